Background: an optimization exercise with open tools, aiming at small area. Do not read the settings as production practice.
Only simulation tests tie the RTL to the original design; equivalence was not proved.
Order is by start time. A run may have started before the one above it ended, and the first run may already hold edits.
Not every run is shown, and edits may drop behaviour that the tests do not exercise.
Power and IR drop assume default switching activity.

===== flow/constraint.sdc =====
create_clock -name core_clock -period 12.0 [get_ports {clk}]
set_input_delay 2.4000 -clock core_clock [delete_from_list [all_inputs] [get_ports {clk}]]
set_output_delay 2.4000 -clock core_clock [all_outputs]
set_load 0.01 [all_outputs]

===== flow/config.mk =====
export PLATFORM = sky130hd
export DESIGN_NAME = IOTDF
export DESIGN_NICKNAME = IOTDF
export VERILOG_FILES = /design/flow/design.v
export SDC_FILE = /design/flow/constraint.sdc
export NUM_CORES = 8
export LEC_CHECK = 0
export CAP_MARGIN = 20
export CORE_MARGIN = 2
export CORE_UTILIZATION = 50
export SLEW_MARGIN = 20

===== flow/design.v =====
`timescale 1ns/10ps
module IOTDF( clk, rst, in_en, iot_in, fn_sel, busy, valid, iot_out);
input          clk;
input          rst;
input          in_en;
input  [7:0]   iot_in;
input  [2:0]   fn_sel;
output         busy;
output         valid;
output [127:0] iot_out;
reg	[127:0]	iot_out_w, iot_out_r;
reg			valid_w, valid_r,
			busy_w, busy_r;
reg	[127:0]	data[7:0], data_next[7:0];  
reg	[142:0]	sum, sum_next;  
reg	[2:0]	cur_state, next_state;  
reg	[7:0]	start_bit;  
reg	[3:0]	count_cycle, count_cycle_next;  
reg [2:0]	count_data, count_data_next;  
reg [2:0]	data_idx, data_idx_next;  
reg	[3:0]	count_round, count_round_next;  
reg [127:0] compare, compare_next;  
reg [127:0] last_extre, last_extre_next;  
reg	[3:0]	i;
parameter S_IDLE	= 3'b000;  
parameter S_LOAD	= 3'b001;  
parameter S_EX		= 3'b010;  
parameter S_OUT		= 3'b011;  
parameter S_END		= 3'b111;  
parameter F_MAX		= 3'b001;  
parameter F_MIN		= 3'b010;  
parameter F_AVG		= 3'b011;  
parameter F_EXTRACT	= 3'b100;  
parameter F_EXCLUDE	= 3'b101;  
parameter F_PEAKMAX	= 3'b110;  
parameter F_PEAKMIN	= 3'b111;  
assign iot_out	= iot_out_r;  
assign valid	= valid_r;  
assign busy		= busy_r;  
always@(*) begin
	count_data_next		= count_data;
	data_idx_next		= data_idx;
	case(cur_state) 
		S_IDLE: begin
			next_state	= S_LOAD;
		end
		S_LOAD: begin
			if(count_cycle == 4'd15) begin
				count_data_next	= count_data + 1;
				data_idx_next	= count_data;
				next_state	= S_EX;
			end else begin
				next_state		= S_LOAD;
			end
		end
		S_EX: begin
			if(count_round == 12) begin
				next_state	= S_END;
			end else begin
				next_state	= S_LOAD;
			end
		end
		S_END: begin
			next_state	= S_END;
		end
		default: begin
			next_state	= S_LOAD;
		end
	endcase
end
always@(*) begin
	for(i=0;i<=7;i=i+1)
		data_next[i] = data[i];
	start_bit			= 127 - (count_cycle << 3);  
	if(in_en) begin
		data_next[count_data][start_bit -: 8]	= iot_in;  
		count_cycle_next	= count_cycle + 1;
	end else begin
		count_cycle_next	= count_cycle;
	end
end
always@(*) begin
	valid_w				= 0;
	busy_w				= 0;
	iot_out_w			= 0;
	sum_next			= sum;
	last_extre_next		= last_extre;
	count_round_next	= count_round;
	compare_next		= compare;
	if(cur_state == S_EX) begin
		if(data_idx == 7) begin
			count_round_next	= count_round + 1;
		end
		case(fn_sel)
			F_MAX: begin
				if(data_idx == 0) begin
					compare_next	= data[0];
				end else begin
					compare_next	= (compare > data[data_idx])? compare : data[data_idx];
				end
				if(data_idx == 7) begin
					valid_w			= 1;
					iot_out_w		= (compare > data[data_idx])? compare : data[data_idx];
				end else begin 
					valid_w		= 0;
					iot_out_w	= 0;
				end
			end
			F_MIN: begin
				if(data_idx == 0) begin
					compare_next	= data[0];
				end else begin
					compare_next	= (compare < data[data_idx])? compare : data[data_idx];
				end
				if(data_idx == 7) begin
					valid_w			= 1;
					iot_out_w		= (compare < data[data_idx])? compare : data[data_idx];
				end else begin 
					valid_w		= 0;
					iot_out_w	= 0;
				end
			end
			F_AVG: begin
				if(data_idx == 0) begin
					sum_next = 143'd0 + data[data_idx];
				end else begin
					sum_next = sum + data[data_idx];
				end
				if(data_idx == 7) begin
					valid_w			= 1;
					iot_out_w		= (sum + data[data_idx]) / 8;
				end else begin 
					valid_w		= 0;
					iot_out_w	= 0;
				end
			end
			F_EXTRACT: begin
				if(data[data_idx] > 128'h6FFFFFFFFFFFFFFFFFFFFFFFFFFFFFFF && data[data_idx] < 128'hAFFFFFFFFFFFFFFFFFFFFFFFFFFFFFFF) begin
					valid_w		= 1;
					iot_out_w	= data[data_idx];
				end else begin 
					valid_w		= 0;
					iot_out_w	= 0;
				end
			end
			F_EXCLUDE: begin
				if(data[data_idx] < 128'h7FFFFFFFFFFFFFFFFFFFFFFFFFFFFFFF || data[data_idx] > 128'hBFFFFFFFFFFFFFFFFFFFFFFFFFFFFFFF) begin
					valid_w		= 1;
					iot_out_w	= data[data_idx];
				end else begin 
					valid_w		= 0;
					iot_out_w	= 0;
				end
			end
			F_PEAKMAX: begin
				last_extre_next	= last_extre;
				compare_next	= compare;
				if(count_round == 0) begin
					if(data_idx == 0) begin
						compare_next	= data[0];
					end else begin
						compare_next	= (compare > data[data_idx])? compare : data[data_idx];
					end
					if(data_idx == 7) begin
						valid_w			= 1;
						iot_out_w		= (compare > data[data_idx])? compare : data[data_idx];
						last_extre_next	= (compare > data[data_idx])? compare : data[data_idx];
					end else begin
						valid_w			= 0;
						iot_out_w		= 0;
					end
				end else begin
					if(data[data_idx] > last_extre) begin
						valid_w			= 1;
						iot_out_w		= data[data_idx];
						compare_next	= (compare > data[data_idx])? compare : data[data_idx];
					end else begin 
						valid_w			= 0;
						iot_out_w		= 0;
					end
					if(data_idx == 7) begin
						last_extre_next	= (compare > data[data_idx])? compare : data[data_idx];
					end
				end
			end
			F_PEAKMIN: begin
				last_extre_next	= last_extre;
				compare_next	= compare;
				if(count_round == 0) begin
					if(data_idx == 0) begin
						compare_next	= data[0];
					end else begin
						compare_next	= (compare < data[data_idx])? compare : data[data_idx];
					end
					if(data_idx == 7) begin
						valid_w			= 1;
						iot_out_w		= (compare < data[data_idx])? compare : data[data_idx];
						last_extre_next	= (compare < data[data_idx])? compare : data[data_idx];
					end else begin
						valid_w			= 0;
						iot_out_w		= 0;
					end
				end else begin
					if(data[data_idx] < last_extre) begin
						valid_w			= 1;
						iot_out_w		= data[data_idx];
						compare_next	= (compare < data[data_idx])? compare : data[data_idx];
					end else begin 
						valid_w			= 0;
						iot_out_w		= 0;
					end
					if(data_idx == 7) begin
						last_extre_next	= (compare < data[data_idx])? compare : data[data_idx];
					end
				end
			end
			default: begin
				valid_w			= 0;
				iot_out_w		= 0;
			end
		endcase
	end else begin
		valid_w			= 0;
		iot_out_w		= 0;
	end
end
always@(posedge clk or posedge rst) begin
	if(rst) begin
		iot_out_r	<= 0;
		valid_r		<= 0;
		busy_r		<= 0;
		for(i=0;i<=7;i=i+1)
			data[i]		<= 0;
		compare		<= 0;
		sum			<= 0;
		data_idx	<= 0;
		count_round	<= 0;
		last_extre	<= 0;
		count_data	<= 0;
		count_cycle	<= 0;
		cur_state	<= S_IDLE;
	end else begin
		for(i=0;i<=7;i=i+1)
			data[i]		<= data_next[i];
		sum			<= sum_next;
		compare		<= compare_next;
		data_idx	<= data_idx_next;
		last_extre	<= last_extre_next;
		count_round	<= count_round_next;
		count_data	<= count_data_next;
		count_cycle	<= count_cycle_next;
		cur_state	<= next_state;
		busy_r		<= busy_w;
		valid_r		<= valid_w;
		iot_out_r	<= iot_out_w;
	end
end
endmodule

===== flow/run.sh =====
#!/bin/bash
# synth_recipe.tcl (not shown) runs the flow's synth.tcl, then flattens the netlist and writes it again
# the make line also repeats each setting of config.mk as NAME=value (left out here)
make -C /OpenROAD-flow-scripts/flow DESIGN_CONFIG=/design/flow/config.mk WORK_HOME=/design/flow/orfs CLKGATE_MAP_FILE= SYNTH_SCRIPT=/design/flow/synth_recipe.tcl finish

==> run notes, run 1 <==
Status: no timing/DRC/antenna violations
CP required: 12.67 ns
Hold Vio Cnt, Final: 0
Element type at the critical path end: flip-flop
# IOs: 144
Hold_ws: 0.4830 ns
I/O Buffers: 142
H-Tree Level Count: 4
Crit-path max FO: 68
DR vias/cell: 7.006
Via count: 95950
Max clock buf depth: 3
Worst EP arrival: 10.01 ns
Initial DRC Count: 12910
DR DRC count: 0
Critical Path Start: data_idx[0]$_DFFE_PP0P_
CP Launch Type: flip-flop
Clock Sinks: 1557
Synth Area in Compound Gates: 26.34%
Tmin final: 9.333 ns
Initial antenna violation count: 44
Die X: 458.1 microns
Routability Congestion: 1.084
Synth cell types: 92
F_max: 107.2 MHz
Cell family with most CP delay: compound AO/OA/AOI/OAI gates
Post-synth EDFFs: 0
Antenna-violating nets left: 0
Post-Route Setup TNS: 0 ns
Num CTS Buffers: 181
# rows: 166
Syn Area/Cell: 9.358 sq um
Core Region: 204800 sq um
Hold Crit Start: last_extre[15]$_DFFE_PP0P_
Post-Syn Area: 103100 sq um
Largest net degree at the start of global routing: 169
All-layer global routing usage: 42.56%
RSZ-0062 raised after global routing: false
Average routed wire per standard cell: 33.49 microns
Leakage Power: 52.29 nW
DRT Pass-1 Iters: 9
Share of cells above drive strength 1: 7.537%
Hold Crit Class: flip-flop to flip-flop
Post_cts resized: 0
Grt ovf: 0
Initial Utilization: 50.35%
Setup bufs post-CTS: 0
Max-slew violations: 0
Synth Area in Adders: 9.447%
Die ar.: 209900 sq um
Most common cell on crit path: buf_4
DP HPWL: 327700 microns
Main combinational cell family by area after synthesis: compound AO/OA/AOI/OAI gates
Post-synth ARST share: 100.0%
Yosys warning count: 3
Finished Layout Cells: 13700
WS Path Type: flip-flop to flip-flop
Power Total: 31.13 mW
Later-pin clock latency in the skew report: 0.87 ns
Area Overhead vs Synth: 10.28%
Final nets: 11630
Clock transition at the registers of the reported paths: 0.06 ns
PD cells: 273.7 nW/um^2
Yosys reg bits: 1557
Syn_nets: 11810
CTS Hold Bufs: 0
CTS tree: done
MaxCap Viol Count: 0
Cells after Synth: 11020
Final worst-path cycle share: 77.77%
Finish-stage setup viols: 0
Worst slew pin tran: 1.232 ns
Synth Area in Simple Gates: 11.66%
CP Cell Sequence: inv_6 -> buf_4 -> buf_4 -> o21ai_0 -> a222oi_1 -> o21ai_0 -> ha_1 -> a21oi_1 -> nand3b_1 -> a221oi_1 -> o21ai_0 -> nor3_1 -> o211ai_1 -> nor2_1 -> buf_4 -> a21o_2 -> buf_4 -> a221oi_1 -> o22ai_1
Die H: 458.1 microns
Most common flop cell mapped by yosys: dfrtp_1
Vias in the first global route: 91410
Placed instance count: 13340
Post-Synth XOR/XNOR Area: 1.996%
Setup Skew: 0.04495 ns
Mux share of post-synthesis cell area: 7.529%
Seq/Total Area, Yosys: 37.78%
Root Driver: clkbuf_16
Slew margin rel.: 17.89%
Global-route wire length before repair: 657700 microns
Worst flop-to-flop path startpoint: data_idx[0]$_DFFE_PP0P_
Crit path largest cell delay: 0.80 ns
VDD IR max: 0.0003168 V
Post-Route WL: 458700 microns
CP max stage cell: a221oi_1
Worst path bufs/invs: 5
[layout by cell type, fill, tap and decap left out, types with 337 or more instances in the layout]
cell     count
ha_1       777
nor2_1     511
a21o_1     337
a22o_1     979
inv_1      587
dfrtp_1   1554
nand2_1    988
mux2i_1    491
a21oi_1    815
o21ai_0    622
[where the power goes]
part	switching [mW]	internal (mW)	total (mW)	leakage (nW)
clock	2.53	3.65	6.18	3.17
sequential	1.44	6.48	7.92	21.1
combinational	11.6	5.40	17.0	28.0
total	15.6	15.5	31.1	52.3
[per-stage QoR]
| stage | cell area, sq um | worst slack [ns] | utilization, % |
|---|---|---|---|
| 3_5_place_dp | 107100 | 3.242 | 52.28 |
| 2_1_floorplan | 103100 | -11.97 | - |
| 3_3_place_gp | 107000 | 2.015 | 52.24 |
| 5_1_grt | 113700 | 2.584 | 55.51 |
| 6_report | 113700 | 2.667 | 55.53 |
| 4_1_cts | 113600 | 3.156 | 55.46 |
[cells in the mapped netlist (22+ instances only)]
master / instances / area [sq um]
buf_2: 101 / 505.5
mux2i_1: 491 / 4915
nor2b_1: 72 / 450.4
a2111o_1: 47 / 529.3
o31ai_1: 27 / 202.7
xnor2_1: 157 / 1375
inv_2: 22 / 82.58
a21o_1: 338 / 2537
or3_1: 24 / 150.1
nor2_1: 516 / 1937
ha_1: 777 / 9722
nand4_1: 236 / 1476
a21boi_0: 22 / 165.2
a222oi_1: 121 / 1211
inv_1: 588 / 2207
and2_1: 52 / 325.3
o2bb2ai_1: 73 / 639.4
o21a_1: 110 / 825.8
nor3_1: 142 / 710.7
o21bai_1: 75 / 563.0
xor2_1: 78 / 683.2
nor4_1: 39 / 244.0
a21oi_1: 820 / 4104
nand3_1: 113 / 565.5
mux2_1: 57 / 641.9
a31oi_1: 94 / 588.1
a211oi_1: 53 / 397.9
a22oi_1: 72 / 540.5
o211ai_1: 51 / 382.9
o22ai_1: 134 / 838.3
nand2_1: 996 / 3739
and4_1: 27 / 236.5
clkbuf_1: 468 / 1757
mux2_2: 156 / 1757
a22o_1: 979 / 8574
nand2b_1: 74 / 462.9
o21ai_0: 625 / 3128
nand3b_1: 117 / 878.3
and3_1: 65 / 406.6
buf_4: 59 / 442.9
a221oi_1: 31 / 271.5
o21ai_1: 54 / 270.3
dfrtp_1: 1557 / 38960
buf_1: 60 / 225.2
[flip-flops by register name, summed over array words and instances, names as in the netlist, 4 cells and up]
name         flops
data          1024
count_cycle      4
count_round      4
last_extre     128
compare        128
iot_out_r      128
sum            131
[metal layers]
| metal | up-vias | GRT usage (%) | share of wire, % |
|---|---|---|---|
| met2 | 6159 | 60.99 | 41 |
| li1 | 40810 | - | - |
| met1 | 47680 | 57.46 | 40 |
| met5 | - | 0 | 0.049 |
| met4 | 30 | 23.78 | 6.6 |
| met3 | 1271 | 12.31 | 12 |
[layout make-up]
class | instances | area (sq um)
antenna | 22 | 55.05
clock buffer | 237 | 5092
fill | 18350 | 91070
tap | 2688 | 3363
timing repair buffer | 346 | 3314
sequential | 1557 | 38970
inverter | 611 | 2302
clock inverter | 93 | 1434
multi-input combinational | 8142 | 59180
[cell families after synthesis]
kind of cell	after synthesis
mux	724
simple gates	2529
flops	1557
other cells	1
compound gates	3875
xor+xnor	235
buf+inv	1320
fa+ha+maj	778
[worst register-to-register path: stages (launching register included)]
cell and delay [ns]:
dfrtp_4 0.73, inv_6 0.69, buf_4 0.55, buf_4 0.54, o21ai_0 0.21, a222oi_1 0.36
o21ai_0 0.50, ha_1 0.38, a21oi_1 0.47, nand3b_1 0.13, a221oi_1 0.80, o21ai_0 0.18
nor3_1 0.56, o211ai_1 0.38, nor2_1 0.17, buf_4 0.37, a21o_2 0.40, buf_4 0.71
a221oi_1 0.46, o22ai_1 0.55
[worst paths after layout]
check	cells past startpoint	slack [ns]	to
max	19	2.67	iot_out_r[126]$_DFF_PP0_
min	2	0.48	last_extre[15]$_DFFE_PP0P_
max reg2reg	19	2.67	iot_out_r[126]$_DFF_PP0_
min reg2reg	2	0.48	last_extre[15]$_DFFE_PP0P_
max in group asynchronous	4	7.89	data_idx[0]$_DFFE_PP0P_
min in group asynchronous	2	1.97	last_extre[44]$_DFFE_PP0P_
==> run 2: changes to the inputs <==
==> flow/design.v (replaced) <==
`timescale 1ns/10ps
module IOTDF( clk, rst, in_en, iot_in, fn_sel, busy, valid, iot_out);
input          clk;
input          rst;
input          in_en;
input  [7:0]   iot_in;
input  [2:0]   fn_sel;
output         busy;
output         valid;
output [127:0] iot_out;
wire f_max  = (fn_sel == 3'd1);
wire f_min  = (fn_sel == 3'd2);
wire f_avg  = (fn_sel == 3'd3);
wire f_ext  = (fn_sel == 3'd4);
wire f_exc  = (fn_sel == 3'd5);
wire f_pmax = (fn_sel == 3'd6);
wire f_pmin = (fn_sel == 3'd7);
wire f_peak = f_pmax | f_pmin;
wire lo_mode = f_min | f_pmin;           
reg  [3:0] bcnt;         
reg  [2:0] wcnt;         
reg        rnd0;         
reg        pass;         
reg  [3:0] pcnt;         
wire last_b  = in_en & (bcnt == 4'd15);
wire first_b = (bcnt == 4'd0);
always @(posedge clk or posedge rst) begin
	if (rst) begin
		bcnt <= 4'd0;
		wcnt <= 3'd0;
		rnd0 <= 1'b1;
		pass <= 1'b0;
		pcnt <= 4'd0;
	end else begin
		if (in_en) bcnt <= bcnt + 4'd1;
		if (last_b) wcnt <= wcnt + 3'd1;
		if (last_b & (wcnt == 3'd7)) rnd0 <= 1'b0;
		if (pass) pcnt <= pcnt + 4'd1;
		if (f_avg & last_b & (wcnt == 3'd7)) pass <= 1'b1;
		else if (pcnt == 4'd15) pass <= 1'b0;
	end
end
reg  [127:0] ra;         
reg  [127:0] rb;         
reg  [119:0] ro;         
reg  [14:0]  pc;         
reg  [2:0]   x3;         
reg          eb, gb;     
reg          ea, ga;     
reg          fd, fq, ff;  
wire [7:0] ha = ra[127:120];
wire [7:0] hb = rb[127:120];
function [1:0] cmp8;
	input [7:0] a, b;
	reg gt, eq;
	integer j;
	begin
		gt = 1'b0;
		eq = 1'b1;
		for (j = 7; j >= 0; j = j - 1) begin
			gt = gt | (eq & a[j] & ~b[j]);
			eq = eq & ~(a[j] ^ b[j]);
		end
		cmp8 = {gt, eq};
	end
endfunction
wire eb_e = first_b | eb;
wire gb_e = ~first_b & gb;
wire [1:0] cb = cmp8(iot_in, hb);
wire b_eq = cb[0];
wire b_bt = lo_mode ? ~(cb[1] | cb[0]) : cb[1];
wire b_first = (f_peak ? rnd0 : 1'b1) & (wcnt == 3'd0);
wire b_sel = b_first | f_avg | gb_e | (eb_e & b_bt);
wire [7:0] tb = b_sel ? iot_in : hb;
wire ea_e = first_b | ea;
wire ga_e = ~first_b & ga;
wire [1:0] ca = cmp8(iot_in, ha);
wire a_eq = ca[0];
wire a_bt = lo_mode ? ~(ca[1] | ca[0]) : ca[1];
wire a_win = ga_e | (ea_e & a_bt);      
reg cin;
reg [7:0] la_s;
reg       la_p;
integer k;
always @(*) begin
	cin = 1'b0;
	for (k = 15; k >= 1; k = k - 1) begin
		la_s = ra[127-8*k -: 8];
		la_p = (k <= 14) ? pc[k] : 1'b0;
		cin = (&la_s[7:1]) & ((la_s[0] & la_p) | ((la_s[0] ^ la_p) & cin));
	end
end
wire       w1    = (wcnt == 3'd1);
wire [7:0] add_a = (w1 & ~pass) ? hb : ha;
wire [7:0] add_b = pass ? {7'd0, cin} : iot_in;
wire       add_c = (w1 & ~pass) ? 1'b0 : pc[0];
wire [8:0] add_s = add_a + add_b + add_c;
wire [2:0] top3  = (pcnt == 4'd0) ? (x3 + add_s[8]) : x3;
wire [7:0] avg_o = {top3, add_s[7:3]};
wire in_ff = (iot_in == 8'hFF);
wire d0 = f_ext ? ((iot_in >= 8'h70) & (iot_in < 8'hAF)) :
                  ((iot_in < 8'h7F) | (iot_in >= 8'hC0));
wire q0 = f_ext ? (iot_in == 8'hAF) : (iot_in == 8'h7F);
wire x_cond = fd | (fq & ~(ff & in_ff));
wire copy_b = f_max | f_min | (f_peak & rnd0);
wire [7:0] to = copy_b ? tb : (f_avg ? avg_o : iot_in);
assign iot_out = {ro, to};
assign busy = 1'b0;
assign valid = f_avg ? (pass & (pcnt == 4'd15)) :
               (last_b & ((f_max | f_min) ? (wcnt == 3'd7) :
                          (f_ext | f_exc) ? x_cond :
                          f_peak ? (rnd0 ? (wcnt == 3'd7) : a_win) : 1'b0));
wire en_a = f_avg ? (pass | (in_en & (wcnt != 3'd0))) : in_en;
wire [7:0] ta = f_avg ? (pass ? 8'd0 : add_s[7:0]) :
                ((wcnt == 3'd7) ? tb : ha);
always @(posedge clk) begin
	ro <= {ro[111:0], to};
	if (in_en) begin
		rb <= {rb[119:0], tb};
		eb <= eb_e & b_eq;
		gb <= gb_e | (eb_e & b_bt);
		ea <= ea_e & a_eq;
		ga <= a_win;
		if (first_b) begin
			fd <= d0;
			fq <= q0;
			ff <= 1'b1;
		end else begin
			ff <= ff & in_ff;
		end
	end
	if (en_a) begin
		ra <= {ra[119:0], ta};
		pc <= {~pass & ~first_b & add_s[8], pc[14:1]};
	end
	if (pass)
		x3 <= add_s[2:0];
	else if (f_avg & in_en & (wcnt != 3'd0) & first_b)
		x3 <= (w1 ? 3'd0 : x3) + add_s[8];
end
endmodule
==> run 2 against run 1 <==
Clock power is about 80% lower. Non-clock buffer count shrank 199. Flip-flop and latch count fell by 1143. First-iteration DRC count decreased by 96%. Via count shrank 93%. Sequential power decreased by 77%. Core utilization rose by 7.1 points. Critical endpoint is now iot_out[7]. Die area shrank 86%. Count of clock-buffer cells in the layout is 182 lower.
==> run notes, run 2 <==
Initial Utilization: 51.00% (+0.64 points)
Worst slew pin tran: 0.9219 ns (-0.3098 ns)
Initial DRC Count: 470 (-96%)
CP Launch Type: input pin
Worst flop-to-flop path startpoint: pc[13]$_DFFE_PP_
Internal: 2.773 mW (-82%)
Setup bufs post-CTS: 0 (unchanged)
Final worst-path cycle share: 75.22% (-2.6 points)
Place WS: 3.009 ns (-0.2330 ns)
Share of cells above drive strength 1: 8.417% (+0.88 points)
Synth cell types: 60 (-35%)
Die X: 170.0 microns (-63%)
MaxCap Viol Count: 0 (unchanged)
Max clock buf depth: 3 (unchanged)
VDD IR max: 0.0001390 V (-56%)
Area Overhead vs Synth: 22.77%
Finish-stage setup viols: 0 (unchanged)
RSZ-0062 raised after global routing: false
Later-pin clock latency in the skew report: 0.52 ns (-0.35 ns)
Synth top cells by count: 281 x edfxtp_1, 120 x dfxtp_1, 34 x ha_1, 34 x nand4_1, 34 x nor2_1
Element type at the critical path end: output port
Die ar.: 28910 sq um (-86%)
Most common flop cell mapped by yosys: edfxtp_1
Cells after Synth: 792 (-93%)
Grt ovf: 0 (unchanged)
Antenna-violating nets left: 0 (unchanged)
Seq pwr share: 50.3% (+25 points)
Post_cts resized: 0 (unchanged)
Clock power share: 33.3% (+13 points)
CP required: 9.60 ns (-3.07 ns)
Max-slew violations: 0 (unchanged)
PD cells: 217.2 nW/um^2 (-21%)
Cell family with most CP delay: compound AO/OA/AOI/OAI gates
DR vias/cell: 5.261 (-25%)
Placed instance count: 1263 (-91%)
Top flop regs: ra: 128 flops, rb: 128 flops, ro: 120 flops
Core Region: 27030 sq um (-87%)
Average routed wire per standard cell: 18.61 microns (-44%)
Post-synth EDFFs: 281 (+281)
Root Driver: clkbuf_16
DRT Pass-1 Iters: 5 (-4)
Sw frac: 24.55% (-26 points)
Combinational group share of total power: 16.3% (-38 points)
Final nets: 1016 (-91%)
F_max: 110.8 MHz (+3.4%)
Hold Crit Class: flip-flop to flip-flop
Yosys reg bits: 414 (-73%)
Clock Sinks: 414 (-73%)
# IOs: 144 (unchanged)
# rows: 60 (-64%)
DR DRC count: 0 (unchanged)
Sw Pwr: 0.9022 mW (-94%)
Most frequent cells in the layout: 281 x edfxtp_1, 141 x clkdlybuf4s50_1, 120 x dfxtp_1
Post-synth ARST share: 3.140% (-97 points)
Setup Skew: 0.01781 ns (-0.02714 ns)
Dominant cells by area after synthesis: edfxtp_1 61%, dfxtp_1 17%, ha_1 3.1%, dfrtp_1 2.2%, nand4_1 1.5%
CP Cell Sequence: clkdlybuf4s50_1 -> inv_1 -> o22ai_1 -> fa_1 -> fa_1 -> a21o_1 -> a21oi_1 -> o21bai_1 -> a21oi_1 -> o21bai_1 -> a21o_1 -> ha_1 -> ha_1 -> nand2_1 -> xnor2_1 -> o22ai_1 -> a21oi_1 -> clkdlybuf4s50_1
Most common cell on crit path: a21oi_1
Power Total: 3.675 mW (-88%)
Slew margin rel.: 38.54% (+21 points)
Global-route wire length before repair: 38330 microns (-94%)
Worst EP arrival: 6.63 ns (-3.38 ns)
Routability Congestion: 0.8611 (-21%)
Initial antenna violation count: 0 (-100%)
Final worst slack: 2.974 ns (+0.3067 ns)
Seq/Total Area, Yosys: 81.03% (+43 points)
Vias in the first global route: 6902 (-92%)
Post-Syn Area: 13780 sq um (-87%)
Post-Route WL: 24920 microns (-95%)
DP HPWL: 16780 microns (-95%)
Ant. Diodes: 0 (-100%)
Num CTS Buffers: 42 (-77%)
Post-Route Setup TNS: 0 ns (unchanged)
Critical Path Start: iot_in[0]
All-layer global routing usage: 17.28% (-25 points)
Top cell type's share of synthesized area: 61.23% (+23 points)
Crit path largest cell delay: 0.58 ns (-0.22 ns)
CTS tree: done
Tmin final: 9.026 ns (-0.3067 ns)
Syn_nets: 842 (-93%)
WS Path Type: input pin to output port
Status: no timing/DRC/antenna violations
Clock transition at the registers of the reported paths: 0.06 ns (about the same)
Most common cell after layout, fill and taps aside: edfxtp_1
Hold Vio Cnt, Final: 0 (unchanged)
Syn Area/Cell: 17.40 sq um (+86%)
Leading area contributor after synthesis: edfxtp_1
Hold Crit Start: ro[110]$_DFF_P_
Worst path bufs/invs: 3 (-2)
Largest net degree at the start of global routing: 78 (-54%)
Via count: 7045 (-93%)
Leakage Power: 6.255 nW (-88%)
CP max stage cell: clkdlybuf4s50_1
CTS Hold Bufs: 0 (unchanged)
Most common cell in the synthesized netlist: edfxtp_1
H-Tree Level Count: 2 (-2)
Finished Layout Cells: 1339 (-90%)
I/O Buffers: 142 (unchanged)
Crit-path max FO: 5 (-93%)
Die H: 170.0 microns (-63%)
Yosys warning count: 1 (-2)
-- run 2: final timing paths --
kind	to	slack (ns)	cells past startpoint
setup / recovery	iot_out[7]	2.97	18
hold / removal	ro[118]$_DFF_P_	0.35	0
setup reg to reg	ro[6]$_DFF_P_	7.01	22
hold reg to reg	ro[118]$_DFF_P_	0.35	0
max in group asynchronous	rnd0$_DFFE_PP1P_	9.42	2
min in group asynchronous	bcnt[1]$_DFFE_PP0P_	2.22	2
-- run 2: final cells by class --
type | count | area (sq um)
Inverter | 23 | 86.33
Tap cell | 341 | 426.7
Fill cell | 1944 | 10110
Clock inverter | 21 | 158.9
Multi-Input combinational cell | 338 | 2464
Sequential cell | 414 | 11170
Clock buffer | 55 | 1161
Timing Repair Buffer | 147 | 1456
-- run 2: routing by layer --
layer  track usage [%]  part of all wire, %  vias up
li1                  -                    -     3328
met1             23.91                   45     3439
met3             3.791                  6.2       54
met4             6.169                  2.7        0
met2             27.28                   46      224
met5                 0                    0        -
-- run 2: through the flow --
step | hold WS [ns] | area, sq um | util, %
finish | 0.3460 | 16920 | 62.61
global route | 0.3522 | 16920 | 62.61
CTS | 0.3484 | 16920 | 62.61
detailed placement | 0.3345 | 15600 | 57.72
global placement | 0.3307 | 15600 | 57.72
floorplan | 0.3817 | 13780 | -
-- run 2: kinds of logic after synthesis --
kind of cell               synth area share (%)
and+or+nand+nor                           5.783
other                                   0.02721
xor gates and xnor gates                  1.843
AOI/OAI and AO/OA                         5.002
muxes                                     1.707
adders and majority gates                 3.459
DFF                                       81.03
buffers and inverters                     1.153
-- run 2: power groups by stage --
stage | combinational, mW | clock (mW) | sequential [mW]
after floorplan | 0.244 | 0 | 1.90
after global placement | 0.600 | 0 | 1.87
after detailed placement | 0.601 | 0 | 1.88
after CTS | 0.605 | 1.26 | 1.85
after global routing | 0.650 | 1.32 | 1.87
final | 0.600 | 1.23 | 1.85
==> run 3: changes to the inputs <==
--- a/flow/design.v
+++ b/flow/design.v
@@ -30,12 +30,10 @@
 		wcnt <= 3'd0;
 		rnd0 <= 1'b1;
 		pass <= 1'b0;
-		pcnt <= 4'd0;
 	end else begin
 		if (in_en) bcnt <= bcnt + 4'd1;
 		if (last_b) wcnt <= wcnt + 3'd1;
 		if (last_b & (wcnt == 3'd7)) rnd0 <= 1'b0;
-		if (pass) pcnt <= pcnt + 4'd1;
 		if (f_avg & last_b & (wcnt == 3'd7)) pass <= 1'b1;
 		else if (pcnt == 4'd15) pass <= 1'b0;
 	end
@@ -52,16 +50,16 @@
 wire [7:0] hb = rb[127:120];
 function [1:0] cmp8;
 	input [7:0] a, b;
-	reg gt, eq;
+	reg gt, lt;
 	integer j;
 	begin
 		gt = 1'b0;
-		eq = 1'b1;
-		for (j = 7; j >= 0; j = j - 1) begin
-			gt = gt | (eq & a[j] & ~b[j]);
-			eq = eq & ~(a[j] ^ b[j]);
+		lt = 1'b0;
+		for (j = 0; j <= 7; j = j + 1) begin
+			gt = (a[j] & ~b[j]) | (a[j] & gt) | (~b[j] & gt);
+			lt = (~a[j] & b[j]) | (~a[j] & lt) | (b[j] & lt);
 		end
-		cmp8 = {gt, eq};
+		cmp8 = {gt, ~(gt | lt)};
 	end
 endfunction
 wire eb_e = first_b | eb;
@@ -87,14 +85,24 @@
 	for (k = 15; k >= 1; k = k - 1) begin
 		la_s = ra[127-8*k -: 8];
 		la_p = (k <= 14) ? pc[k] : 1'b0;
-		cin = (&la_s[7:1]) & ((la_s[0] & la_p) | ((la_s[0] ^ la_p) & cin));
+		cin = (&la_s[7:1]) & ((la_s[0] & la_p) | (la_s[0] & cin) | (la_p & cin));
 	end
 end
 wire       w1    = (wcnt == 3'd1);
 wire [7:0] add_a = (w1 & ~pass) ? hb : ha;
 wire [7:0] add_b = pass ? {7'd0, cin} : iot_in;
 wire       add_c = (w1 & ~pass) ? 1'b0 : pc[0];
-wire [8:0] add_s = add_a + add_b + add_c;
+reg  [8:0] add_s;
+reg        add_k;
+integer    m;
+always @(*) begin
+	add_k = add_c;
+	for (m = 0; m < 8; m = m + 1) begin
+		add_s[m] = add_a[m] ^ add_b[m] ^ add_k;
+		add_k = (add_a[m] & add_b[m]) | (add_a[m] & add_k) | (add_b[m] & add_k);
+	end
+	add_s[8] = add_k;
+end
 wire [2:0] top3  = (pcnt == 4'd0) ? (x3 + add_s[8]) : x3;
 wire [7:0] avg_o = {top3, add_s[7:3]};
 wire in_ff = (iot_in == 8'hFF);
@@ -111,24 +119,23 @@
                           (f_ext | f_exc) ? x_cond :
                           f_peak ? (rnd0 ? (wcnt == 3'd7) : a_win) : 1'b0));
 wire en_a = f_avg ? (pass | (in_en & (wcnt != 3'd0))) : in_en;
-wire [7:0] ta = f_avg ? (pass ? 8'd0 : add_s[7:0]) :
+wire [7:0] ta = f_avg ? add_s[7:0] :
                 ((wcnt == 3'd7) ? tb : ha);
+always @(posedge clk)
+	pcnt <= pass ? pcnt + 4'd1 : 4'd0;
 always @(posedge clk) begin
 	ro <= {ro[111:0], to};
-	if (in_en) begin
+	eb <= eb_e & b_eq;
+	gb <= gb_e | (eb_e & b_bt);
+	ea <= ea_e & a_eq;
+	ga <= a_win;
+	ff <= first_b | (ff & in_ff);
+	if (first_b) begin
+		fd <= d0;
+		fq <= q0;
+	end
+	if (in_en)
 		rb <= {rb[119:0], tb};
-		eb <= eb_e & b_eq;
-		gb <= gb_e | (eb_e & b_bt);
-		ea <= ea_e & a_eq;
-		ga <= a_win;
-		if (first_b) begin
-			fd <= d0;
-			fq <= q0;
-			ff <= 1'b1;
-		end else begin
-			ff <= ff & in_ff;
-		end
-	end
 	if (en_a) begin
 		ra <= {ra[119:0], ta};
 		pc <= {~pass & ~first_b & add_s[8], pc[14:1]};
==> flow/flow/run.sh (new file) <==
#!/bin/bash
# Layout flow: the standard ORFS flow (standard.sh) with three changes:
#  - synthesis is the standard flow's synth_recipe.tcl unchanged, except that its final
#    technology-mapping abc call runs flow/abc_area_deep.script (a longer
#    area-oriented ABC script). Flip-flops are mapped before that call by
#    dfflibmap and are left as they are, so registers keep their names and cells.
#  - port buffers use sky130_fd_sc_hd__buf_1 (every port is still buffered).
#  - CTS clusters sinks with clkbuf_8 buffers and inserts no dummy loads.
# Each tool's full output stays in the ORFS logs under orfs/logs; make's output
# goes to flow.log in this folder.
set -uo pipefail
W=$(pwd)
{
  echo 'proc abc {args} { set i [lsearch -exact $args -script]; if {$i >= 0} { lset args [expr {$i + 1}] $::env(OWN_ABC_SCRIPT) }; yosys abc {*}$args }'
  cat "$W/synth_recipe.tcl"
} > "$W/synth_own.tcl"
export OWN_ABC_SCRIPT="$W/flow/abc_area_deep.script"
bash "$W/standard.sh" \
  SYNTH_SCRIPT="$W/synth_own.tcl" \
  ABC_AREA=1 \
  BUFFER_PORTS_ARGS="-buffer_cell sky130_fd_sc_hd__buf_1" \
  CTS_ARGS="-sink_clustering_enable -repair_clock_nets -dont_use_dummy_load -sink_clustering_size 20 -sink_clustering_max_diameter 60 -buf_list sky130_fd_sc_hd__clkbuf_8" \
  finish > "$W/flow.log" 2>&1
rc=$?
mkdir -p "$W/logs_copy"
cp -r "$W/orfs/logs/." "$W/logs_copy/" 2>/dev/null || true
exit $rc
==> flow/flow/abc_area_deep.script (new file) <==
strash
&get -n
&deepsyn -T 60
&put
dch -f
map -a
topo
stime -c
buffer -c
upsize -c
dnsize -c
==> flow/standard.sh (new file) <==
#!/bin/bash
# synth_recipe.tcl (not shown) runs the flow's synth.tcl, then flattens the netlist and writes it again
# the make line also repeats each setting of config.mk as NAME=value (left out here)
make -C /OpenROAD-flow-scripts/flow DESIGN_CONFIG=/design/flow/config.mk WORK_HOME=/design/flow/orfs CLKGATE_MAP_FILE= SYNTH_SCRIPT=/design/flow/synth_recipe.tcl "${@:-finish}"
--- a/flow/config.mk
+++ b/flow/config.mk
@@ -5,6 +5,7 @@
 export SDC_FILE = /design/flow/constraint.sdc
 export NUM_CORES = 8
 export LEC_CHECK = 0
+export ABC_AREA = 1
 export CAP_MARGIN = 20
 export CORE_MARGIN = 2
 export CORE_UTILIZATION = 50
removed: flow/run.sh
==> run 3 against run 2 <==
Core utilization decreased by 6.7 points. Critical path depth increased by 14. Flip-flop and latch count unchanged. Wire length decreased by 4.6%. Critical path type is now flip-flop to output port.
==> run notes, run 3 <==
Finished Layout Cells: 1272 (-5.0%)
Yosys reg bits: 414 (unchanged)
Element type at the critical path end: output port
Antenna-violating nets left: 0 (unchanged)
Grt ovf: 0 (unchanged)
Crit-path max FO: 2 (-3)
Initial DRC Count: 617 (+31%)
Worst slew pin tran: 1.033 ns (+0.1110 ns)
DR DRC count: 0 (unchanged)
F_max: 100.8 MHz (-9.0%)
DR WL met3: 1607 microns (+4.6%)
Worst EP arrival: 7.52 ns (+0.89 ns)
CP max stage cell: fa_1
Average routed wire per standard cell: 18.68 microns (+0.39%)
Slew margin rel.: 31.14% (-7.4 points)
Most common cell in the synthesized netlist: edfxtp_1
All-layer global routing usage: 16.91% (-0.36 points)
Post-Route Setup TNS: 0 ns (unchanged)
R2R depth: 31 (+41%)
Tmin final: 9.918 ns (+0.8925 ns)
Routability Congestion: 0.9242 (+7.3%)
Hold Vio Cnt, Final: 0 (unchanged)
Synth top cells by count: 276 x edfxtp_1, 129 x dfxtp_1, 60 x nand2_1
Most common cell on crit path: fa_1
Placed instance count: 1243 (-1.6%)
Root Driver: clkbuf_8
Hold Crit Class: flip-flop to flip-flop
Top cell type's share of synthesized area: 63.27% (+2.0 points)
Num CTS Buffers: 29 (-31%)
Via count: 6689 (-5.1%)
Leading area contributor after synthesis: edfxtp_1
CP required: 9.60 ns (about the same)
Syn_nets: 799 (-5.1%)
Setup bufs post-CTS: 0 (unchanged)
Clock Sinks: 414 (unchanged)
Seq/Total Area, Yosys: 84.71% (+3.7 points)
CTS Hold Bufs: 0 (unchanged)
Die X: 165.9 microns (-2.4%)
Status: no timing/DRC/antenna violations
Die ar.: 27510 sq um (-4.8%)
# rows: 59 (-1.7%)
Final worst-path cycle share: 82.65% (+7.4 points)
Post-Syn Area: 13100 sq um (-4.9%)
Leakage Power: 5.170 nW (-17%)
Global-route wire length before repair: 36160 microns (-5.7%)
Initial Utilization: 50.56% (-0.44 points)
Area Overhead vs Synth: 10.63%
Die H: 165.9 microns (-2.4%)
Later-pin clock latency in the skew report: 0.60 ns (+0.08 ns)
DP HPWL: 15880 microns (-5.3%)
Synth cell types: 38 (-37%)
MaxCap Viol Count: 0 (unchanged)
Highest Signal Layer: met4
Most common cell after layout, fill and taps aside: edfxtp_1
Post-Route WL: 23760 microns (-4.6%)
Clock transition at the registers of the reported paths: 0.10 ns (+0.04 ns)
Yosys warning count: 1 (unchanged)
Finish-stage setup viols: 0 (unchanged)
Max-slew violations: 0 (unchanged)
Dominant cells by area after synthesis: edfxtp_1 63%, dfxtp_1 20%, nand2_1 1.7%, dfrtp_1 1.5%, inv_1 1.5%
WS Path Type: flip-flop to output port
I/O Buffers: 142 (unchanged)
Post_cts resized: 0 (unchanged)
Worst hold path depth: 0 (unchanged)
Syn Area/Cell: 17.12 sq um (-1.6%)
Place WS: 2.573 ns (-0.4356 ns)
Initial antenna violation count: 0 (unchanged)
PD cells: 210.2 nW/um^2 (-3.2%)
CP Launch Type: flip-flop
Final worst slack: 2.082 ns (-0.8925 ns)
Post-synth ARST share: 2.174% (-0.97 points)
Share of cells above drive strength 1: 5.870% (-2.5 points)
Cells after Synth: 765 (-3.4%)
Crit path largest cell delay: 0.44 ns (-0.14 ns)
H-Tree Level Count: 1 (-1)
Ant. Diodes: 0 (unchanged)
WL met2: 10660 microns (-6.8%)
Power Total: 3.047 mW (-17%)
Setup Skew: 0.07630 ns (+0.05849 ns)
Final nets: 973 (-4.2%)
VDD IR max: 0.0001531 V (+10%)
RSZ-0062 raised after global routing: false
Layout Utilization: 55.93% (-6.7 points)
Max clock buf depth: 3 (unchanged)
Largest net degree at the start of global routing: 86 (+10%)
Vias in the first global route: 6327 (-8.3%)
# IOs: 144 (unchanged)
Post-synth EDFFs: 276 (-1.8%)
Top flop regs: ra: 128 flops, rb: 128 flops, ro: 120 flops
Most frequent cells in the layout: 276 x edfxtp_1, 141 x buf_1, 129 x dfxtp_1
Core Region: 25910 sq um (-4.1%)
Wire length on met1: 10650 microns (-5.6%)
DR vias/cell: 5.259 (about the same)
DRT Pass-1 Iters: 5 (unchanged)
Most common flop cell mapped by yosys: edfxtp_1
CTS tree: done
-- run 3: cell count changes after synthesis, moves of 13 or more --
cell / previous run / this run
a21o_1: 14 / 0
ha_1: 34 / 12
nand4_1: 34 / 16
o21ai_0: 8 / 21
nand2_1: 33 / 60
xnor2_1: 23 / 1
inv_1: 21 / 53
-- run 3: layout make-up --
cell class | instances | area, sq um
Fill cell | 2072 | 11420
Sequential cell | 414 | 11100
Multi-Input combinational cell | 287 | 1770
Timing Repair Buffer | 149 | 589.3
Tap cell | 335 | 419.2
Clock buffer | 29 | 399.1
Inverter | 58 | 217.7
-- run 3: per-stage QoR --
step           area (sq um)  hold WS [ns]
4_1_cts               14490        0.3326
2_1_floorplan         13100        0.3817
6_report              14490        0.3298
3_5_place_dp          14090        0.3344
5_1_grt               14490        0.3322
3_3_place_gp          14090        0.3295
-- run 3: metal layers --
| layer | track usage [%] | up-vias |
|---|---|---|
| li1 | - | 3119 |
| met1 | 24.11 | 3263 |
| met2 | 26.43 | 255 |
| met3 | 3.313 | 52 |
| met4 | 5.784 | 0 |
| met5 | 0 | - |
-- run 3: worst paths after layout --
| path | from | end | slack, ns |
|---|---|---|---|
| min in group asynchronous | rst | bcnt[2]$_DFFE_PP0P_ | 1.79 |
| setup reg to reg | pc[14]$_DFFE_PP_ | ro[7]$_DFF_P_ | 5.04 |
| max in group asynchronous | rst | rnd0$_DFFE_PP1P_ | 9.88 |
| hold / removal | ro[94]$_DFF_P_ | ro[102]$_DFF_P_ | 0.33 |
| hold reg to reg | ro[94]$_DFF_P_ | ro[102]$_DFF_P_ | 0.33 |
| setup / recovery | pc[14]$_DFFE_PP_ | iot_out[7] | 2.08 |
-- run 3: cell families (layout without fill, tap and decap cells) --
group,after synthesis,after routing,synth area share (%)
flops,414,414,84.71
simple gates,155,155,5.224
compound gates,105,105,5.396
buf+inv,64,236,1.863
fa+ha+maj,20,20,2.369
xor+xnor,5,5,0.3343
other cells,1,1,0.02863
mux,1,1,0.07641
-- run 3: critical path, delay by kind of cell, from the launching register on --
family | cells | cell delay (ns)
buffers and inverters | 3 | 0.29
adders and majority gates | 10 | 3.43
AOI/OAI and AO/OA | 17 | 2.68
DFF | 1 | 0.36
and+or+nand+nor | 2 | 0.21
-- run 3: power by group --
part,leakage (nW),internal [mW],switching (mW),total [mW]
logic,1.07,0.150,0.338,0.488
registers,3.89,1.82,0.136,1.95
clock network,0.209,0.216,0.389,0.605
total,5.17,2.18,0.862,3.05
==> run 4: changes to the inputs <==
==> flow/run.sh (new file) <==
#!/bin/bash
# synth_recipe.tcl (not shown) runs the flow's synth.tcl, then flattens the netlist and writes it again
# the make line also repeats each setting of config.mk as NAME=value (left out here)
make -C /OpenROAD-flow-scripts/flow DESIGN_CONFIG=/design/flow/config.mk WORK_HOME=/design/flow/orfs CLKGATE_MAP_FILE= SYNTH_SCRIPT=/design/flow/synth_recipe.tcl finish
--- a/flow/config.mk
+++ b/flow/config.mk
@@ -9,4 +9,6 @@
 export CAP_MARGIN = 20
 export CORE_MARGIN = 2
 export CORE_UTILIZATION = 50
+export CTS_CLUSTER_DIAMETER = 100
+export CTS_CLUSTER_SIZE = 30
 export SLEW_MARGIN = 20
removed: flow/flow/run.sh
removed: flow/flow/abc_area_deep.script
removed: flow/standard.sh
==> run 4 against run 3 <==
Still clean on timing, DRC and antenna. Die area up 2.0%. Non-clock buffer count is 3 lower. Flip-flop and latch count stayed put. Final area grew 8.2%. Critical path depth is 12 lower. Clock skew decreased by 0.065 ns. Register-to-register slack improved by 0.63 ns. Power up 8.3%. Wire length fell by 1.8%. Area after synthesis rose by 2.0%. Global-route usage shrank 0.34 points. Worst hold slack better by 0.020 ns. Critical path type is now input pin to output port.
==> run notes, run 4 <==
Post_cts resized: 0 (unchanged)
Leakage Power: 5.854 nW (+13%)
Top cell type's share of synthesized area: 62.01% (-1.3 points)
Leading area contributor after synthesis: edfxtp_1
Num CTS Buffers: 17 (-41%)
Cell family with most CP delay: adder cells
Synth top cells by count: 276 x edfxtp_1, 139 x nand2_1, 129 x dfxtp_1
Combinational group share of total power: 21.4% (+5.4 points)
Later-pin clock latency in the skew report: 0.51 ns (-0.09 ns)
All-layer global routing usage: 16.58% (-0.34 points)
Die X: 167.5 microns (+0.98%)
Post-synth ARST share: 2.174% (unchanged)
Grt ovf: 0 (unchanged)
Initial antenna violation count: 0 (unchanged)
Yosys warning count: 1 (unchanged)
CTS tree: done
Worst EP arrival: 7.78 ns (+0.26 ns)
Worst hold path depth: 0 (unchanged)
CP max stage cell: clkdlybuf4s50_1
Crit path largest cell delay: 0.56 ns (+0.12 ns)
CP Cell Sequence: clkdlybuf4s50_1 -> inv_1 -> nor2_1 -> a21oi_1 -> fa_1 -> fa_1 -> fa_1 -> fa_1 -> fa_1 -> fa_1 -> fa_1 -> fa_1 -> inv_1 -> ha_1 -> ha_1 -> nand2_1 -> xnor2_1 -> o21ai_0 -> nand2_1 -> clkdlybuf4s50_1
Worst slew pin tran: 1.058 ns (+0.02502 ns)
Most common cell on crit path: fa_1
Root Driver: clkbuf_16
Area Overhead vs Synth: 17.35%
Initial Utilization: 51.14% (+0.59 points)
Initial DRC Count: 557 (-9.7%)
DR DRC count: 0 (unchanged)
Most frequent cells in the layout: 276 x edfxtp_1, 141 x clkdlybuf4s50_1, 139 x nand2_1
Synth cell types: 38 (unchanged)
Max clock buf depth: 3 (unchanged)
Reg-to-reg endpoint: x3[2]$_DFFE_PP_
Post-Route WL: 23330 microns (-1.8%)
DR vias/cell: 5.147 (-2.1%)
CP Launch Type: input pin
R2R depth: 43 (+39%)
Antenna-violating nets left: 0 (unchanged)
Internal: 2.425 mW (+11%)
Status: no timing/DRC/antenna violations
Layout Utilization: 60.02% (+4.1 points)
Post-synth EDFFs: 276 (unchanged)
I/O Buffers: 142 (unchanged)
Finished Layout Cells: 1357 (+6.7%)
Routability Congestion: 0.8262 (-11%)
Ant. Diodes: 0 (unchanged)
Setup bufs post-CTS: 0 (unchanged)
CP required: 9.60 ns (about the same)
WS Path Type: input pin to output port
Global-route wire length before repair: 36380 microns (+0.61%)
Element type at the critical path end: output port
Crit-path max FO: 5 (+3)
Post-Route Setup TNS: 0 ns (unchanged)
F_max: 98.21 MHz (-2.6%)
Clock Sinks: 414 (unchanged)
DP HPWL: 15740 microns (-0.88%)
Top flop regs: ra: 128 flops, rb: 128 flops, ro: 120 flops
Die ar.: 28050 sq um (+2.0%)
Max-slew violations: 0 (unchanged)
Largest net degree at the start of global routing: 84 (-2.3%)
Yosys reg bits: 414 (unchanged)
Slew margin rel.: 29.47% (-1.7 points)
Post-Syn Area: 13370 sq um (+2.0%)
Syn Area/Cell: 15.61 sq um (-8.8%)
Setup Skew: 0.01158 ns (-0.06472 ns)
Dominant cells by area after synthesis: edfxtp_1 62%, dfxtp_1 19%, nand2_1 3.9%, dfrtp_1 1.5%, nand3_1 1.4%
Vias in the first global route: 6673 (+5.5%)
CTS Hold Bufs: 0 (unchanged)
Finish-stage setup viols: 0 (unchanged)
Sw Pwr: 0.8754 mW (+1.5%)
VDD IR max: 0.0001088 V (-29%)
H-Tree Level Count: 1 (unchanged)
Core Region: 26130 sq um (+0.85%)
Hold Vio Cnt, Final: 0 (unchanged)
Most common flop cell mapped by yosys: edfxtp_1
Reg2reg setup slack: 5.67 ns (+0.63 ns)
RSZ-0062 raised after global routing: false
Critical Path Start: iot_in[0]
Final worst-path cycle share: 84.86% (+2.2 points)
Most common cell after layout, fill and taps aside: edfxtp_1
# IOs: 144 (unchanged)
Hold EP: ro[11]$_DFF_P_
Clock transition at the registers of the reported paths: 0.11 ns (about the same)
PD cells: 210.5 nW/um^2 (+0.10%)
Average routed wire per standard cell: 17.20 microns (-8.0%)
Hold Crit Start: ro[3]$_DFF_P_
Worst path bufs/invs: 4 (+1)
Cells after Synth: 856 (+12%)
Sw frac: 26.52% (-1.8 points)
Syn_nets: 890 (+11%)
MaxCap Viol Count: 0 (unchanged)
# rows: 59 (unchanged)
Seq pwr share: 58.4% (-5.8 points)
DRT Pass-1 Iters: 18 (+13)
Most common cell in the synthesized netlist: edfxtp_1
Clock power share: 20.2% (+0.4 points)
Seq/Total Area, Yosys: 83.03% (-1.7 points)
Via count: 6985 (+4.4%)
Die H: 167.5 microns (+0.98%)
Worst flop-to-flop path startpoint: ra[11]$_DFFE_PP_
Final nets: 1045 (+7.4%)
Placed instance count: 1327 (+6.8%)
Tmin final: 10.18 ns (+0.2643 ns)
Share of cells above drive strength 1: 4.697% (-1.2 points)
Power Total: 3.301 mW (+8.3%)
Hold Crit Class: flip-flop to flip-flop
==> run 4: cell count changes after synthesis, sizes merged, moves of 11 or more <==
cell,previous run,this run
nand3,17,37
a21oi,14,28
inv,58,47
a22oi,12,0
nand2,60,149
o22ai,15,4
==> run 4: layout make-up <==
class,instances,area (sq um)
clock buffers,28,466.7
clock inverters,2,16.27
fillers,2051,10450
inverters,48,180.2
multi-input cells,384,2056
flip-flops and latches,414,11100
well taps,335,419.2
repair buffers,146,1449
==> run 4: power by group through the flow <==
stage	Sequential, mW	Clock [mW]	Combinational, mW
global placement	1.96	0	0.708
global route	1.96	0.741	0.766
CTS	1.93	0.697	0.714
finish	1.93	0.666	0.706
floorplan	2.01	0	0.236
detailed placement	1.96	0	0.712
==> run 4: through the flow <==
| step | hold slack [ns] | setup slack, ns | cell area, sq um |
|---|---|---|---|
| floorplan | 0.3817 | 1.863 | 13370 |
| global placement | 0.3308 | 1.896 | 15200 |
| detailed placement | 0.3344 | 1.821 | 15200 |
| CTS | 0.3546 | 1.820 | 15680 |
| global route | 0.3575 | 1.488 | 15680 |
| finish | 0.3498 | 1.817 | 15680 |
==> run 4: kinds of logic after synthesis <==
| group | count (synthesis) | share of synthesized area, % |
|---|---|---|
| compound gates | 83 | 3.557 |
| xor+xnor | 5 | 0.3277 |
| fa+ha+maj | 20 | 2.322 |
| buf+inv | 58 | 1.676 |
| flops | 414 | 83.03 |
| other cells | 1 | 0.02806 |
| simple gates | 275 | 9.062 |
==> run 4: worst max-delay path by stage <==
stage | to | slack [ns] | cells past startpoint
6_report | iot_out[7] | 1.82 | 20
5_1_grt | iot_out[7] | 1.49 | 20
4_1_cts | iot_out[7] | 1.82 | 20
3_5_place_dp | iot_out[5] | 1.82 | 19
3_3_place_gp | iot_out[7] | 1.90 | 20
2_1_floorplan | pc[0]$_DFFE_PP_ | 1.86 | 5
==> run 4: routing by layer <==
| layer | wire length, microns | track usage (%) |
|---|---|---|
| met1 | 10540 | 23.46 |
| met2 | 10910 | 27.06 |
| met3 | 1450 | 2.836 |
| met4 | 441 | 4.310 |
| met5 | 0 | 0 |
==> run 5: changes to the inputs <==
--- a/flow/design.v
+++ b/flow/design.v
@@ -89,9 +89,10 @@
 	end
 end
 wire       w1    = (wcnt == 3'd1);
-wire [7:0] add_a = (w1 & ~pass) ? hb : ha;
-wire [7:0] add_b = pass ? {7'd0, cin} : iot_in;
-wire       add_c = (w1 & ~pass) ? 1'b0 : pc[0];
+wire       a_w0  = f_avg & w1 & ~pass;
+wire [7:0] add_a = a_w0 ? hb : ha;
+wire [7:0] add_b = pass ? {7'd0, cin} : (iot_in & {8{f_avg}});
+wire       add_c = f_avg & ~a_w0 & pc[0];
 reg  [8:0] add_s;
 reg        add_k;
 integer    m;
@@ -103,13 +104,14 @@
 	end
 	add_s[8] = add_k;
 end
-wire [2:0] top3  = (pcnt == 4'd0) ? (x3 + add_s[8]) : x3;
+wire [2:0] x3_i  = ((w1 & ~pass) ? 3'd0 : x3) + add_s[8];
+wire [2:0] top3  = (pcnt == 4'd0) ? x3_i : x3;
 wire [7:0] avg_o = {top3, add_s[7:3]};
 wire in_ff = (iot_in == 8'hFF);
 wire d0 = f_ext ? ((iot_in >= 8'h70) & (iot_in < 8'hAF)) :
                   ((iot_in < 8'h7F) | (iot_in >= 8'hC0));
 wire q0 = f_ext ? (iot_in == 8'hAF) : (iot_in == 8'h7F);
-wire x_cond = fd | (fq & ~(ff & in_ff));
+wire x_cond = ga | (ea & ~(ff & in_ff));
 wire copy_b = f_max | f_min | (f_peak & rnd0);
 wire [7:0] to = copy_b ? tb : (f_avg ? avg_o : iot_in);
 assign iot_out = {ro, to};
@@ -119,21 +121,16 @@
                           (f_ext | f_exc) ? x_cond :
                           f_peak ? (rnd0 ? (wcnt == 3'd7) : a_win) : 1'b0));
 wire en_a = f_avg ? (pass | (in_en & (wcnt != 3'd0))) : in_en;
-wire [7:0] ta = f_avg ? add_s[7:0] :
-                ((wcnt == 3'd7) ? tb : ha);
+wire [7:0] ta = (f_peak & (wcnt == 3'd7)) ? tb : add_s[7:0];
 always @(posedge clk)
 	pcnt <= pass ? pcnt + 4'd1 : 4'd0;
 always @(posedge clk) begin
 	ro <= {ro[111:0], to};
 	eb <= eb_e & b_eq;
 	gb <= gb_e | (eb_e & b_bt);
-	ea <= ea_e & a_eq;
-	ga <= a_win;
+	ea <= (f_ext | f_exc) ? (first_b ? q0 : ea) : (ea_e & a_eq);
+	ga <= (f_ext | f_exc) ? (first_b ? d0 : ga) : a_win;
 	ff <= first_b | (ff & in_ff);
-	if (first_b) begin
-		fd <= d0;
-		fq <= q0;
-	end
 	if (in_en)
 		rb <= {rb[119:0], tb};
 	if (en_a) begin
@@ -143,6 +140,6 @@
 	if (pass)
 		x3 <= add_s[2:0];
 	else if (f_avg & in_en & (wcnt != 3'd0) & first_b)
-		x3 <= (w1 ? 3'd0 : x3) + add_s[8];
+		x3 <= x3_i;
 end
 endmodule
==> flow/flow/run.sh (new file) <==
#!/bin/bash
# Layout flow: the standard ORFS flow (standard.sh) with three changes:
#  - synthesis is the standard flow's synth_recipe.tcl unchanged, except that its final
#    technology-mapping abc call runs flow/abc_area_deep.script (a longer
#    area-oriented ABC script). Flip-flops are mapped before that call by
#    dfflibmap and are left as they are, so registers keep their names and cells.
#  - port buffers use sky130_fd_sc_hd__buf_1 (every port is still buffered).
#  - CTS clusters sinks with clkbuf_8 buffers and inserts no dummy loads.
# Each tool's full output stays in the ORFS logs under orfs/logs; make's output
# goes to flow.log in this folder.
set -uo pipefail
W=$(pwd)
{
  echo 'proc abc {args} { set i [lsearch -exact $args -script]; if {$i >= 0} { lset args [expr {$i + 1}] $::env(OWN_ABC_SCRIPT) }; yosys abc {*}$args }'
  cat "$W/synth_recipe.tcl"
} > "$W/synth_own.tcl"
export OWN_ABC_SCRIPT="$W/flow/abc_area_deep.script"
bash "$W/standard.sh" \
  SYNTH_SCRIPT="$W/synth_own.tcl" \
  ABC_AREA=1 \
  BUFFER_PORTS_ARGS="-buffer_cell sky130_fd_sc_hd__buf_1" \
  CTS_ARGS="-sink_clustering_enable -repair_clock_nets -dont_use_dummy_load -sink_clustering_size 20 -sink_clustering_max_diameter 60 -buf_list sky130_fd_sc_hd__clkbuf_8" \
  finish > "$W/flow.log" 2>&1
rc=$?
mkdir -p "$W/logs_copy"
cp -r "$W/orfs/logs/." "$W/logs_copy/" 2>/dev/null || true
exit $rc
==> flow/flow/abc_area_deep.script (new file) <==
strash
&get -n
&deepsyn -T 60
&put
dch -f
map -a
topo
stime -c
buffer -c
upsize -c
dnsize -c
==> flow/standard.sh (new file) <==
#!/bin/bash
# synth_recipe.tcl (not shown) runs the flow's synth.tcl, then flattens the netlist and writes it again
# the make line also repeats each setting of config.mk as NAME=value (left out here)
make -C /OpenROAD-flow-scripts/flow DESIGN_CONFIG=/design/flow/config.mk WORK_HOME=/design/flow/orfs CLKGATE_MAP_FILE= SYNTH_SCRIPT=/design/flow/synth_recipe.tcl "${@:-finish}"
--- a/flow/config.mk
+++ b/flow/config.mk
@@ -9,6 +9,4 @@
 export CAP_MARGIN = 20
 export CORE_MARGIN = 2
 export CORE_UTILIZATION = 50
-export CTS_CLUSTER_DIAMETER = 100
-export CTS_CLUSTER_SIZE = 30
 export SLEW_MARGIN = 20
removed: flow/run.sh
==> run 5 against run 4 <==
Still clean. Non-clock buffer count increased by 2. Via count shrank 6.3%. Setup slack lost 0.36 ns. Critical path type unchanged.
==> run notes, run 5 <==
WL met2: 10120 microns (-7.2%)
VDD IR max: 0.0001531 V (+41%)
Post-Route Setup TNS: 0 ns (unchanged)
Largest net degree at the start of global routing: 82 (-2.4%)
Most common flop cell mapped by yosys: edfxtp_1
Num CTS Buffers: 28 (+11)
Synth Area in Adders: 2.194% (-0.13 points)
Top cell type's share of synthesized area: 63.75% (+1.7 points)
Most common cell after layout, fill and taps aside: edfxtp_1
Hold Crit Class: flip-flop to flip-flop
Vias in the first global route: 6107 (-8.5%)
Place WS: 1.468 ns (-0.3535 ns)
Post-Syn Area: 13000 sq um (-2.7%)
Post-synth EDFFs: 276 (unchanged)
DR vias/cell: 5.189 (+0.80%)
# rows: 59 (unchanged)
Wire length on met1: 10200 microns (-3.2%)
DRT Pass-1 Iters: 5 (-13)
Slew margin rel.: 34.24% (+4.8 points)
Initial antenna violation count: 0 (unchanged)
Core Region: 25760 sq um (-1.4%)
Hold Vio Cnt, Final: 0 (unchanged)
DR DRC count: 0 (unchanged)
Grt ovf: 0 (unchanged)
Setup Skew: 0.06556 ns (+0.05398 ns)
Leakage Power: 5.087 nW (-13%)
Area Overhead vs Synth: 10.60%
Antenna-violating nets left: 0 (unchanged)
Most common cell in the synthesized netlist: edfxtp_1
Final worst slack: 1.461 ns (-0.3564 ns)
Max clock buf depth: 3 (unchanged)
WS Path Type: input pin to output port
Initial Utilization: 50.46% (-0.69 points)
Post-Route WL: 22350 microns (-4.2%)
DP HPWL: 15260 microns (-3.1%)
I/O Buffers: 142 (unchanged)
Syn_nets: 788 (-11%)
Cells after Synth: 756 (-12%)
Post-Synth XOR/XNOR Area: 0.3369% (+0.0092 points)
Routability Congestion: 0.8807 (+6.6%)
CTS Hold Bufs: 0 (unchanged)
Average routed wire per standard cell: 17.73 microns (+3.1%)
Main combinational cell family by area after synthesis: compound AO/OA/AOI/OAI gates
Via count: 6543 (-6.3%)
Worst slew pin tran: 0.9864 ns (-0.07151 ns)
CTS tree: done
DR WL met3: 1740 microns (+20%)
H-Tree Level Count: 1 (unchanged)
MaxCap Viol Count: 0 (unchanged)
Yosys warning count: 1 (unchanged)
Dominant cells by area after synthesis: edfxtp_1 64%, dfxtp_1 20%, nand2_1 1.8%, dfrtp_1 1.5%, inv_1 1.5%
Later-pin clock latency in the skew report: 0.58 ns (+0.07 ns)
Initial DRC Count: 592 (+6.3%)
Status: no timing/DRC/antenna violations
PD cells: 196.6 nW/um^2 (-6.6%)
Final worst-path cycle share: 87.83% (+3.0 points)
Mux share of post-synthesis cell area: 0% (unchanged)
Worst EP arrival: 8.14 ns (+0.36 ns)
Synth Area in Simple Gates: 5.207% (-3.9 points)
Clock Sinks: 412 (-0.48%)
Most frequent cells in the layout: 276 x edfxtp_1, 141 x buf_1, 127 x dfxtp_1
Synth Area in Compound Gates: 5.390% (+1.8 points)
Post_cts resized: 0 (unchanged)
Finish-stage setup viols: 0 (unchanged)
Die ar.: 27310 sq um (-2.7%)
Post-synth ARST share: 2.184% (+0.011 points)
Yosys reg bits: 412 (-0.48%)
Crit-path max FO: 16 (+11)
Leading area contributor after synthesis: edfxtp_1
Root Driver: clkbuf_8
Ant. Diodes: 0 (unchanged)
Final nets: 960 (-8.1%)
Share of cells above drive strength 1: 5.184% (+0.49 points)
Syn Area/Cell: 17.20 sq um (+10%)
CP required: 9.60 ns (about the same)
Seq/Total Area, Yosys: 85.05% (+2.0 points)
Clock transition at the registers of the reported paths: 0.11 ns (about the same)
Die H: 165.2 microns (-1.3%)
Synth top cells by count: 276 x edfxtp_1, 127 x dfxtp_1, 61 x nand2_1
Element type at the critical path end: output port
Tmin final: 10.54 ns (+0.3564 ns)
Setup bufs post-CTS: 0 (unchanged)
Top flop regs: ra: 128 flops, rb: 128 flops, ro: 120 flops
RSZ-0062 raised after global routing: false
# IOs: 144 (unchanged)
Global-route wire length before repair: 33350 microns (-8.3%)
All-layer global routing usage: 16.06% (-0.52 points)
Reg2reg setup slack: 4.83 ns (-0.84 ns)
CP Launch Type: input pin
F_max: 94.88 MHz (-3.4%)
Highest Signal Layer: met4
Hold_ws: 0.3240 ns (-0.02584 ns)
Layout Utilization: 55.81% (-4.2 points)
Synth cell types: 37 (-2.6%)
Die X: 165.2 microns (-1.3%)
Max-slew violations: 0 (unchanged)
[run 5: cell families after synthesis]
group	count (synthesis)
flops	412
simple gates	155
compound gates	104
buf+inv	61
fa+ha+maj	18
xor+xnor	5
other cells	1
[run 5: worst paths after layout]
check                                startpoint             endpoint  depth (start not counted)
worst min-delay path             ro[31]$_DFF_P_       ro[39]$_DFF_P_                          0
worst max-delay path                  fn_sel[0]           iot_out[7]                         25
max in group asynchronous                   rst     pass$_DFFE_PP0P_                          2
worst min register to register   ro[31]$_DFF_P_       ro[39]$_DFF_P_                          0
min in group asynchronous                   rst  bcnt[1]$_DFFE_PP0P_                          2
worst max register to register  ra[8]$_DFFE_PP_        ro[7]$_DFF_P_                         30
[run 5: worst max-delay path, stage by stage]
cell	delay [ns]
buf_1	0.18
inv_1	0.06
nor2_1	0.17
inv_1	0.06
nor2_1	0.11
buf_4	0.19
inv_2	0.12
nor2_1	0.60
o21ai_0	0.24
fa_1	0.48
fa_1	0.39
fa_1	0.38
fa_1	0.39
fa_1	0.39
fa_1	0.39
fa_1	0.36
inv_1	0.07
fa_1	0.19
ha_1	0.15
ha_1	0.16
xor2_1	0.14
inv_1	0.07
nand2_1	0.05
o211ai_1	0.19
buf_1	0.18
[run 5: through the flow]
stage          total power, mW  instance area [sq um]  instances
2_1_floorplan            2.074                  13000        756
6_report                 2.827                  14380       1261
5_1_grt                  2.980                  14380       1261
3_5_place_dp             2.276                  13990       1233
3_3_place_gp             2.270                  13990       1233
4_1_cts                  2.863                  14370       1261
[run 5: final cells by class]
| type | count | area (sq um) |
|---|---|---|
| multi-input combinational | 283 | 1728 |
| clock buffer | 28 | 385.4 |
| fill | 2018 | 11390 |
| timing repair buffer | 148 | 581.8 |
| tap | 335 | 419.2 |
| inverter | 55 | 206.4 |
| sequential | 412 | 11060 |
[run 5: power by group]
group	total, mW	internal (mW)	switching [mW]	leakage, nW
sequential	1.87	1.76	0.108	3.88
combinational	0.371	0.107	0.263	1.01
clock	0.586	0.209	0.377	0.201
total	2.83	2.08	0.749	5.09
[run 5: per-layer routing]
metal / track usage (%) / vias up
li1: - / 3101
met5: 0 / -
met1: 22.87 / 3189
met4: 3.478 / 0
met2: 26.02 / 231
met3: 3.097 / 22
==> run 6: changes to the inputs <==
--- a/flow/design.v
+++ b/flow/design.v
@@ -21,7 +21,6 @@
 reg  [2:0] wcnt;         
 reg        rnd0;         
 reg        pass;         
-reg  [3:0] pcnt;         
 wire last_b  = in_en & (bcnt == 4'd15);
 wire first_b = (bcnt == 4'd0);
 always @(posedge clk or posedge rst) begin
@@ -45,7 +44,8 @@
 reg  [2:0]   x3;         
 reg          eb, gb;     
 reg          ea, ga;     
-reg          fd, fq, ff;  
+wire [3:0]   pcnt = {ga, ea, gb, eb};
+wire [3:0]   pcnt_n = pass ? pcnt + 4'd1 : 4'd0;
 wire [7:0] ha = ra[127:120];
 wire [7:0] hb = rb[127:120];
 function [1:0] cmp8;
@@ -111,7 +111,7 @@
 wire d0 = f_ext ? ((iot_in >= 8'h70) & (iot_in < 8'hAF)) :
                   ((iot_in < 8'h7F) | (iot_in >= 8'hC0));
 wire q0 = f_ext ? (iot_in == 8'hAF) : (iot_in == 8'h7F);
-wire x_cond = ga | (ea & ~(ff & in_ff));
+wire x_cond = ga | (ea & ~(gb & in_ff));
 wire copy_b = f_max | f_min | (f_peak & rnd0);
 wire [7:0] to = copy_b ? tb : (f_avg ? avg_o : iot_in);
 assign iot_out = {ro, to};
@@ -122,15 +122,12 @@
                           f_peak ? (rnd0 ? (wcnt == 3'd7) : a_win) : 1'b0));
 wire en_a = f_avg ? (pass | (in_en & (wcnt != 3'd0))) : in_en;
 wire [7:0] ta = (f_peak & (wcnt == 3'd7)) ? tb : add_s[7:0];
-always @(posedge clk)
-	pcnt <= pass ? pcnt + 4'd1 : 4'd0;
 always @(posedge clk) begin
 	ro <= {ro[111:0], to};
-	eb <= eb_e & b_eq;
-	gb <= gb_e | (eb_e & b_bt);
-	ea <= (f_ext | f_exc) ? (first_b ? q0 : ea) : (ea_e & a_eq);
-	ga <= (f_ext | f_exc) ? (first_b ? d0 : ga) : a_win;
-	ff <= first_b | (ff & in_ff);
+	eb <= f_avg ? pcnt_n[0] : (eb_e & b_eq);
+	gb <= f_avg ? pcnt_n[1] : (f_ext | f_exc) ? (first_b | (gb & in_ff)) : (gb_e | (eb_e & b_bt));
+	ea <= f_avg ? pcnt_n[2] : (f_ext | f_exc) ? (first_b ? q0 : ea) : (ea_e & a_eq);
+	ga <= f_avg ? pcnt_n[3] : (f_ext | f_exc) ? (first_b ? d0 : ga) : a_win;
 	if (in_en)
 		rb <= {rb[119:0], tb};
 	if (en_a) begin
==> run 6 against run 5 <==
Still clean. Count of clock-buffer cells in the layout is the same. Setup slack lost 0.21 ns. Final area shrank 0.69%. Sequential share of layout area shrank 0.17 points. Sequential power grew 3%. Critical path type unchanged. Largest cell class unchanged. Largest power group unchanged.
==> run notes, run 6 <==
Status: no timing/DRC/antenna violations
Most common cell in the synthesized netlist: edfxtp_1
Routability Congestion: 0.9263 (+5.2%)
Post-Route Setup TNS: 0 ns (unchanged)
Post-synth ARST share: 2.211% (+0.027 points)
Placed instance count: 1224 (-0.73%)
Internal: 2.127 mW (+2.4%)
Initial Utilization: 51.18% (+0.72 points)
Die H: 164.8 microns (-0.28%)
DR DRC count: 0 (unchanged)
Most common flop cell mapped by yosys: edfxtp_1
Most common cell after layout, fill and taps aside: edfxtp_1
Layout Utilization: 56.54% (+0.73 points)
Area Overhead vs Synth: 10.47%
Max-slew violations: 0 (unchanged)
Share of cells above drive strength 1: 5.098% (-0.086 points)
Die X: 164.8 microns (-0.28%)
CP required: 9.60 ns (about the same)
Finished Layout Cells: 1252 (-0.71%)
Place WS: 1.294 ns (-0.1739 ns)
Setup bufs post-CTS: 0 (unchanged)
CP Launch Type: input pin
R2R depth: 30 (unchanged)
All-layer global routing usage: 16.62% (+0.56 points)
Most common cell on crit path: fa_1
F_max: 93.00 MHz (-2.0%)
Max clock buf depth: 3 (unchanged)
Hold Vio Cnt, Final: 0 (unchanged)
Clock transition at the registers of the reported paths: 0.11 ns (about the same)
Hold_ws: 0.3372 ns (+0.01325 ns)
Core Region: 25250 sq um (-2.0%)
Die ar.: 27150 sq um (-0.56%)
Top cell type's share of synthesized area: 64.12% (+0.37 points)
H-Tree Level Count: 1 (unchanged)
VDD IR max: 0.0001402 V (-8.4%)
Average routed wire per standard cell: 18.27 microns (+3.1%)
Power Total: 2.919 mW (+3.3%)
Post-place instance area: 13890 sq um (-0.66%)
Post-Route WL: 22880 microns (+2.3%)
RSZ-0062 raised after global routing: false
Most frequent cells in the layout: 276 x edfxtp_1, 141 x buf_1, 122 x dfxtp_1
Yosys reg bits: 407 (-1.2%)
Tmin final: 10.75 ns (+0.2136 ns)
Element type at the critical path end: output port
CTS Hold Bufs: 0 (unchanged)
Hold Crit Class: flip-flop to flip-flop
Slew margin rel.: 36.58% (+2.3 points)
Initial antenna violation count: 1 (+1)
# IOs: 144 (unchanged)
PD cells: 204.4 nW/um^2 (+4.0%)
Finish-stage setup viols: 0 (unchanged)
Final instance area: 14280 sq um (-0.69%)
Clock power share: 20.1% (-0.6 points)
WS Path Type: input pin to output port
Yosys warning count: 1 (unchanged)
Num CTS Buffers: 28 (unchanged)
DR vias/cell: 5.285 (+1.9%)
Combinational group share of total power: 13.8% (+0.7 points)
Crit path largest cell delay: 0.66 ns (+0.06 ns)
Leading area contributor after synthesis: edfxtp_1
Sw frac: 27.11% (+0.62 points)
MaxCap Viol Count: 0 (unchanged)
Grt ovf: 0 (unchanged)
Syn_nets: 786 (-0.25%)
Root Driver: clkbuf_8
Worst hold path depth: 0 (unchanged)
DRT Pass-1 Iters: 6 (+1)
Via count: 6617 (+1.1%)
CTS tree: done
I/O Buffers: 142 (unchanged)
Synth top cells by count: 276 x edfxtp_1, 122 x dfxtp_1, 59 x nand2_1
Vias in the first global route: 6234 (+2.1%)
Setup Skew: 0.07028 ns (+0.004722 ns)
Crit-path max FO: 16 (unchanged)
Ant. Diodes: 0 (unchanged)
Cells after Synth: 754 (-0.26%)
Antenna-violating nets left: 0 (unchanged)
Leakage Power: 5.053 nW (-0.68%)
Syn Area/Cell: 17.14 sq um (-0.31%)
Worst slew pin tran: 0.9513 ns (-0.03513 ns)
Global-route wire length before repair: 33980 microns (+1.9%)
Post_cts resized: 0 (unchanged)
Final worst slack: 1.247 ns (-0.2136 ns)
DP HPWL: 15460 microns (+1.3%)
CP max stage cell: nor2_1
Largest net degree at the start of global routing: 82 (unchanged)
Top flop regs: ra: 128 flops, rb: 128 flops, ro: 120 flops
Post-synth EDFFs: 276 (unchanged)
Worst EP arrival: 8.35 ns (+0.21 ns)
# rows: 58 (-1.7%)
Post-Syn Area: 12920 sq um (-0.58%)
Dominant cells by area after synthesis: edfxtp_1 64%, dfxtp_1 19%, nand2_1 1.7%, dfrtp_1 1.5%, inv_1 1.3%
Clock Sinks: 407 (-1.2%)
Final nets: 956 (-0.42%)
Seq/Total Area, Yosys: 84.77% (-0.28 points)
Sw Pwr: 0.7912 mW (+5.7%)
Later-pin clock latency in the skew report: 0.59 ns (about the same)
Seq pwr share: 66.2% (about the same)
Synth cell types: 37 (unchanged)
Final worst-path cycle share: 89.61% (+1.8 points)
Initial DRC Count: 571 (-3.5%)
run 6: cell types whose count changed after synthesis, moves of 4 or more:
cell / change
nor2_1: +4
o21ai_0: +8
o21ai_1: -6
dfxtp_1: -5
inv_1: -6
run 6: cell families (layout without fill, tap and decap cells):
family          after synthesis  after routing  synth area share (%)
compound gates              109            109                 5.644
flops                       407            407                 84.77
simple gates                156            156                 5.257
buf+inv                      57            225                 1.685
xor+xnor                      6              6                0.4066
other cells                   1              1               0.02901
fa+ha+maj                    18             18                 2.207
run 6: critical path: cells and delay by family:
kind,cells,cell delay [ns]
adders and majority gates,10,3.31
AOI/OAI and AO/OA,3,0.56
xor gates and xnor gates,1,0.13
and+or+nand+nor,3,0.88
buffers and inverters,8,1.07
run 6: routing by layer:
metal  track usage (%)  wire (microns)  vias up
met5                 0               0        -
met4             5.336             684        0
met3             4.093            1696       50
met2             25.01           10090      259
met1             24.10           10410     3212
li1                  -               -     3096
run 6: cell type report:
cell class / instances / area, sq um
multi-input combinational: 290 / 1758
tap: 330 / 412.9
clock buffer: 28 / 385.4
sequential: 407 / 10960
timing repair buffer: 148 / 581.8
inverter: 49 / 183.9
fill: 2010 / 10980
run 6: worst paths after layout:
kind | start | to | slack, ns
max | fn_sel[0] | iot_out[7] | 1.25
min | ro[56]$_DFF_P_ | ro[64]$_DFF_P_ | 0.34
max reg2reg | ra[15]$_DFFE_PP_ | x3[2]$_DFFE_PP_ | 4.88
min reg2reg | ro[56]$_DFF_P_ | ro[64]$_DFF_P_ | 0.34
max in group asynchronous | rst | rnd0$_DFFE_PP1P_ | 9.89
min in group asynchronous | rst | bcnt[3]$_DFFE_PP0P_ | 1.77
run 6: power groups by stage:
| stage | Clock (mW) | Combinational (mW) | Sequential, mW |
|---|---|---|---|
| after global routing | 0.659 | 0.453 | 1.96 |
| after detailed placement | 0 | 0.405 | 1.96 |
| final | 0.585 | 0.402 | 1.93 |
| after global placement | 0 | 0.408 | 1.96 |
| after floorplan | 0 | 0.166 | 1.99 |
| after CTS | 0.615 | 0.407 | 1.93 |
==> run 7: changes to the inputs <==
==> flow/flow/abc_area_deep.script (replaced) <==
strash
&get -n
&deepsyn -T 60
&put
dch -f
map -a
topo
stime -c
dnsize -c
==> run 7 against run 6 <==
Still clean. Core utilization about the same. Non-clock buffer count increased by 1. Critical path depth increased by 6. Cell count about the same. Power increased by 1.0%. Critical endpoint unchanged. Largest cell class unchanged. Largest power group unchanged.
==> run notes, run 7 <==
DR DRC count: 0 (unchanged)
# IOs: 144 (unchanged)
Setup Skew: 0.07643 ns (+0.006146 ns)
Sw frac: 27.94% (+0.83 points)
Most common cell after layout, fill and taps aside: edfxtp_1
CP max stage cell: fa_1
Average routed wire per standard cell: 19.05 microns (+4.2%)
Setup bufs post-CTS: 0 (unchanged)
VDD IR max: 0.0001503 V (+7.1%)
Num CTS Buffers: 28 (unchanged)
H-Tree Level Count: 1 (unchanged)
Slew margin rel.: 31.72% (-4.9 points)
Internal: 2.125 mW (-0.13%)
Die X: 164.3 microns (-0.27%)
Combinational group share of total power: 14.1% (+0.3 points)
Hold Crit Class: flip-flop to flip-flop
# rows: 58 (unchanged)
Die ar.: 27010 sq um (-0.54%)
Hold Crit Start: ro[8]$_DFF_P_
Post_cts resized: 0 (unchanged)
Status: no timing/DRC/antenna violations
Crit-path max FO: 2 (-14)
Max-slew violations: 0 (unchanged)
Most common cell in the synthesized netlist: edfxtp_1
Top flop regs: ra: 128 flops, rb: 128 flops, ro: 120 flops
Post-Route WL: 23870 microns (+4.3%)
Post-Syn Area: 12850 sq um (-0.55%)
Die H: 164.3 microns (-0.27%)
Finish-stage setup viols: 0 (unchanged)
Leading area contributor after synthesis: edfxtp_1
CP Launch Type: flip-flop
Share of cells above drive strength 1: 4.225% (-0.87 points)
Power Total: 2.948 mW (+1.0%)
Ant. Diodes: 0 (unchanged)
Later-pin clock latency in the skew report: 0.60 ns (about the same)
I/O Buffers: 142 (unchanged)
Core Region: 25180 sq um (-0.29%)
Top cell type's share of synthesized area: 64.48% (+0.36 points)
Seq/Total Area, Yosys: 85.24% (+0.47 points)
Final worst-path cycle share: 89.42% (-0.19 points)
Grt ovf: 0 (unchanged)
PD cells: 207.0 nW/um^2 (+1.3%)
Clock transition at the registers of the reported paths: 0.12 ns (about the same)
Tmin final: 10.73 ns (-0.02241 ns)
RSZ-0062 raised after global routing: false
Crit path largest cell delay: 0.43 ns (-0.23 ns)
Largest net degree at the start of global routing: 78 (-4.9%)
Synth cell types: 34 (-8.1%)
Multi-input gate area: 1713 sq um (-2.6%)
Routability Congestion: 0.9198 (-0.70%)
WS Path Type: flip-flop to output port
Register area: 10960 sq um (unchanged)
MaxCap Viol Count: 0 (unchanged)
Post-synth EDFFs: 276 (unchanged)
DP HPWL: 16530 microns (+6.9%)
Worst path bufs/invs: 3 (-5)
CTS Hold Bufs: 0 (unchanged)
Leakage Power: 4.855 nW (-3.9%)
Root Driver: clkbuf_8
Hold_ws: 0.3357 ns (-0.001576 ns)
CTS tree: done
Final instance area: 14240 sq um (-0.26%)
Via count: 6612 (-0.076%)
Final nets: 957 (+0.10%)
Post-synth ARST share: 2.211% (unchanged)
Clock power share: 20.1% (about the same)
Worst flop-to-flop path startpoint: pc[14]$_DFFE_PP_
Worst slew pin tran: 1.013 ns (+0.06220 ns)
Area Overhead vs Synth: 10.80%
Cell family with most CP delay: compound AO/OA/AOI/OAI gates
DR vias/cell: 5.277 (-0.16%)
Yosys warning count: 1 (unchanged)
Post-place instance area: 13860 sq um (-0.27%)
Most frequent cells in the layout: 276 x edfxtp_1, 141 x buf_1, 122 x dfxtp_1
Critical Path Start: pc[14]$_DFFE_PP_
Initial DRC Count: 607 (+6.3%)
Max clock buf depth: 3 (unchanged)
Most common flop cell mapped by yosys: edfxtp_1
CP required: 9.60 ns (about the same)
Seq pwr share: 65.8% (-0.4 points)
Layout filler cell count: 1949 (-3.0%)
Vias in the first global route: 6218 (-0.26%)
F_max: 93.19 MHz (+0.21%)
Synth top cells by count: 276 x edfxtp_1, 122 x dfxtp_1, 59 x nand2_1
Post-Route Setup TNS: 0 ns (unchanged)
Initial Utilization: 51.04% (-0.14 points)
Yosys reg bits: 407 (unchanged)
Syn Area/Cell: 17.21 sq um (+0.38%)
Element type at the critical path end: output port
Antenna-violating nets left: 0 (unchanged)
Initial antenna violation count: 0 (-1)
Layout Utilization: 56.55% (about the same)
Syn_nets: 779 (-0.89%)
DRT Pass-1 Iters: 5 (-1)
Clock Sinks: 407 (unchanged)
Dominant cells by area after synthesis: edfxtp_1 64%, dfxtp_1 19%, nand2_1 1.7%, dfrtp_1 1.6%, o21ai_0 1.5%
Sw Pwr: 0.8238 mW (+4.1%)
All-layer global routing usage: 17.39% (+0.77 points)
Hold Vio Cnt, Final: 0 (unchanged)
Global-route wire length before repair: 35360 microns (+4.1%)
Cells after Synth: 747 (-0.93%)
Worst EP arrival: 8.33 ns (-0.02 ns)
[run 7: final cells by class]
| class | instances | area share (%) |
|---|---|---|
| clock buffers | 28 | 2.706 |
| inverters | 49 | 1.292 |
| multi-input cells | 290 | 12.03 |
| flip-flops and latches | 407 | 76.94 |
| well taps | 330 | 2.899 |
| repair buffers | 149 | 4.138 |
[run 7: worst register-to-register path, delay by kind of cell (launching register included)]
kind | cells | cell delay, ns
simple gates | 1 | 0.11
flops | 1 | 0.38
buf+inv | 2 | 0.17
xor+xnor | 1 | 0.15
compound gates | 16 | 3.42
fa+ha+maj | 10 | 3.31
[run 7: cells by family after synthesis]
| group | count (synthesis) | synth area share, % |
|---|---|---|
| adder cells (fa/ha/maj) | 18 | 2.219 |
| buffers and inverters | 50 | 1.489 |
| other | 1 | 0.02917 |
| AND/OR/NAND/NOR | 156 | 5.286 |
| AO/OA/AOI/OAI | 109 | 5.325 |
| flip-flops | 407 | 85.24 |
| XOR/XNOR | 6 | 0.4088 |
[run 7: through the flow]
stage               std cells  worst slack, ns
floorplan                 747            1.701
global placement         1225            1.462
detailed placement       1225            1.331
CTS                      1253            1.211
global route             1253           0.6031
finish                   1253            1.270
[run 7: worst paths after layout]
path	endpoint	depth (start not counted)	slack (ns)
max in group asynchronous	rnd0$_DFFE_PP1P_	2	9.92
setup reg to reg	ro[7]$_DFF_P_	30	4.29
hold / removal	ro[16]$_DFF_P_	0	0.34
hold reg to reg	ro[16]$_DFF_P_	0	0.34
setup / recovery	iot_out[7]	31	1.27
min in group asynchronous	bcnt[0]$_DFFE_PP0P_	2	1.79
[run 7: power by group through the flow]
| stage | sequential [mW] | combinational [mW] | clock (mW) |
|---|---|---|---|
| floorplan | 1.99 | 0.156 | 0 |
| global placement | 1.97 | 0.416 | 0 |
| detailed placement | 1.98 | 0.416 | 0 |
| CTS | 1.95 | 0.418 | 0.615 |
| global route | 1.97 | 0.468 | 0.662 |
| finish | 1.94 | 0.415 | 0.593 |
[run 7: layer usage]
| metal | up-vias | track usage, % | wire length (microns) |
|---|---|---|---|
| met5 | - | 0 | 0 |
| met4 | 0 | 5.343 | 643 |
| met3 | 51 | 3.737 | 1772 |
| met2 | 268 | 27.88 | 10780 |
| met1 | 3189 | 24.06 | 10670 |
| li1 | 3104 | - | - |
==> run 8: changes to the inputs <==
--- a/flow/flow/run.sh
+++ b/flow/flow/run.sh
@@ -19,7 +19,7 @@
   SYNTH_SCRIPT="$W/synth_own.tcl" \
   ABC_AREA=1 \
   BUFFER_PORTS_ARGS="-buffer_cell sky130_fd_sc_hd__buf_1" \
-  CTS_ARGS="-sink_clustering_enable -repair_clock_nets -dont_use_dummy_load -sink_clustering_size 20 -sink_clustering_max_diameter 60 -buf_list sky130_fd_sc_hd__clkbuf_8" \
+  CTS_ARGS="-sink_clustering_enable -repair_clock_nets -dont_use_dummy_load -sink_clustering_size 20 -sink_clustering_max_diameter 80 -buf_list sky130_fd_sc_hd__clkbuf_8" \
   finish > "$W/flow.log" 2>&1
 rc=$?
 mkdir -p "$W/logs_copy"
==> run 8 against run 7 <==
Still clean on timing, DRC and antenna. Global-route usage fell by 0.056 points. Non-clock buffer count did not move. Flip-flop and latch count did not move. Final area fell by 0.39%. Critical path depth fell by 6. Die area did not move. Power fell by 1.4%. Clock skew fell by 0.040 ns. Critical endpoint unchanged. Highest routed layer unchanged.
==> run notes, run 8 <==
Dominant cells by area after synthesis: edfxtp_1 64%, dfxtp_1 19%, nand2_1 1.7%, dfrtp_1 1.6%, o21ai_0 1.5%
PD cells: 204.9 nW/um^2 (-1.0%)
Routability Congestion: 0.9198 (unchanged)
Global-route wire length before repair: 35370 microns (about the same)
DR DRC count: 0 (unchanged)
Synth cell types: 34 (unchanged)
CTS tree: done
RSZ-0062 raised after global routing: false
CTS Hold Bufs: 0 (unchanged)
CP Launch Type: input pin
Most common cell on crit path: fa_1
Combinational group share of total power: 14.3% (+0.2 points)
Finish-stage setup viols: 0 (unchanged)
Most common cell in the synthesized netlist: edfxtp_1
Average routed wire per standard cell: 19.04 microns (about the same)
Post-synth ARST share: 2.211% (unchanged)
Worst slew pin tran: 1.041 ns (+0.02794 ns)
Top cell type's share of synthesized area: 64.48% (unchanged)
Most common cell after layout, fill and taps aside: edfxtp_1
Die X: 164.3 microns (unchanged)
Initial DRC Count: 574 (-5.4%)
VDD IR max: 0.0001495 V (-0.49%)
Crit-path max FO: 12 (+10)
Top flop regs: ra: 128 flops, rb: 128 flops, ro: 120 flops
Vias in the first global route: 6170 (-0.77%)
Tmin final: 10.72 ns (-0.01443 ns)
Clock power share: 19.0% (-1.1 points)
Cells after Synth: 747 (unchanged)
Area Overhead vs Synth: 10.37%
Max clock buf depth: 3 (unchanged)
# IOs: 144 (unchanged)
H-Tree Level Count: 1 (unchanged)
DP HPWL: 16530 microns (unchanged)
Synth top cells by count: 276 x edfxtp_1, 122 x dfxtp_1, 59 x nand2_1
Num CTS Buffers: 24 (-14%)
Setup Skew: 0.03646 ns (-0.03996 ns)
F_max: 93.32 MHz (+0.13%)
All-layer global routing usage: 17.34% (-0.056 points)
Seq pwr share: 66.7% (+0.9 points)
Layout Utilization: 56.34% (-0.22 points)
Post-Syn Area: 12850 sq um (unchanged)
Worst path bufs/invs: 8 (+5)
Max-slew violations: 0 (unchanged)
# rows: 58 (unchanged)
DRT Pass-1 Iters: 5 (unchanged)
Core Region: 25180 sq um (unchanged)
Slew margin rel.: 29.84% (-1.9 points)
Ant. Diodes: 0 (unchanged)
Final nets: 953 (-0.42%)
Element type at the critical path end: output port
Sw Pwr: 0.8100 mW (-1.7%)
I/O Buffers: 142 (unchanged)
Clock Sinks: 407 (unchanged)
CP required: 9.60 ns (about the same)
Status: no timing/DRC/antenna violations
Later-pin clock latency in the skew report: 0.56 ns (-0.04 ns)
Antenna-violating nets left: 0 (unchanged)
Leakage Power: 4.826 nW (-0.59%)
Yosys warning count: 1 (unchanged)
Worst EP arrival: 8.32 ns (about the same)
Cell family with most CP delay: adder cells
DR vias/cell: 5.290 (+0.24%)
Die ar.: 27010 sq um (unchanged)
Post-Route WL: 23780 microns (-0.38%)
Sw frac: 27.87% (-0.070 points)
Final instance area: 14190 sq um (-0.39%)
Leading area contributor after synthesis: edfxtp_1
Syn Area/Cell: 17.21 sq um (unchanged)
Via count: 6607 (-0.076%)
WS Path Type: input pin to output port
Share of cells above drive strength 1: 3.808% (-0.42 points)
Setup bufs post-CTS: 0 (unchanged)
Post_cts resized: 0 (unchanged)
Seq/Total Area, Yosys: 85.24% (unchanged)
Grt ovf: 0 (unchanged)
Internal: 2.096 mW (-1.3%)
Most frequent cells in the layout: 276 x edfxtp_1, 141 x buf_1, 122 x dfxtp_1
Hold Crit Class: flip-flop to flip-flop
Final worst-path cycle share: 89.30% (-0.12 points)
CP max stage cell: fa_1
MaxCap Viol Count: 0 (unchanged)
Die H: 164.3 microns (unchanged)
Crit path largest cell delay: 0.43 ns (about the same)
Yosys reg bits: 407 (unchanged)
Root Driver: clkbuf_8
Hold Vio Cnt, Final: 0 (unchanged)
Post-place instance area: 13860 sq um (unchanged)
Syn_nets: 779 (unchanged)
Largest net degree at the start of global routing: 78 (unchanged)
Clock transition at the registers of the reported paths: 0.11 ns (about the same)
Post-Route Setup TNS: 0 ns (unchanged)
Post-synth EDFFs: 276 (unchanged)
Initial Utilization: 51.04% (unchanged)
Initial antenna violation count: 0 (unchanged)
Most common flop cell mapped by yosys: edfxtp_1
-- run 8: stage by stage --
step	hold slack (ns)	setup WS, ns	power (mW)	cells
6_report	0.3515	1.284	2.906	1249
5_1_grt	0.3517	0.6552	3.065	1249
4_1_cts	0.3515	1.239	2.942	1249
3_5_place_dp	0.3330	1.331	2.392	1225
3_3_place_gp	0.3295	1.462	2.388	1225
2_1_floorplan	0.3817	1.701	2.148	747
-- run 8: layout make-up --
type	instances	area (sq um)
repair buffers	149	589.3
clock buffers	24	330.3
fillers	1962	11000
multi-input cells	290	1713
well taps	330	412.9
flip-flops and latches	407	10960
inverters	49	183.9
-- run 8: worst paths after layout --
check	slack (ns)	cells past startpoint	from	endpoint
min in group asynchronous	1.80	2	rst	bcnt[2]$_DFFE_PP0P_
hold / removal	0.35	0	ro[87]$_DFF_P_	ro[95]$_DFF_P_
setup / recovery	1.28	25	fn_sel[0]	iot_out[7]
setup reg to reg	4.34	30	ra[8]$_DFFE_PP_	ro[7]$_DFF_P_
hold reg to reg	0.35	0	ro[87]$_DFF_P_	ro[95]$_DFF_P_
max in group asynchronous	9.87	2	rst	rnd0$_DFFE_PP1P_
-- run 8: cell families after synthesis --
kind of cell,count (synthesis),synth area share [%]
DFF,407,85.24
and+or+nand+nor,156,5.286
AOI/OAI and AO/OA,109,5.325
buffers and inverters,50,1.489
adders and majority gates,18,2.219
xor gates and xnor gates,6,0.4088
other,1,0.02917
-- run 8: layer usage --
metal  track usage (%)  vias to the layer above  routed length, microns
li1                  -                     3098                       -
met1             24.15                     3205                   10600
met2             27.96                      256                   10710
met3             3.283                       48                    1809
met4             5.303                        0                     661
met5                 0                        -                       0
-- run 8: power by group through the flow --
stage	logic, mW	registers (mW)	clock network [mW]
finish	0.414	1.94	0.552
global placement	0.416	1.97	0
detailed placement	0.416	1.98	0
CTS	0.418	1.95	0.577
global route	0.468	1.97	0.625
floorplan	0.156	1.99	0

[port drivers added, routing unchanged]
No port has a modelled driver above. Below, the same layouts with a new extraction and two added sets of constraints. Step 1: set_driving_cell puts a clkbuf_16 on clk and a buf_2 on each other input, an assumption about the parent block. Step 2 also shifts input and output timing later by t, the mid clock arrival at the registers, as if the neighbouring blocks saw the same clock. Three values: ideal, step 1, step 2; two values: the first two.
run | shift t [ns] | slack for setup (ns) | worst setup path at the end | pins driven straight from the clock port
run 1 | 0.939 | 2.667 / 2.667 / 2.667 | register to register | 1
run 2 | 0.562 | 2.974 / 2.939 / 2.939 | input to output | 1
run 3 | 0.609 | 2.082 / 2.037 / 2.647 | register to output | 1
run 4 | 0.556 | 1.817 / 1.758 / 1.758 | input to output | 1
run 5 | 0.592 | 1.461 / 1.424 / 1.424 | input to output | 1
run 6 | 0.601 | 1.247 / 1.227 / 1.227 | input to output | 1
run 7 | 0.605 | 1.270 / 1.228 / 1.269 | input to output | 1
run 8 | 0.585 | 1.284 / 1.262 / 1.262 | input to output | 1
After both steps setup and hold are still met in every run listed. The setup slack of run 4, which loses most, moves by -0.059 ns with the drivers and by -0.059 ns with both steps.
